From an optimization exercise on the open Yosys and OpenROAD flow, aimed at small area and a short achievable clock period; shortcuts taken in it are not production practice.
Only simulation tests tie the RTL to the original design; equivalence was not proved.
The runs stand in the order in which they began. Some may have run side by side, so a run need not build on the results above it, and the first need not be the original design.
Some runs may be left out. An edit can pass the tests and still lose a function that they never use.

==> config.mk <==
export PLATFORM = sky130hd
export DESIGN_NAME = hulkFinder
export DESIGN_NICKNAME = hulkFinder
export VERILOG_FILES = /design/flow/design.v
export SDC_FILE = /design/flow/constraint.sdc
export NUM_CORES = 4
export LEC_CHECK = 0
export CAP_MARGIN = 20
export CORE_MARGIN = 2
export CORE_UTILIZATION = 40
export SLEW_MARGIN = 20
==> constraint.sdc <==
create_clock -name core_clock -period 11.0 [get_ports {clk}]
set_input_delay 2.2000 -clock core_clock [delete_from_list [all_inputs] [get_ports {clk}]]
set_output_delay 2.2000 -clock core_clock [all_outputs]
set_load 0.01 [all_outputs]
==> design.v <==
module fiveBitToAsciiDecoder(
	input [4:0]data,
	input mode,
	output [7:0]char
	);
	reg [7:0] next_char;
	always@(*)
	begin
		case({mode,data})
			6'b000000 : next_char = 8'b01100001;
			6'b000001 : next_char = 8'b01100010;
			6'b000010 : next_char = 8'b01100011;
			6'b000011 : next_char = 8'b01100100;
			6'b000100 : next_char = 8'b01100101;
			6'b000101 : next_char = 8'b01100110;
			6'b000110 : next_char = 8'b01100111;
			6'b000111 : next_char = 8'b01101000;
			6'b001000 : next_char = 8'b01101001;
			6'b001001 : next_char = 8'b01101010;
			6'b001010 : next_char = 8'b01101011;
			6'b001011 : next_char = 8'b01101100;
			6'b001100 : next_char = 8'b01101101;
			6'b001101 : next_char = 8'b01101110;
			6'b001110 : next_char = 8'b01101111;
			6'b001111 : next_char = 8'b01110000;
			6'b010000 : next_char = 8'b01110001;
			6'b010001 : next_char = 8'b01110010;
			6'b010010 : next_char = 8'b01110011;
			6'b010011 : next_char = 8'b01110100;
			6'b010100 : next_char = 8'b01110101;
			6'b010101 : next_char = 8'b01110110;
			6'b010110 : next_char = 8'b01110111;
			6'b010111 : next_char = 8'b01111000;
			6'b011000 : next_char = 8'b01111001;
			6'b011001 : next_char = 8'b01111010;
			6'b011010 : next_char = 8'b00100000;
			6'b011011 : next_char = 8'b00101100;
			6'b011100 : next_char = 8'b00101110;
			6'b011101 : next_char = 8'b00100001;
			6'b011110 : next_char = 8'b00101101;
			6'b011111 : next_char = 8'b00111111;
			6'b100000 : next_char = 8'b01000001;
			6'b100001 : next_char = 8'b01000010;
			6'b100010 : next_char = 8'b01000011;
			6'b100011 : next_char = 8'b01000100;
			6'b100100 : next_char = 8'b01000101;
			6'b100101 : next_char = 8'b01000110;
			6'b100110 : next_char = 8'b01000111;
			6'b100111 : next_char = 8'b01001000;
			6'b101000 : next_char = 8'b01001001;
			6'b101001 : next_char = 8'b01001010;
			6'b101010 : next_char = 8'b01001011;
			6'b101011 : next_char = 8'b01001100;
			6'b101100 : next_char = 8'b01001101;
			6'b101101 : next_char = 8'b01001110;
			6'b101110 : next_char = 8'b01001111;
			6'b101111 : next_char = 8'b01010000;
			6'b110000 : next_char = 8'b01010001;
			6'b110001 : next_char = 8'b01010010;
			6'b110010 : next_char = 8'b01010011;
			6'b110011 : next_char = 8'b01010100;
			6'b110100 : next_char = 8'b01010101;
			6'b110101 : next_char = 8'b01010110;
			6'b110110 : next_char = 8'b01010111;
			6'b110111 : next_char = 8'b01011000;
			6'b111000 : next_char = 8'b01011001;
			6'b111001 : next_char = 8'b01011010;
			6'b111010 : next_char = 8'b00100000;
			6'b111011 : next_char = 8'b00101100;
			6'b111100 : next_char = 8'b00101110;
			6'b111101 : next_char = 8'b00100001;
			6'b111110 : next_char = 8'b00101101;
			6'b111111 : next_char = 8'b00111111;
			default : next_char = 8'b00000000;
		endcase
	end
	assign char = next_char;
endmodule
module random_generator(
	input  rst,
	input  clk,
	input  ena,
	output [29:0]lfsr_next
);
	reg  [29:0] lfsr_reg;
	wire 		  feedback;
	always@(posedge clk or posedge rst) begin
		if (rst) begin
				lfsr_reg <= 30'b1000000000;
			end
		else if (ena) begin
				lfsr_reg <= lfsr_next;
			end
	end
	assign feedback = lfsr_reg[29] ^ lfsr_reg[28] ^ lfsr_reg[25] ^ lfsr_reg[24];
	assign lfsr_next = {lfsr_reg[28:0], feedback};
endmodule
module singleTeaBlock(
	input	clk,
	input [30:0]inLfsrState,
	input [127:0]key,
	input [63:0]inData,
	input [31:0]sum,
	output [63:0]outData,
	output [30:0]outLfsrState,
	output [127:0]keyOutput
);
	reg [31:0] block1;
	reg [31:0] block2;
	reg [31:0] b1, b2;
	reg [30:0] lfsrStateReg;
	reg [127:0] keyReg;
	always@(posedge clk)
	begin
		b2 = inData[31:0];
		b1 = inData[63:32];
		b2 = b2 - (((b1 << 4)+key[63:32]) ^ (b1 + sum) ^ ((b1 >> 5)+key[31:0]));
		b1 = b1 - (((b2 << 4)+key[127:96]) ^ (b2 + sum) ^ ((b2 >> 5)+key[95:64]));
		block2 <= b2;
		block1 <= b1;
		lfsrStateReg <= inLfsrState;
		keyReg <= key;
	end
	assign outData = {block1,block2};
	assign outLfsrState = lfsrStateReg;
	assign keyOutput = keyReg;
endmodule
module pdfCheckerFsm(
	input rst,
	input clk,
	input ena,
	input [63:0]data,
	output rdy
);
	reg state_reg, state_next;
	localparam finding = 1'b0, foundState = 1'b1;
	always@(posedge clk or posedge rst)
	begin
		if(rst)
			begin
			state_reg <= finding;
			end
		else if (ena)
			begin
			state_reg <= state_next;
			end
	end
	always@(*)
	begin
		case(state_reg)
			finding:	
					begin
						if(data[63:8]=="%PDF-1.")	
							state_next = foundState;
						else 
							state_next = finding;
					end
			foundState:
					begin
					state_next = finding;
					end
		endcase
	end
	assign rdy = state_next;
endmodule
module hulkFinder(
	input clk,
	input ena,
	input rst,
	input mode,
	input [31:0] dataA, dataB,
	output [31:0] result,
	output rdy
	);
	wire	[29:0] lfsr;
	wire	[7:0] char0;
	wire	[7:0] char1;
	wire	[7:0] char2;
	wire	[7:0] char3;
	wire	[7:0] char4;
	wire	[7:0] char5;
	wire	[127:0] key;
	wire	[63:0] decrypted;
	reg	[79:0] firstKeyPart;
	wire [63:0] teaWire01;
	wire [63:0] teaWire12;
	wire [63:0] teaWire23;
	wire [63:0] teaWire34;
	wire [63:0] teaWire45;
	wire [63:0] teaWire56;
	wire [63:0] teaWire67;
	wire [63:0] teaWire78;
	wire [63:0] teaWire89;
	wire [63:0] teaWire910;
	wire [63:0] teaWire1011;
	wire [63:0] teaWire1112;
	wire [63:0] teaWire1213;
	wire [63:0] teaWire1314;
	wire [63:0] teaWire1415;
	wire [63:0] teaWire1516;
	wire [63:0] teaWire1617;
	wire [63:0] teaWire1718;
	wire [63:0] teaWire1819;
	wire [63:0] teaWire1920;
	wire [63:0] teaWire2021;
	wire [63:0] teaWire2122;
	wire [63:0] teaWire2223;
	wire [63:0] teaWire2324;
	wire [63:0] teaWire2425;
	wire [63:0] teaWire2526;
	wire [63:0] teaWire2627;
	wire [63:0] teaWire2728;
	wire [63:0] teaWire2829;
	wire [63:0] teaWire2930;
	wire [63:0] teaWire3031;
	wire [63:0] teaWire3132;
	wire [30:0] LfsrStateWire0;
	wire [30:0] LfsrStateWire1;
	wire [30:0] LfsrStateWire2;
	wire [30:0] LfsrStateWire3;
	wire [30:0] LfsrStateWire4;
	wire [30:0] LfsrStateWire5;
	wire [30:0] LfsrStateWire6;
	wire [30:0] LfsrStateWire7;
	wire [30:0] LfsrStateWire8;
	wire [30:0] LfsrStateWire9;
	wire [30:0] LfsrStateWire10;
	wire [30:0] LfsrStateWire11;
	wire [30:0] LfsrStateWire12;
	wire [30:0] LfsrStateWire13;
	wire [30:0] LfsrStateWire14;
	wire [30:0] LfsrStateWire15;
	wire [30:0] LfsrStateWire16;
	wire [30:0] LfsrStateWire17;
	wire [30:0] LfsrStateWire18;
	wire [30:0] LfsrStateWire19;
	wire [30:0] LfsrStateWire20;
	wire [30:0] LfsrStateWire21;
	wire [30:0] LfsrStateWire22;
	wire [30:0] LfsrStateWire23;
	wire [30:0] LfsrStateWire24;
	wire [30:0] LfsrStateWire25;
	wire [30:0] LfsrStateWire26;
	wire [30:0] LfsrStateWire27;
	wire [30:0] LfsrStateWire28;
	wire [30:0] LfsrStateWire29;
	wire [30:0] LfsrStateWire30;
	wire [30:0] LfsrStateWire31;
	wire [127:0] keyWire0;
	wire [127:0] keyWire1;
	wire [127:0] keyWire2;
	wire [127:0] keyWire3;
	wire [127:0] keyWire4;
	wire [127:0] keyWire5;
	wire [127:0] keyWire6;
	wire [127:0] keyWire7;
	wire [127:0] keyWire8;
	wire [127:0] keyWire9;
	wire [127:0] keyWire10;
	wire [127:0] keyWire11;
	wire [127:0] keyWire12;
	wire [127:0] keyWire13;
	wire [127:0] keyWire14;
	wire [127:0] keyWire15;
	wire [127:0] keyWire16;
	wire [127:0] keyWire17;
	wire [127:0] keyWire18;
	wire [127:0] keyWire19;
	wire [127:0] keyWire20;
	wire [127:0] keyWire21;
	wire [127:0] keyWire22;
	wire [127:0] keyWire23;
	wire [127:0] keyWire24;
	wire [127:0] keyWire25;
	wire [127:0] keyWire26;
	wire [127:0] keyWire27;
	wire [127:0] keyWire28;
	wire [127:0] keyWire29;
	wire [127:0] keyWire30;
	wire [127:0] keyWire31;
	assign result = {1'b0,LfsrStateWire31};
	always@(mode)
	begin
		if(mode==1'b0)
			firstKeyPart = 80'h48756c6b206973207468;
		else
			firstKeyPart = 80'h48554c4b204953205448;
	end
	assign key = {firstKeyPart,char5,char4,char3,char2,char1,char0};
	random_generator gen0(
		.rst	(rst),
		.clk	(clk),
		.ena	(ena),
		.lfsr_next(lfsr)
	);
	pdfCheckerFsm fsm0(
		.rst(rst),
		.clk(clk),
		.ena(ena),
		.data(decrypted),
		.rdy(rdy)
	);
	fiveBitToAsciiDecoder dec0(
		.data(lfsr[4:0]),
		.mode(mode),
		.char(char0)
	);
	fiveBitToAsciiDecoder dec1(
		.data(lfsr[9:5]),
		.mode(mode),
		.char(char1)
	);
	fiveBitToAsciiDecoder dec2(
		.data(lfsr[14:10]),
		.mode(mode),
		.char(char2)
	);
	fiveBitToAsciiDecoder dec3(
		.data(lfsr[19:15]),
		.mode(mode),
		.char(char3)
	);
	fiveBitToAsciiDecoder dec4(
		.data(lfsr[24:20]),
		.mode(mode),
		.char(char4)
	);
	fiveBitToAsciiDecoder dec5(
		.data(lfsr[29:25]),
		.mode(mode),
		.char(char5)
	);
	singleTeaBlock tea0(
		.key(key),
		.clk(clk),
		.inData({dataA,dataB}),
		.sum(32'hc6ef3720),
		.outData(teaWire01),
		.inLfsrState({mode, lfsr[29:0]}),
		.outLfsrState(LfsrStateWire0),
		.keyOutput(keyWire0)
	);
	singleTeaBlock tea1(
		.key(keyWire0),
		.clk(clk),
		.inData(teaWire01),
		.sum(32'h28b7bd67),
		.outData(teaWire12),
		.inLfsrState(LfsrStateWire0),
		.outLfsrState(LfsrStateWire1),
		.keyOutput(keyWire1)
	);
	singleTeaBlock tea2(
		.key(keyWire1),
		.clk(clk),
		.inData(teaWire12),
		.sum(32'h8a8043ae),
		.outData(teaWire23),
		.inLfsrState(LfsrStateWire1),
		.outLfsrState(LfsrStateWire2),
		.keyOutput(keyWire2)
	);
	singleTeaBlock tea3(
		.key(keyWire2),
		.clk(clk),
		.inData(teaWire23),
		.sum(32'hec48c9f5),
		.outData(teaWire34),
		.inLfsrState(LfsrStateWire2),
		.outLfsrState(LfsrStateWire3),
		.keyOutput(keyWire3)
	);
	singleTeaBlock tea4(
		.key(keyWire3),
		.clk(clk),
		.inData(teaWire34),
		.sum(32'h4e11503c),
		.outData(teaWire45),
		.inLfsrState(LfsrStateWire3),
		.outLfsrState(LfsrStateWire4),
		.keyOutput(keyWire4)
	);
	singleTeaBlock tea5(
		.key(keyWire4),
		.clk(clk),
		.inData(teaWire45),
		.sum(32'hafd9d683),
		.outData(teaWire56),
		.inLfsrState(LfsrStateWire4),
		.outLfsrState(LfsrStateWire5),
		.keyOutput(keyWire5)
	);
	singleTeaBlock tea6(
		.key(keyWire5),
		.clk(clk),
		.inData(teaWire56),
		.sum(32'h11a25cca),
		.outData(teaWire67),
		.inLfsrState(LfsrStateWire5),
		.outLfsrState(LfsrStateWire6),
		.keyOutput(keyWire6)
	);
	singleTeaBlock tea7(
		.key(keyWire6),
		.clk(clk),
		.inData(teaWire67),
		.sum(32'h736ae311),
		.outData(teaWire78),
		.inLfsrState(LfsrStateWire6),
		.outLfsrState(LfsrStateWire7),
		.keyOutput(keyWire7)
	);
	singleTeaBlock tea8(
		.key(keyWire7),
		.clk(clk),
		.inData(teaWire78),
		.sum(32'hd5336958),
		.outData(teaWire89),
		.inLfsrState(LfsrStateWire7),
		.outLfsrState(LfsrStateWire8),
		.keyOutput(keyWire8)
	);
	singleTeaBlock tea9(
		.key(keyWire8),
		.clk(clk),
		.inData(teaWire89),
		.sum(32'h36fbef9f),
		.outData(teaWire910),
		.inLfsrState(LfsrStateWire8),
		.outLfsrState(LfsrStateWire9),
		.keyOutput(keyWire9)
	);
	singleTeaBlock tea10(
		.key(keyWire9),
		.clk(clk),
		.inData(teaWire910),
		.sum(32'h98c475e6),
		.outData(teaWire1011),
		.inLfsrState(LfsrStateWire9),
		.outLfsrState(LfsrStateWire10),
		.keyOutput(keyWire10)
	);
	singleTeaBlock tea11(
		.key(keyWire10),
		.clk(clk),
		.inData(teaWire1011),
		.sum(32'hfa8cfc2d),
		.outData(teaWire1112),
		.inLfsrState(LfsrStateWire10),
		.outLfsrState(LfsrStateWire11),
		.keyOutput(keyWire11)
	);
	singleTeaBlock tea12(
		.key(keyWire11),
		.clk(clk),
		.inData(teaWire1112),
		.sum(32'h5c558274),
		.outData(teaWire1213),
		.inLfsrState(LfsrStateWire11),
		.outLfsrState(LfsrStateWire12),
		.keyOutput(keyWire12)
	);
	singleTeaBlock tea13(
		.key(keyWire12),
		.clk(clk),
		.inData(teaWire1213),
		.sum(32'hbe1e08bb),
		.outData(teaWire1314),
		.inLfsrState(LfsrStateWire12),
		.outLfsrState(LfsrStateWire13),
		.keyOutput(keyWire13)
	);
	singleTeaBlock tea14(
		.key(keyWire13),
		.clk(clk),
		.inData(teaWire1314),
		.sum(32'h1fe68f02),
		.outData(teaWire1415),
		.inLfsrState(LfsrStateWire13),
		.outLfsrState(LfsrStateWire14),
		.keyOutput(keyWire14)
	);
	singleTeaBlock tea15(
		.key(keyWire14),
		.clk(clk),
		.inData(teaWire1415),
		.sum(32'h81af1549),
		.outData(teaWire1516),
		.inLfsrState(LfsrStateWire14),
		.outLfsrState(LfsrStateWire15),
		.keyOutput(keyWire15)
	);
	singleTeaBlock tea16(
		.key(keyWire15),
		.clk(clk),
		.inData(teaWire1516),
		.sum(32'he3779b90),
		.outData(teaWire1617),
		.inLfsrState(LfsrStateWire15),
		.outLfsrState(LfsrStateWire16),
		.keyOutput(keyWire16)
	);
	singleTeaBlock tea17(
		.key(keyWire16),
		.clk(clk),
		.inData(teaWire1617),
		.sum(32'h454021d7),
		.outData(teaWire1718),
		.inLfsrState(LfsrStateWire16),
		.outLfsrState(LfsrStateWire17),
		.keyOutput(keyWire17)
	);
	singleTeaBlock tea18(
		.key(keyWire17),
		.clk(clk),
		.inData(teaWire1718),
		.sum(32'ha708a81e),
		.outData(teaWire1819),
		.inLfsrState(LfsrStateWire17),
		.outLfsrState(LfsrStateWire18),
		.keyOutput(keyWire18)
	);
	singleTeaBlock tea19(
		.key(keyWire18),
		.clk(clk),
		.inData(teaWire1819),
		.sum(32'h8d12e65),
		.outData(teaWire1920),
		.inLfsrState(LfsrStateWire18),
		.outLfsrState(LfsrStateWire19),
		.keyOutput(keyWire19)
	);
	singleTeaBlock tea20(
		.key(keyWire19),
		.clk(clk),
		.inData(teaWire1920),
		.sum(32'h6a99b4ac),
		.outData(teaWire2021),
		.inLfsrState(LfsrStateWire19),
		.outLfsrState(LfsrStateWire20),
		.keyOutput(keyWire20)
	);
	singleTeaBlock tea21(
		.key(keyWire20),
		.clk(clk),
		.inData(teaWire2021),
		.sum(32'hcc623af3),
		.outData(teaWire2122),
		.inLfsrState(LfsrStateWire20),
		.outLfsrState(LfsrStateWire21),
		.keyOutput(keyWire21)
	);
	singleTeaBlock tea22(
		.key(keyWire21),
		.clk(clk),
		.inData(teaWire2122),
		.sum(32'h2e2ac13a),
		.outData(teaWire2223),
		.inLfsrState(LfsrStateWire21),
		.outLfsrState(LfsrStateWire22),
		.keyOutput(keyWire22)
	);
	singleTeaBlock tea23(
		.key(keyWire22),
		.clk(clk),
		.inData(teaWire2223),
		.sum(32'h8ff34781),
		.outData(teaWire2324),
		.inLfsrState(LfsrStateWire22),
		.outLfsrState(LfsrStateWire23),
		.keyOutput(keyWire23)
	);
	singleTeaBlock tea24(
		.key(keyWire23),
		.clk(clk),
		.inData(teaWire2324),
		.sum(32'hf1bbcdc8),
		.outData(teaWire2425),
		.inLfsrState(LfsrStateWire23),
		.outLfsrState(LfsrStateWire24),
		.keyOutput(keyWire24)
	);
	singleTeaBlock tea25(
		.key(keyWire24),
		.clk(clk),
		.inData(teaWire2425),
		.sum(32'h5384540f),
		.outData(teaWire2526),
		.inLfsrState(LfsrStateWire24),
		.outLfsrState(LfsrStateWire25),
		.keyOutput(keyWire25)
	);
	singleTeaBlock tea26(
		.key(keyWire25),
		.clk(clk),
		.inData(teaWire2526),
		.sum(32'hb54cda56),
		.outData(teaWire2627),
		.inLfsrState(LfsrStateWire25),
		.outLfsrState(LfsrStateWire26),
		.keyOutput(keyWire26)
	);
	singleTeaBlock tea27(
		.key(keyWire26),
		.clk(clk),
		.inData(teaWire2627),
		.sum(32'h1715609d),
		.outData(teaWire2728),
		.inLfsrState(LfsrStateWire26),
		.outLfsrState(LfsrStateWire27),
		.keyOutput(keyWire27)
	);
	singleTeaBlock tea28(
		.key(keyWire27),
		.clk(clk),
		.inData(teaWire2728),
		.sum(32'h78dde6e4),
		.outData(teaWire2829),
		.inLfsrState(LfsrStateWire27),
		.outLfsrState(LfsrStateWire28),
		.keyOutput(keyWire28)
	);
	singleTeaBlock tea29(
		.clk(clk),
		.key(keyWire28),
		.inData(teaWire2829),
		.sum(32'hdaa66d2b),
		.outData(teaWire2930),
		.inLfsrState(LfsrStateWire28),
		.outLfsrState(LfsrStateWire29),
		.keyOutput(keyWire29)
	);
	singleTeaBlock tea30(
		.clk(clk),
		.key(keyWire29),
		.inData(teaWire2930),
		.sum(32'h3c6ef372),
		.outData(teaWire3031),
		.inLfsrState(LfsrStateWire29),
		.outLfsrState(LfsrStateWire30),
		.keyOutput(keyWire30)
	);
	singleTeaBlock tea31(
		.clk(clk),
		.key(keyWire30),
		.inData(teaWire3031),
		.sum(32'h9e3779b9),
		.outData(decrypted),
		.inLfsrState(LfsrStateWire30),
		.outLfsrState(LfsrStateWire31),
		.keyOutput(keyWire31)
	);
endmodule
==> run.sh <==
#!/bin/bash
# synth_recipe.tcl (not shown) runs the flow's synth.tcl, then flattens the netlist and writes it again
# the make line also repeats each setting of config.mk as NAME=value (left out here)
make -C /OpenROAD-flow-scripts/flow DESIGN_CONFIG=/design/flow/config.mk WORK_HOME=/design/flow/orfs CLKGATE_MAP_FILE= SYNTH_SCRIPT=/design/flow/synth_recipe.tcl finish
==> impl_metrics.json, run 1 <==
{
  "outcome": "finished clean",
  "cts_buffers": 522,
  "yosys.area.top_type_share_pct": 25.3,
  "ys_seq_area_share_pct": 25.5,
  "ant_nets": 0,
  "vias": 288370,
  "critPathLaunchType": "register",
  "synth_top_family_by_area": "XOR/XNOR gates",
  "cpMostUsedCell": "a21o_1",
  "drt-initial-drc-count": 22405,
  "use_met1_pct": 34.5,
  "track_usage_pct": 23.9,
  "crit_required_ns": 11.95,
  "drv_slew": 0,
  "nNetsFinal": 43888,
  "slew_headroom_pct": 20.2,
  "synth_top_area_cell": "dfxtp_1",
  "area_growth_pct": 10.3,
  "setup_viol": 0,
  "htreeDepth": 6,
  "ys_ff_latch": 4396,
  "critPathKind": "reg2reg",
  "clk_path_buf_depth": 4,
  "clock-sinks": 4396,
  "ys_warn_count": 5,
  "top_level_ports": 101,
  "mostFrequentLayoutCell": "xnor2_1",
  "finClkSkew_ns": 0.0654,
  "hp-class": "reg2reg",
  "drcViolationCount": 0,
  "start_util_pct": 40.1,
  "root_buffer": "clkbuf_16",
  "tightest_slew_ns": 1.19,
  "grt_pass1_wl_um": 1670000,
  "period_minus_slack_ns": 10.07,
  "synthSimpleGateAreaFrac_pct": 13.1,
  "grt-busiest-layer": "met2",
  "r2r-end": "tea8.block1[31]",
  "synthesis.area_um2": 345000,
  "synth.distinct_cells": 139,
  "dp_hpwl_um": 876000,
  "crit_path_max_incr_delay_ns": 0.71,
  "min-delay-start": "tea28.lfsrStateReg[27]",
  "synthMuxAreaShare_pct": 0.256,
  "cts_tree": "yes",
  "die_h_um": 933,
  "avgViaCountPerCell": 5.53,
  "portBuffers": 99,
  "gp_congestion": 0.920,
  "worstHoldPathCells": 0,
  "grt_pass1_vias": 280316,
  "fp.dieW_um": 933,
  "layout_common_cells": "xnor2_1, dfxtp_1, ha_1, a21oi_1, nor2_1",
  "hold_violations": 0,
  "avgSynthCellArea_um2": 8.70,
  "drive_above_1_share_pct": 5.43,
  "syn_inst": 39719,
  "use_met2_pct": 37.5,
  "grt_start_max_net_pins": 44,
  "cp-end-kind": "register",
  "final_util_pct": 44.2,
  "path_clk_slew_ns": 0.06,
  "fmax_mhz": 99.3,
  "finalCritPeriodShare_pct": 91.6,
  "worstHoldEndpoint": "tea29.lfsrStateReg[27]",
  "cts_hold_buf": 0,
  "die_area_um2": 871000,
  "crit_slowest_cell": "a2111oi_1",
  "rsz0062_at_grt": "false",
  "met3_usage_pct": 2.38,
  "reg2reg_setup_slack_ns": 0.93,
  "syn_nets": 43438,
  "r2r_cells": 39,
  "drv_cap": 0,
  "finalWirelength_um": 1090000,
  "antenna_found_initial": 63,
  "wl_per_cell_um": 20.9,
  "grt_overflow": 0,
  "crit_fanout": 6,
  "synth_compound_area_share_pct": 18.8,
  "num_rows": 341,
  "synth_edf_count": 0,
  "worst_ep_arrival_time_ns": 11.02,
  "rr_startpoint": "tea7.block1[5]",
  "netlist_top_cells_area": "dfxtp_1, xnor2_1, ha_1",
  "clkLatencyLatePin_ns": 1.13,
  "async_flop_share_pct": 0.705,
  "synthAdderAreaFrac_pct": 13.5,
  "drt_first_pass_iters": 7,
  "synth_xor_xnor_area_share_pct": 26.1,
  "coreArea_um2": 861000,
  "synth-main-ff-cell": "dfxtp_1"
}
## synth_stat cells (703+ instances only)
cell	instances
clkbuf_1	703
a21oi_1	2588
a21o_1	1421
dfxtp_1	4365
o21ai_0	1640
ha_1	3523
xnor2_1	8581
nor3_1	823
nand2_1	2242
inv_1	1501
nand3_1	848
nor2_1	2436
xor2_1	1428
## routing by layer
| layer | wire length [um] | vias to the layer above |
|---|---|---|
| met1 | 525000 | 138178 |
| met5 | 41 | - |
| met3 | 58900 | 1543 |
| li1 | - | 140618 |
| met4 | 35700 | 6 |
| met2 | 471000 | 8025 |
## layout make-up
type,instances,area (um^2)
sequential,4396,88200
inverter,1626,6100
fill,83657,481000
tap,11490,14400
clock buffer,677,14700
multi-input combinational,32920,248000
clock inverter,268,3600
antenna,27,67.6
timing repair buffer,703,5550
## kinds of logic after synthesis
kind of cell | Yosys count
XOR/XNOR | 10131
AO/OA/AOI/OAI | 9766
AND/OR/NAND/NOR | 9286
flip-flops | 4396
adder cells (fa/ha/maj) | 3651
buffers and inverters | 2403
multiplexers | 85
other | 1
## worst max path at each step
stage / endpoint / slack (ns) / from
floorplan: tea0.block1[31] / 1.58 / mode
global placement: tea0.block1[31] / -0.18 / dataA[9]
detailed placement: tea0.block1[31] / 0.18 / dataA[9]
CTS: tea0.block1[31] / 0.89 / gen0.lfsr_reg[25]
global route: tea0.block1[31] / 0.12 / gen0.lfsr_reg[25]
finish: tea8.block1[31] / 0.93 / tea7.block1[5]
## worst max-delay path: cells and delay by family, from the launching register on
kind | cells | cell delay (ns)
compound gates | 21 | 5.21
xor+xnor | 5 | 1.32
fa+ha+maj | 4 | 1.36
buf+inv | 1 | 0.23
flops | 1 | 0.41
simple gates | 8 | 1.41
## metrics by stage
stage | setup slack, ns | area (um^2) | hold slack (ns) | TNS (ns) | cells
6_report | 0.926 | 381000 | 0.283 | 0 | 52107
2_1_floorplan | 1.58 | 345000 | 0.310 | 0 | 39719
3_3_place_gp | -0.183 | 362000 | 0.310 | -0.235 | 51134
5_1_grt | 0.123 | 381000 | 0.281 | 0 | 52082
4_1_cts | 0.888 | 381000 | 0.283 | 0 | 52080
3_5_place_dp | 0.175 | 362000 | 0.312 | 0 | 51135
## what timing repair did
| action | in CTS | in global routing |
|---|---|---|
| setup endpoints to repair | 0 | 1 |
| buffers inserted | 0 | 0 |
| resized for setup | 0 | 1 |
| hold endpoints to repair | 0 | 0 |
Power of run 1 is left out: the tool's default activity adds up to more than one toggle a clock period on the data nets, which glitch-free logic cannot reach.
==> inputs of run 2 (changes only) <==
==> design.v (replaced) <==
module fiveBitToAsciiDecoder(
	input [4:0] data,
	output [5:0] code
	);
	reg [4:0] lo;
	wire letter = (data < 5'd26);
	always @(*) begin
		case (data)
			5'd26: lo = 5'h00;
			5'd27: lo = 5'h0c;
			5'd28: lo = 5'h0e;
			5'd29: lo = 5'h01;
			5'd30: lo = 5'h0d;
			5'd31: lo = 5'h1f;
			default: lo = data + 5'd1;
		endcase
	end
	assign code = {letter, lo};
endmodule
module asciiToFiveBitDecoder(
	input [5:0] code,
	output reg [4:0] data
	);
	always @(*) begin
		if (code[5])
			data = code[4:0] - 5'd1;
		else
			case (code[4:0])
				5'h0c: data = 5'd27;
				5'h0e: data = 5'd28;
				5'h01: data = 5'd29;
				5'h0d: data = 5'd30;
				5'h1f: data = 5'd31;
				default: data = 5'd26;
			endcase
	end
endmodule
module charOfCode(
	input [5:0] code,
	input mode,
	output [7:0] char
	);
	assign char = {1'b0, code[5], ~code[5] | ~mode, code[4:0]};
endmodule
module random_generator(
	input  rst,
	input  clk,
	input  ena,
	output [29:0] lfsr_next
);
	reg  [29:0] lfsr_reg;
	wire        feedback;
	always @(posedge clk or posedge rst) begin
		if (rst)
			lfsr_reg <= 30'b1000000000;
		else if (ena)
			lfsr_reg <= lfsr_next;
	end
	assign feedback = lfsr_reg[29] ^ lfsr_reg[28] ^ lfsr_reg[25] ^ lfsr_reg[24];
	assign lfsr_next = {lfsr_reg[28:0], feedback};
endmodule
module teaHalfRound(
	input  [31:0] u,
	input  [31:0] v,
	input  [31:0] ka,
	input  [31:0] kb,
	input  [31:0] sum,
	output [31:0] f,
	output [31:0] vOut
);
	assign f = ((u << 4) + ka) ^ (u + sum) ^ ((u >> 5) + kb);
	assign vOut = v - f;
endmodule
module teaFixedKey(
	input mode,
	output [31:0] k0,
	output [31:0] k1
);
	assign k0 = mode ? 32'h48554c4b : 32'h48756c6b;
	assign k1 = mode ? 32'h20495320 : 32'h20697320;
endmodule
module teaLfsrKey(
	input mode,
	input [35:0] codes,
	output [31:0] k2,
	output [31:0] k3
);
	wire [7:0] c0, c1, c2, c3, c4, c5;
	charOfCode d0(.code(codes[5:0]),   .mode(mode), .char(c0));
	charOfCode d1(.code(codes[11:6]),  .mode(mode), .char(c1));
	charOfCode d2(.code(codes[17:12]), .mode(mode), .char(c2));
	charOfCode d3(.code(codes[23:18]), .mode(mode), .char(c3));
	charOfCode d4(.code(codes[29:24]), .mode(mode), .char(c4));
	charOfCode d5(.code(codes[35:30]), .mode(mode), .char(c5));
	assign k2 = {(mode ? 16'h5448 : 16'h7468), c5, c4};
	assign k3 = {c3, c2, c1, c0};
endmodule
module singleTeaBlock #(
	parameter [31:0] SUM_A = 32'hc6ef3720,
	parameter [31:0] SUM_B = 32'h28b7bd67,
	parameter LAST = 0
)(
	input clk,
	input [36:0] inLfsrState,
	input [63:0] inData,
	output reg [63:0] outData,
	output reg [36:0] outLfsrState
);
	wire [31:0] k0, k1, k2, k3, f0, f1, v0n, v1n;
	teaFixedKey fk(.mode(inLfsrState[36]), .k0(k0), .k1(k1));
	teaLfsrKey lk(.mode(inLfsrState[36]), .codes(inLfsrState[35:0]), .k2(k2), .k3(k3));
	teaHalfRound h0(.u(inData[31:0]), .v(inData[63:32]), .ka(k0), .kb(k1), .sum(SUM_A), .f(f0), .vOut(v0n));
	teaHalfRound h1(.u(v0n), .v(inData[31:0]), .ka(k2), .kb(k3), .sum(SUM_B), .f(f1), .vOut(v1n));
	always @(posedge clk) begin
		outData <= {(LAST ? v0n - 32'h25504446 : v0n), v1n};
		outLfsrState <= inLfsrState;
	end
endmodule
module pdfCheckerFsm(
	input rst,
	input clk,
	input ena,
	input match,
	output rdy
);
	reg state_reg;
	always @(posedge clk or posedge rst) begin
		if (rst)
			state_reg <= 1'b0;
		else if (ena)
			state_reg <= rdy;
	end
	assign rdy = ~state_reg & match;
endmodule
module hulkFinder(
	input clk,
	input ena,
	input rst,
	input mode,
	input [31:0] dataA, dataB,
	output [31:0] result,
	output rdy
	);
	localparam [31:0] DELTA = 32'h9e3779b9;
	localparam [31:0] SUM1  = 32'hc6ef3720;
	wire [29:0] lfsr;
	wire [63:0] data [0:32];
	wire [36:0] lfsrState [0:32];
	random_generator gen0(
		.rst(rst),
		.clk(clk),
		.ena(ena),
		.lfsr_next(lfsr)
	);
	wire [31:0] k2in, k3in, f1in, v1in;
	reg  [63:0] data1;
	reg  [36:0] lfsrState1;
	wire [35:0] codesIn;
	genvar i;
	generate
		for (i = 0; i < 6; i = i + 1) begin : enc
			fiveBitToAsciiDecoder dec(.data(lfsr[5 * i +: 5]), .code(codesIn[6 * i +: 6]));
		end
	endgenerate
	teaLfsrKey lk0(.mode(mode), .codes(codesIn), .k2(k2in), .k3(k3in));
	teaHalfRound h0(.u(dataA), .v(dataB), .ka(k2in), .kb(k3in), .sum(SUM1), .f(f1in), .vOut(v1in));
	always @(posedge clk) begin
		data1 <= {dataA, v1in};
		lfsrState1 <= {mode, codesIn};
	end
	assign data[1] = data1;
	assign lfsrState[1] = lfsrState1;
	generate
		for (i = 1; i <= 31; i = i + 1) begin : stage
			singleTeaBlock #(
				.SUM_A(SUM1 - (i - 1) * DELTA),
				.SUM_B(SUM1 - i * DELTA),
				.LAST(i == 31)
			) tea (
				.clk(clk),
				.inLfsrState(lfsrState[i]),
				.inData(data[i]),
				.outData(data[i + 1]),
				.outLfsrState(lfsrState[i + 1])
			);
		end
	endgenerate
	wire [31:0] k0out, k1out, f0out, v0unused;
	teaFixedKey fk0(.mode(lfsrState[32][36]), .k0(k0out), .k1(k1out));
	teaHalfRound h63(.u(data[32][31:0]), .v(data[32][63:32]), .ka(k0out), .kb(k1out),
		.sum(SUM1 - 31 * DELTA), .f(f0out), .vOut(v0unused));
	wire match = (f0out == data[32][63:32]) && (data[32][31:8] == 24'h2d312e);
	pdfCheckerFsm fsm0(
		.rst(rst),
		.clk(clk),
		.ena(ena),
		.match(match),
		.rdy(rdy)
	);
	wire [29:0] lfsrOut;
	generate
		for (i = 0; i < 6; i = i + 1) begin : dec
			asciiToFiveBitDecoder dec(.code(lfsrState[32][6 * i +: 6]), .data(lfsrOut[5 * i +: 5]));
		end
	endgenerate
	assign result = {1'b0, lfsrState[32][36], lfsrOut};
endmodule
==> run 2 against run 1 <==
Net effect: core utilization shrank 0.68 points; final cell count shrank 4.9%; flip-flop and latch count decreased by 1133; maximum frequency is 4.3% higher; cell area down 8.3%; global-route usage increased by 0.35 points; clock skew shrank 0.0023 ns; critical endpoint is now stage[8].tea.outData[31]; largest cell class unchanged.
==> impl_metrics.json, run 2 <==
{
  "num_rows": 329,
  "start_util_pct": 40.2,
  "worst_ep_arrival_time_ns": 10.59,
  "async_flop_share_pct": 0.950,
  "path_clk_slew_ns": 0.06,
  "synth_most_common_cell": "xnor2_1",
  "cts_buffers": 382,
  "hp-class": "reg2reg",
  "worstHoldEndpoint": "stage[18].tea.outLfsrState[28]",
  "ys_warn_count": 36,
  "clkLatencyLatePin_ns": 1.08,
  "drv_slew": 0,
  "drive_above_1_share_pct": 4.33,
  "reg2reg_setup_slack_ns": 1.34,
  "setup_viol": 0,
  "post_cts_buffers": 0,
  "synth_common_cells": "xnor2_1, ha_1, dfxtp_1",
  "fin_tns_setup_ns": 0,
  "yosys.area.top_type_share_pct": 23.4,
  "avgViaCountPerCell": 5.56,
  "root_buffer": "clkbuf_16",
  "area_growth_pct": 8.43,
  "coreArea_um2": 803000,
  "antenna_found_initial": 31,
  "finalCritPeriodShare_pct": 87.8,
  "htreeDepth": 5,
  "r2r_cells": 38,
  "drcViolationCount": 0,
  "gp_congestion": 0.923,
  "die_h_um": 902,
  "grt_pass1_wl_um": 1590000,
  "slew_headroom_pct": 21.9,
  "drv_cap": 0,
  "crit_path_max_incr_delay_ns": 0.48,
  "rr_startpoint": "stage[7].tea.outLfsrState[36]",
  "syn_nets": 42430,
  "fmax_mhz": 104,
  "hold_violations": 0,
  "top_register": "stage.tea.outData",
  "synth_edf_count": 0,
  "r2r-end": "stage[8].tea.outData[31]",
  "nNetsFinal": 42369,
  "min-delay-start": "stage[17].tea.outLfsrState[28]",
  "critPathKind": "reg2reg",
  "cts_tree": "yes",
  "portBuffers": 99,
  "ctsResizeCount": 0,
  "avgSynthCellArea_um2": 8.33,
  "top_level_ports": 101,
  "drt_first_pass_iters": 9,
  "dp_hpwl_um": 839000,
  "synth_top_area_cell": "xnor2_1",
  "period_minus_slack_ns": 9.66,
  "drt-initial-drc-count": 19812,
  "fp.dieW_um": 902,
  "worstHoldPathCells": 0,
  "grt_start_max_net_pins": 43,
  "clock-sinks": 3263,
  "top_regs": "stage.tea.outData x1984, stage.tea.outLfsrState x1147, data1 x64",
  "finalWirelength_um": 1030000,
  "largest_reg_flops": 1984,
  "ys_seq_area_share_pct": 20.3,
  "ys_ff_latch": 3263,
  "clk_path_buf_depth": 4,
  "synth-main-ff-cell": "dfxtp_1",
  "grt_pass1_vias": 269140,
  "synthesis.area_um2": 322000,
  "crit_required_ns": 11.93,
  "synth.distinct_cells": 126,
  "crit_slowest_cell": "dfxtp_1",
  "critPathLaunchType": "register",
  "track_usage_pct": 24.2,
  "layout_common_cells": "xnor2_1, ha_1, dfxtp_1, a21oi_1, nor2_1",
  "syn_inst": 38671,
  "crit_fanout": 8,
  "vias": 275400,
  "die_area_um2": 813000,
  "ant_nets": 0,
  "cp-end-kind": "register",
  "tightest_slew_ns": 1.16,
  "cts_hold_buf": 0,
  "mostFrequentLayoutCell": "xnor2_1",
  "rsz0062_at_grt": "false",
  "netlist_top_cells_area": "xnor2_1, dfxtp_1, ha_1",
  "grt_overflow": 0,
  "wl_per_cell_um": 20.8,
  "finClkSkew_ns": 0.0631,
  "outcome": "finished clean"
}
run 2: layer usage:
layer / GRT usage, % / part of all wire, % / vias up
li1: - / - / 135076
met1: 32.7 / 46 / 131747
met2: 40.9 / 46 / 7016
met3: 2.01 / 4.7 / 1547
met4: 7.59 / 3.6 / 14
met5: 0 / 0.0086 / -
run 2: cell families (layout without fill, tap and decap cells):
family / count (synthesis) / count (layout) / share of synthesized area, %
other: 1 / 39 / 0.00116
buffers and inverters: 2598 / 2853 / 3.04
XOR/XNOR: 10360 / 10360 / 28.5
multiplexers: 70 / 70 / 0.229
AO/OA/AOI/OAI: 9519 / 9519 / 19.6
flip-flops: 3263 / 3263 / 20.3
adder cells (fa/ha/maj): 3691 / 3691 / 14.6
AND/OR/NAND/NOR: 9169 / 9169 / 13.7
run 2: worst max-delay path: cells and delay by family (launching register included):
family | cells | cell delay [ns]
AOI/OAI and AO/OA | 14 | 3.81
xor gates and xnor gates | 9 | 2.10
adders and majority gates | 5 | 1.58
buffers and inverters | 3 | 0.64
DFF | 1 | 0.48
and+or+nand+nor | 7 | 0.96
run 2: area by class of cell:
type / instances / area, um^2
Inverter: 1648 / 6190
Timing Repair Buffer: 505 / 4040
Antenna cell: 38 / 95.1
Sequential cell: 3263 / 65500
Tap cell: 10592 / 13300
Fill cell: 79293 / 453000
Clock buffer: 472 / 10400
Multi-Input combinational cell: 32810 / 247000
Clock inverter: 228 / 2890
run 2: metrics by stage:
| step | utilization (%) | cells | worst slack (ns) | area, um^2 | hold WS, ns |
|---|---|---|---|---|---|
| after global placement | 41.9 | 48815 | 1.47 | 336000 | 0.352 |
| after floorplan | - | 38671 | 2.70 | 322000 | 0.329 |
| after CTS | 43.5 | 49515 | 1.33 | 349000 | 0.363 |
| after global routing | 43.5 | 49537 | 0.732 | 349000 | 0.372 |
| final | 43.5 | 49556 | 1.34 | 349000 | 0.355 |
| after detailed placement | 41.9 | 48815 | 1.36 | 336000 | 0.355 |
run 2: how the worst max path moves through the flow:
stage | end | cells after the start | start
floorplan | stage[19].tea.outData[31] | 38 | stage[18].tea.outLfsrState[36]
global placement | stage[8].tea.outData[31] | 38 | stage[7].tea.outLfsrState[36]
detailed placement | stage[1].tea.outData[31] | 35 | lfsrState1[36]
CTS | stage[1].tea.outData[31] | 35 | lfsrState1[36]
global route | stage[17].tea.outData[31] | 40 | stage[16].tea.outLfsrState[36]
finish | stage[8].tea.outData[31] | 38 | stage[7].tea.outLfsrState[36]
Power of run 2 is left out for the same reason.
==> inputs of run 3 (changes only) <==
--- a/design.v
+++ b/design.v
@@ -60,4 +60,80 @@
 	assign lfsr_next = {lfsr_reg[28:0], feedback};
 endmodule
+module pfxAdd #(parameter W = 32, parameter ARCH = 1)(
+	input [W-1:0] a,
+	input [W-1:0] b,
+	input ci,
+	output [W-1:0] s
+);
+	generate
+	if (ARCH == 0) begin : beh
+		assign s = a + b + ci;
+	end else begin : pfx
+	reg [W-1:0] g, p, g2, p2, c;
+	integer l, i, j;
+	always @(*) begin
+		g = a & b;
+		p = a ^ b;
+		g[0] = g[0] | (p[0] & ci);
+		if (ARCH == 1) begin
+			for (l = 0; (1 << l) < W; l = l + 1)
+				for (i = (2 << l) - 1; i < W; i = i + (2 << l)) begin
+					g[i] = g[i] | (p[i] & g[i - (1 << l)]);
+					p[i] = p[i] & p[i - (1 << l)];
+				end
+			for (l = 5; l >= 0; l = l - 1)
+				if ((2 << l) < W)
+					for (i = 3 * (1 << l) - 1; i < W; i = i + (2 << l)) begin
+						g[i] = g[i] | (p[i] & g[i - (1 << l)]);
+						p[i] = p[i] & p[i - (1 << l)];
+					end
+		end else if (ARCH == 2) begin
+			for (i = 1; i < W; i = i + 1) begin
+				g[i] = g[i] | (p[i] & g[i - 1]);
+				p[i] = p[i] & p[i - 1];
+			end
+		end else if (ARCH == 3) begin
+			for (l = 0; (1 << l) < W; l = l + 1)
+				for (i = 0; i < W; i = i + 1)
+					if ((i >> l) & 1) begin
+						j = ((i >> l) << l) - 1;
+						g[i] = g[i] | (p[i] & g[j]);
+						p[i] = p[i] & p[j];
+					end
+		end else if (ARCH == 4) begin
+			for (i = 1; i < W; i = i + 2) begin
+				g[i] = g[i] | (p[i] & g[i - 1]);
+				p[i] = p[i] & p[i - 1];
+			end
+			for (l = 1; (1 << l) < W; l = l + 1) begin
+				g2 = g; p2 = p;
+				for (i = 1; i < W; i = i + 2)
+					if (i >= (1 << l) + 1) begin
+						g2[i] = g[i] | (p[i] & g[i - (1 << l)]);
+						p2[i] = p[i] & p[i - (1 << l)];
+					end
+				g = g2; p = p2;
+			end
+			for (i = 2; i < W; i = i + 2) begin
+				g[i] = g[i] | (p[i] & g[i - 1]);
+				p[i] = p[i] & p[i - 1];
+			end
+		end else begin
+			for (l = 0; (1 << l) < W; l = l + 1) begin
+				g2 = g; p2 = p;
+				for (i = 0; i < W; i = i + 1)
+					if (i >= (1 << l)) begin
+						g2[i] = g[i] | (p[i] & g[i - (1 << l)]);
+						p2[i] = p[i] & p[i - (1 << l)];
+					end
+				g = g2; p = p2;
+			end
+		end
+		c = {g[W-2:0], ci};
+	end
+	assign s = a ^ b ^ c;
+	end
+	endgenerate
+endmodule
 module teaHalfRound(
 	input  [31:0] u,
@@ -69,6 +145,12 @@
 	output [31:0] vOut
 );
-	assign f = ((u << 4) + ka) ^ (u + sum) ^ ((u >> 5) + kb);
-	assign vOut = v - f;
+	localparam ARCH_K = 1, ARCH_S = 3;
+	wire [31:0] a, b, c;
+	pfxAdd #(.W(28), .ARCH(ARCH_K)) ra(.a(u[27:0]), .b(ka[31:4]), .ci(1'b0), .s(a[31:4]));
+	assign a[3:0] = ka[3:0];
+	pfxAdd #(.W(32), .ARCH(ARCH_K)) rb(.a(u), .b(sum), .ci(1'b0), .s(b));
+	pfxAdd #(.W(32), .ARCH(ARCH_K)) rc(.a({5'b00000, u[31:5]}), .b(kb), .ci(1'b0), .s(c));
+	assign f = a ^ b ^ c;
+	pfxAdd #(.W(32), .ARCH(ARCH_S)) rs(.a(v), .b(~f), .ci(1'b1), .s(vOut));
 endmodule
 module teaFixedKey(
--- a/config.mk
+++ b/config.mk
@@ -8,4 +8,5 @@
 export CAP_MARGIN = 20
 export CORE_MARGIN = 2
-export CORE_UTILIZATION = 40
+export CORE_UTILIZATION = 55
+export PLACE_DENSITY = 0.65
 export SLEW_MARGIN = 20
==> run 3 against run 2 <==
Net effect: final cell count is 22% lower; flip-flop and latch count unchanged; largest cell class unchanged; synthesized cell count shrank 20%; still clean.
==> impl_metrics.json, run 3 <==
{
  "grt-busiest-layer": "met2",
  "drive_above_1_share_pct": 4.41,
  "seqCellArea_um2": 65500,
  "finalCritPeriodShare_pct": 91.7,
  "synth_common_cells": "xnor2_1, ha_1, dfxtp_1",
  "portBuffers": 99,
  "cpMostUsedCell": "xnor2_1",
  "use_met2_pct": 50.9,
  "top_register": "stage.tea.outData",
  "top_regs": "stage.tea.outData x1984, stage.tea.outLfsrState x1147, data1 x64",
  "synth-main-ff-cell": "dfxtp_1",
  "outcome": "finished clean",
  "cts_buffers": 376,
  "r2r_cells": 44,
  "async_flop_share_pct": 0.950,
  "post_cts_buffers": 0,
  "synthesis.area_um2": 294000,
  "fp.dieW_um": 736,
  "track_usage_pct": 28.9,
  "crit_fanout": 6,
  "hold_violations": 0,
  "die_area_um2": 541000,
  "start_util_pct": 55.2,
  "top_level_ports": 101,
  "htreeDepth": 5,
  "met3_usage_pct": 2.83,
  "avgSynthCellArea_um2": 9.54,
  "fin_area_um2": 319000,
  "synth_edf_count": 0,
  "rr_startpoint": "stage[9].tea.outData[0]",
  "crit_required_ns": 11.90,
  "period_minus_slack_ns": 10.09,
  "ys_seq_area_share_pct": 22.2,
  "finalWirelength_um": 796000,
  "crit_path_max_incr_delay_ns": 0.51,
  "drcViolationCount": 0,
  "crit_slowest_cell": "o21ai_0",
  "syn_nets": 37184,
  "min-delay-start": "stage[27].tea.outLfsrState[1]",
  "die_h_um": 736,
  "vias": 218125,
  "path_clk_slew_ns": 0.06,
  "hp-class": "reg2reg",
  "drt-initial-drc-count": 12863,
  "grt_pass1_wl_um": 1250000,
  "cts_hold_buf": 0,
  "mostFrequentLayoutCell": "xnor2_1",
  "worstHoldEndpoint": "stage[28].tea.outLfsrState[1]",
  "critPathLaunchType": "register",
  "clkLatencyLatePin_ns": 1.05,
  "netlist_top_cells_area": "ha_1, dfxtp_1, xnor2_1",
  "ant_nets": 0,
  "slew_headroom_pct": 28.9,
  "num_rows": 268,
  "synth_most_common_cell": "xnor2_1",
  "fin_tns_setup_ns": 0,
  "worstHoldPathCells": 0,
  "finClkSkew_ns": 0.0586,
  "dp_hpwl_um": 668000,
  "ys_ff_latch": 3263,
  "layout_common_cells": "xnor2_1, ha_1, dfxtp_1, inv_1, xor2_1",
  "rsz0062_at_grt": "false",
  "syn_inst": 30871,
  "root_buffer": "clkbuf_16",
  "r2r-end": "stage[10].tea.outData[31]",
  "cp-end-kind": "register",
  "worst_ep_arrival_time_ns": 10.99,
  "grt_pass1_vias": 221249,
  "antenna_found_initial": 25,
  "drt_first_pass_iters": 8,
  "coreArea_um2": 533000,
  "tightest_slew_ns": 1.06,
  "grt_start_max_net_pins": 43,
  "use_met1_pct": 37.3,
  "setup_viol": 0,
  "drv_slew": 0,
  "ctsResizeCount": 0,
  "placed_cell_area_um2": 306000,
  "ys_warn_count": 39,
  "avgViaCountPerCell": 5.61,
  "multi_input_area_um2": 218000,
  "wl_per_cell_um": 20.5,
  "fillers": 46224,
  "synth.distinct_cells": 140,
  "critPathKind": "reg2reg",
  "clk_path_buf_depth": 4,
  "clock-sinks": 3263,
  "largest_reg_flops": 1984,
  "yosys.area.top_type_share_pct": 22.5,
  "reg2reg_setup_slack_ns": 0.91,
  "gp_congestion": 0.918,
  "area_growth_pct": 8.40,
  "drv_cap": 0,
  "fmax_mhz": 99.1,
  "cts_tree": "yes",
  "grt_overflow": 0,
  "synth_top_area_cell": "ha_1",
  "nNetsFinal": 37820
}
==> run 3: metrics by stage <==
stage | cells | utilization (%) | hold slack [ns] | worst slack (ns)
floorplan | 30871 | - | 0.329 | 2.21
global placement | 38149 | 57.4 | 0.335 | 1.07
detailed placement | 38149 | 57.4 | 0.342 | 1.01
CTS | 38841 | 59.9 | 0.352 | 0.951
global route | 38842 | 59.9 | 0.361 | 0.0928
finish | 38850 | 59.9 | 0.352 | 0.910
==> run 3: critical path: cells and delay by family (launching register included) <==
| kind | cells | cell delay, ns |
|---|---|---|
| buf+inv | 2 | 0.25 |
| flops | 1 | 0.34 |
| simple gates | 10 | 1.81 |
| xor+xnor | 8 | 1.52 |
| fa+ha+maj | 6 | 1.87 |
| compound gates | 18 | 4.17 |
==> run 3: final cells by class <==
type	instances	share of cell area (%)
tap	7020	2.75
clock inverter	221	0.909
clock buffer	471	3.23
timing repair buffer	407	1.03
multi-input combinational	24794	68.4
sequential	3263	20.5
inverter	2665	3.13
antenna	9	0.00705
==> run 3: worst max path at each step <==
stage / cells past startpoint / end / startpoint / slack (ns)
4_1_cts: 44 / stage[10].tea.outData[31] / stage[9].tea.outData[0] / 0.95
3_5_place_dp: 44 / stage[10].tea.outData[31] / stage[9].tea.outData[0] / 1.01
2_1_floorplan: 40 / stage[4].tea.outData[31] / stage[3].tea.outData[0] / 2.21
3_3_place_gp: 44 / stage[10].tea.outData[31] / stage[9].tea.outData[0] / 1.07
5_1_grt: 44 / stage[10].tea.outData[31] / stage[9].tea.outData[0] / 0.09
6_report: 44 / stage[10].tea.outData[31] / stage[9].tea.outData[0] / 0.91
==> run 3: logic make-up after synthesis <==
logic type | share of synthesized area [%]
other | 0.00127
adders and majority gates | 29.0
xor gates and xnor gates | 23.7
and+or+nand+nor | 8.85
AOI/OAI and AO/OA | 12.4
muxes | 0.201
buffers and inverters | 3.59
DFF | 22.2
==> run 3: per-layer routing <==
metal	wire length, um	vias to the layer above	part of all wire (%)
met5	37	-	0.0046
met4	25600	6	3.2
met3	35800	1297	4.5
met2	383000	4706	48
met1	352000	104758	44
li1	-	107358	-
Power of run 3 is left out for the same reason.
==> inputs of run 4 (changes only) <==
--- a/config.mk
+++ b/config.mk
@@ -10,3 +10,4 @@
 export CORE_UTILIZATION = 55
 export PLACE_DENSITY = 0.65
+export SETUP_SLACK_MARGIN = 2.0
 export SLEW_MARGIN = 20
==> run 4 against run 3 <==
Net effect: worst hold slack got worse by 0.0017 ns; final cell count increased by 1.3%; die area unchanged; synthesized area unchanged; register-to-register slack improved by 1.3 ns; critical path type unchanged; worst setup slack improved by 1.3 ns; maximum frequency increased by 14%; via count increased by 1.3%; wire length increased by 1.8%; still clean on timing, DRC and antenna; highest routed layer unchanged.
==> impl_metrics.json, run 4 <==
{
  "finalCritPeriodShare_pct": 80.2,
  "num_rows": 268,
  "outcome": "finished clean",
  "track_usage_pct": 29.0,
  "clk_path_buf_depth": 4,
  "grt_overflow": 0,
  "antenna_found_initial": 23,
  "synth-main-ff-cell": "dfxtp_1",
  "synth_xor_xnor_area_share_pct": 23.7,
  "critPathKind": "reg2reg",
  "crit_slowest_cell": "or4_4",
  "top_register": "stage.tea.outData",
  "fin_tns_setup_ns": 0,
  "mostFrequentLayoutCell": "xnor2_1",
  "coreArea_um2": 533000,
  "post-place-ws_ns": 1.01,
  "worst_ep_arrival_time_ns": 9.77,
  "synth_most_common_cell": "xnor2_1",
  "synth_top_area_cell": "ha_1",
  "drv_slew": 0,
  "crit_fanout": 5,
  "syn_nets": 37184,
  "netlist_top_cells_area": "ha_1, dfxtp_1, xnor2_1",
  "tightest_slew_ns": 1.15,
  "slew_headroom_pct": 22.5,
  "drive_above_1_share_pct": 9.97,
  "clkLatencyLatePin_ns": 1.05,
  "ys_warn_count": 39,
  "clock-sinks": 3263,
  "syn_inst": 30871,
  "critPathLaunchType": "register",
  "die_h_um": 736,
  "synthMuxAreaShare_pct": 0.201,
  "grt_start_max_net_pins": 43,
  "vias": 221013,
  "fmax_mhz": 113,
  "ys_ff_latch": 3263,
  "finClkSkew_ns": 0.0582,
  "synth_edf_count": 0,
  "crit_path_max_incr_delay_ns": 0.59,
  "grt_pass1_wl_um": 1250000,
  "setup_viol": 0,
  "top_level_ports": 101,
  "cts_tree": "yes",
  "path_clk_slew_ns": 0.06,
  "synth_common_cells": "xnor2_1, ha_1, dfxtp_1",
  "top_regs": "stage.tea.outData x1984, stage.tea.outLfsrState x1147, data1 x64",
  "synthesis.area_um2": 294000,
  "fp.dieW_um": 736,
  "wl_per_cell_um": 20.6,
  "drt_first_pass_iters": 7,
  "synth.distinct_cells": 140,
  "synth_top_family_by_area": "adder cells",
  "dp_hpwl_um": 668000,
  "area_growth_pct": 12.4,
  "portBuffers": 99,
  "grt_pass1_vias": 222325,
  "crit_required_ns": 11.95,
  "async_flop_share_pct": 0.950,
  "drt-initial-drc-count": 12824,
  "synthAdderAreaFrac_pct": 29.0,
  "layout_common_cells": "xnor2_1, ha_1, dfxtp_1, inv_1, xor2_1",
  "hp-class": "reg2reg",
  "root_buffer": "clkbuf_16",
  "synthSimpleGateAreaFrac_pct": 8.85,
  "rsz0062_at_grt": "true",
  "avgSynthCellArea_um2": 9.54,
  "htreeDepth": 5,
  "gp_congestion": 0.918,
  "period_minus_slack_ns": 8.82,
  "synth_compound_area_share_pct": 12.4,
  "largest_reg_flops": 1984,
  "drcViolationCount": 0,
  "avgViaCountPerCell": 5.61,
  "cts_buffers": 376,
  "fillers": 45071,
  "cp-end-kind": "register",
  "setup_ws_ns": 2.18,
  "drv_cap": 0,
  "die_area_um2": 541000,
  "ys_seq_area_share_pct": 22.2,
  "yosys.area.top_type_share_pct": 22.5,
  "hold_violations": 0,
  "nNetsFinal": 38340,
  "ant_nets": 0,
  "start_util_pct": 55.2,
  "finalWirelength_um": 810000
}
[run 4: cell counts after synthesis]
No cell type changed its count.
[run 4: path summary, 6_finish.rpt]
check	start	end	slack, ns	cells past startpoint
worst max-delay path	stage[23].tea.outData[0]	stage[24].tea.outData[31]	2.18	45
worst min-delay path	stage[27].tea.outLfsrState[1]	stage[28].tea.outLfsrState[1]	0.35	0
worst max register to register	stage[23].tea.outData[0]	stage[24].tea.outData[31]	2.18	45
worst min register to register	stage[27].tea.outLfsrState[1]	stage[28].tea.outLfsrState[1]	0.35	0
max in group asynchronous	rst	gen0.lfsr_reg[9]	9.02	3
min in group asynchronous	rst	gen0.lfsr_reg[2]	1.62	3
[run 4: cell type report]
| type | count | area (um^2) | area share [%] |
|---|---|---|---|
| Antenna cell | 10 | 25.0 | 0.00756 |
| Clock buffer | 471 | 10300 | 3.12 |
| Timing Repair Buffer | 927 | 7250 | 2.19 |
| Multi-Input combinational cell | 24794 | 226000 | 68.3 |
| Inverter | 2665 | 10100 | 3.06 |
| Clock inverter | 221 | 2900 | 0.877 |
| Tap cell | 7020 | 8780 | 2.65 |
| Sequential cell | 3263 | 65700 | 19.8 |
[run 4: per-layer routing]
metal | track usage (%) | wire [um]
met2 | 51.2 | 393000
met1 | 37.4 | 355000
met4 | 8.66 | 26700
met3 | 2.78 | 36000
met5 | 0 | 23
[run 4: cells by family (layout without fill, tap and decap cells)]
family,Yosys count,count (layout)
xor+xnor,7936,7936
fa+ha+maj,6255,6255
compound gates,5319,5319
simple gates,5227,5227
flops,3263,3263
buf+inv,2814,4284
mux,56,56
other cells,1,11
[run 4: per-stage QoR]
stage | instances | cell area (um^2) | hold slack [ns] | utilization, %
after floorplan | 30871 | 294000 | 0.329 | -
after global placement | 38149 | 306000 | 0.335 | 57.4
after detailed placement | 38149 | 306000 | 0.342 | 57.4
after CTS | 38925 | 322000 | 0.352 | 60.3
after global routing | 39363 | 331000 | 0.361 | 62.1
final | 39371 | 331000 | 0.351 | 62.1
[run 4: what timing repair did]
item	4_1_cts	5_1_grt
endpoints found under the hold margin	0	0
hold buffers	0	0
gates resized for setup	400	1330
pin swaps	82	634
setup buffers	84	436
endpoints found under the setup margin	160	197
[run 4: critical path, delay by kind of cell (launching register included)]
family	cells	cell delay (ns)
flops	1	0.37
buf+inv	3	0.33
xor+xnor	9	1.43
simple gates	10	1.92
fa+ha+maj	6	1.52
compound gates	17	3.14
Power of run 4 is left out for the same reason.
==> inputs of run 5 (changes only) <==
--- a/config.mk
+++ b/config.mk
@@ -10,4 +10,4 @@
 export CORE_UTILIZATION = 55
 export PLACE_DENSITY = 0.65
-export SETUP_SLACK_MARGIN = 2.0
+export SETUP_SLACK_MARGIN = 4.0
 export SLEW_MARGIN = 20
==> run 5 against run 4 <==
Net effect: global-route usage up 2.1 points; maximum frequency up 1.3%; worst setup slack better by 0.11 ns; final cell count up 5.1%; largest cell class unchanged.
==> impl_metrics.json, run 5 <==
{
  "drt-initial-drc-count": 13577,
  "crit_slowest_cell": "fa_2",
  "avgSynthCellArea_um2": 9.54,
  "yosys.area.top_type_share_pct": 22.5,
  "area_growth_pct": 24.9,
  "die_h_um": 736,
  "synth_top_area_cell": "ha_1",
  "num_rows": 268,
  "gp_congestion": 0.920,
  "portBuffers": 99,
  "period_minus_slack_ns": 8.71,
  "grt_pass1_wl_um": 1340000,
  "finClkSkew_ns": 0.0684,
  "grt_start_max_net_pins": 43,
  "final_util_pct": 69.0,
  "rsz0062_at_grt": "true",
  "async_flop_share_pct": 0.950,
  "crit_fanout": 8,
  "hp-class": "reg2reg",
  "finalWirelength_um": 883000,
  "start_util_pct": 55.2,
  "min-delay-start": "stage[3].tea.outLfsrState[1]",
  "synth_most_common_cell": "xnor2_1",
  "mostFrequentLayoutCell": "xnor2_1",
  "track_usage_pct": 31.1,
  "synth_edf_count": 0,
  "ys_warn_count": 39,
  "setup_viol": 0,
  "syn_nets": 37184,
  "synthesis.area_um2": 294000,
  "cts_tree": "yes",
  "critPathLaunchType": "register",
  "largest_reg_flops": 1984,
  "synth_common_cells": "xnor2_1, ha_1, dfxtp_1",
  "crit_required_ns": 11.95,
  "top_register": "stage.tea.outData",
  "rr_startpoint": "stage[23].tea.outLfsrState[36]",
  "grt_overflow": 0,
  "path_clk_slew_ns": 0.06,
  "netlist_top_cells_area": "ha_1, dfxtp_1, xnor2_1",
  "tightest_slew_ns": 1.05,
  "worstHoldEndpoint": "stage[4].tea.outLfsrState[1]",
  "r2r-end": "stage[24].tea.outData[30]",
  "ys_seq_area_share_pct": 22.2,
  "avgViaCountPerCell": 5.64,
  "critPathTopFamily": "adder cells",
  "drt_first_pass_iters": 6,
  "top_level_ports": 101,
  "nNetsFinal": 40332,
  "fp.dieW_um": 736,
  "slew_headroom_pct": 29.3,
  "drv_slew": 0,
  "hold_violations": 0,
  "antenna_found_initial": 22,
  "finalCritPeriodShare_pct": 79.2,
  "layout_common_cells": "xnor2_1, ha_1, dfxtp_1, buf_4, inv_1",
  "reg2reg_setup_slack_ns": 2.29,
  "cp_num_buf_inv": 5,
  "fin_tns_setup_ns": 0,
  "cts_hold_buf": 0,
  "cp-end-kind": "register",
  "worst_ep_arrival_time_ns": 9.66,
  "outcome": "finished clean",
  "fmax_mhz": 115,
  "synth-main-ff-cell": "dfxtp_1",
  "coreArea_um2": 533000,
  "worstSetupStartpoint": "stage[23].tea.outLfsrState[36]",
  "drive_above_1_share_pct": 24.3,
  "drv_cap": 0,
  "top_regs": "stage.tea.outData x1984, stage.tea.outLfsrState x1147, data1 x64",
  "worstHoldPathCells": 0,
  "dp_hpwl_um": 677000,
  "root_buffer": "clkbuf_16",
  "clk_path_buf_depth": 4,
  "clkLatencyLatePin_ns": 1.06,
  "r2r_cells": 41,
  "wl_per_cell_um": 21.3,
  "crit_path_max_incr_delay_ns": 0.62,
  "grt_pass1_vias": 236404,
  "cpMostUsedCell": "xnor2_1",
  "syn_inst": 30871,
  "ant_nets": 0,
  "critPathKind": "reg2reg",
  "htreeDepth": 5,
  "ys_ff_latch": 3263,
  "die_area_um2": 541000,
  "vias": 233204,
  "synth.distinct_cells": 140,
  "clock-sinks": 3263,
  "drcViolationCount": 0,
  "cts_buffers": 371
}
## run 5: changes by cell type in the layout (fill, tap and decap cells not counted), moves of 198 or more
cell     change
dfxtp_1    -198
xnor2_2    +375
xnor2_1    -449
o21ai_0    -201
buf_4     +1684
ha_4       +302
ha_1       -503
ha_2       +201
buf_6      +308
a21oi_1    -364
a21oi_2    +275
## run 5: per-layer routing
| metal | track usage (%) | wire [um] | vias up |
|---|---|---|---|
| met2 | 54.5 | 428000 | 5560 |
| met4 | 11.5 | 37800 | 6 |
| met3 | 3.37 | 41900 | 1797 |
| met1 | 39.4 | 375000 | 113602 |
| met5 | 0 | 42 | - |
| li1 | - | - | 112239 |
## run 5: worst max path at each step
stage	cells after the start	slack [ns]	endpoint
2_1_floorplan	44	2.88	stage[24].tea.outData[31]
3_3_place_gp	39	1.72	stage[8].tea.outData[31]
3_5_place_dp	39	1.55	stage[8].tea.outData[31]
4_1_cts	44	2.48	stage[24].tea.outData[31]
5_1_grt	43	1.92	stage[24].tea.outData[30]
6_report	41	2.29	stage[24].tea.outData[30]
## run 5: final cells by class
type / count / area, um^2
antenna: 28 / 70.1
clock buffer: 467 / 10300
clock inverter: 219 / 2800
fill: 40497 / 165000
inverter: 2665 / 10300
multi-input combinational: 24794 / 246000
sequential: 3263 / 66200
tap: 7020 / 8780
timing repair buffer: 2924 / 23500
## run 5: logic make-up after synthesis
logic type               after synthesis  synth area share, %
multiplexers                          56                0.201
flip-flops                          3263                 22.2
AO/OA/AOI/OAI                       5319                 12.4
adder cells (fa/ha/maj)             6255                 29.0
buffers and inverters               2814                 3.59
XOR/XNOR                            7936                 23.7
AND/OR/NAND/NOR                     5227                 8.85
other                                  1              0.00127
## run 5: timing repair
| item | CTS | global route |
|---|---|---|
| pin swaps | 2350 | 2053 |
| cloned | 0 | 0 |
| setup endpoints to repair | 642 | 587 |
| setup buffers | 1707 | 932 |
| gates resized for setup | 3127 | 2033 |
## run 5: through the flow
stage / std cells / hold WS [ns] / setup slack, ns / area, um^2
2_1_floorplan: 30871 / 0.327 / 2.88 / 300000
3_3_place_gp: 38027 / 0.341 / 1.72 / 310000
3_5_place_dp: 38027 / 0.337 / 1.55 / 310000
4_1_cts: 40420 / 0.337 / 2.48 / 351000
5_1_grt: 41364 / 0.339 / 1.92 / 368000
6_report: 41380 / 0.342 / 2.29 / 368000
Power of run 5 is left out for the same reason.
==> inputs of run 6 (changes only) <==
--- a/config.mk
+++ b/config.mk
@@ -8,6 +8,6 @@
 export CAP_MARGIN = 20
 export CORE_MARGIN = 2
-export CORE_UTILIZATION = 55
-export PLACE_DENSITY = 0.65
-export SETUP_SLACK_MARGIN = 4.0
+export CORE_UTILIZATION = 65
+export PLACE_DENSITY = 0.72
+export SETUP_SLACK_MARGIN = 2.5
 export SLEW_MARGIN = 20
==> run 6 against run 5 <==
Net effect: clock skew is 0.017 ns lower; sequential share of layout area is 1.3 points higher; maximum frequency is 0.64% higher; core utilization rose by 6.7 points; global-route usage rose by 3.5 points; cell area is 7.0% lower; worst setup slack improved by 0.056 ns; critical path type unchanged.
==> impl_metrics.json, run 6 <==
{
  "grt_pass1_vias": 228812,
  "finClkSkew_ns": 0.0517,
  "wl_per_cell_um": 21.5,
  "mostFrequentLayoutCell": "xnor2_1",
  "worst_ep_arrival_time_ns": 9.58,
  "die_h_um": 677,
  "critPathKind": "reg2reg",
  "crit_path_max_incr_delay_ns": 0.59,
  "rr_startpoint": "stage[23].tea.outData[0]",
  "crit_fanout": 4,
  "portBuffers": 99,
  "cpMostUsedCell": "xnor2_1",
  "nNetsFinal": 39027,
  "r2r_cells": 41,
  "ys_warn_count": 39,
  "crit_required_ns": 11.93,
  "drt-initial-drc-count": 15272,
  "ys_ff_latch": 3263,
  "avgSynthCellArea_um2": 9.54,
  "r2r-end": "stage[24].tea.outData[31]",
  "setup_viol": 0,
  "fin_tns_setup_ns": 0,
  "synth_edf_count": 0,
  "period_minus_slack_ns": 8.65,
  "layout_common_cells": "xnor2_1, ha_1, dfxtp_1, inv_1, buf_4",
  "hold_violations": 0,
  "min-delay-start": "stage[22].tea.outLfsrState[31]",
  "tightest_slew_ns": 1.14,
  "met3_usage_pct": 4.35,
  "cts_buffers": 358,
  "top_register": "stage.tea.outData",
  "grt_pass1_wl_um": 1280000,
  "async_flop_share_pct": 0.950,
  "synth.distinct_cells": 140,
  "netlist_top_cells_area": "ha_1, dfxtp_1, xnor2_1",
  "fp.dieW_um": 677,
  "critPathLaunchType": "register",
  "synth-main-ff-cell": "dfxtp_1",
  "worstHoldEndpoint": "stage[23].tea.outLfsrState[31]",
  "area_growth_pct": 16.1,
  "slew_headroom_pct": 23.6,
  "dp_hpwl_um": 659000,
  "vias": 229661,
  "finalCritPeriodShare_pct": 78.7,
  "coreArea_um2": 452000,
  "ant_nets": 0,
  "ys_seq_area_share_pct": 22.2,
  "clkLatencyLatePin_ns": 1.05,
  "grt_overflow": 0,
  "antenna_found_initial": 13,
  "grt_start_max_net_pins": 43,
  "clock-sinks": 3263,
  "drive_above_1_share_pct": 15.5,
  "synth_top_area_cell": "ha_1",
  "drt_first_pass_iters": 7,
  "rsz0062_at_grt": "true",
  "syn_inst": 30871,
  "drv_slew": 0,
  "top_regs": "stage.tea.outData x1984, stage.tea.outLfsrState x1147, data1 x64",
  "use_met1_pct": 44.2,
  "hp-class": "reg2reg",
  "root_buffer": "clkbuf_16",
  "fmax_mhz": 116,
  "top_level_ports": 101,
  "cts_hold_buf": 0,
  "crit_slowest_cell": "fa_2",
  "cp-end-kind": "register",
  "largest_reg_flops": 1984,
  "clk_path_buf_depth": 4,
  "start_util_pct": 65.2,
  "outcome": "finished clean",
  "num_rows": 247,
  "use_met2_pct": 59.4,
  "grt-busiest-layer": "met2",
  "die_area_um2": 458000,
  "worstHoldPathCells": 0,
  "path_clk_slew_ns": 0.07,
  "drcViolationCount": 0,
  "avgViaCountPerCell": 5.89,
  "synth_most_common_cell": "xnor2_1",
  "finalWirelength_um": 837000,
  "reg2reg_setup_slack_ns": 2.35,
  "synthesis.area_um2": 294000,
  "gp_congestion": 0.954,
  "syn_nets": 37184,
  "htreeDepth": 5,
  "track_usage_pct": 34.6,
  "cts_tree": "yes",
  "drv_cap": 0,
  "yosys.area.top_type_share_pct": 22.5,
  "synth_common_cells": "xnor2_1, ha_1, dfxtp_1"
}
==> run 6: logic make-up after synthesis <==
group           share of synthesized area, %
compound gates                          12.4
xor+xnor                                23.7
fa+ha+maj                               29.0
buf+inv                                 3.59
flops                                   22.2
mux                                    0.201
other cells                          0.00127
simple gates                            8.85
==> run 6: layer usage <==
metal / share of wire, % / wire length, um
met5: 0.0065 / 54
met4: 4.6 / 38800
met3: 6.0 / 50200
met2: 48 / 400000
met1: 42 / 348000
==> run 6: timing repair <==
item,CTS,global route
setup buffers,409,842
setup endpoints to repair,296,241
pin swaps,551,1600
resized for setup,1288,2083
==> run 6: layout make-up <==
class / instances / area (um^2)
diodes: 5 / 12.5
clock inverters: 211 / 2770
well taps: 5976 / 7480
fillers: 32095 / 110000
inverters: 2665 / 10200
multi-input cells: 24794 / 233000
flip-flops and latches: 3263 / 65900
repair buffers: 1632 / 12700
clock buffers: 454 / 9970
==> run 6: worst max-delay path by stage <==
stage	from	endpoint	slack [ns]
after floorplan	stage[3].tea.outData[0]	stage[4].tea.outData[31]	2.48
after global placement	stage[5].tea.outLfsrState[36]	stage[6].tea.outData[31]	1.21
after detailed placement	stage[5].tea.outLfsrState[36]	stage[6].tea.outData[31]	1.08
after CTS	stage[23].tea.outData[0]	stage[24].tea.outData[30]	2.46
after global routing	stage[23].tea.outData[1]	stage[24].tea.outData[31]	1.90
final	stage[23].tea.outData[0]	stage[24].tea.outData[31]	2.35
==> run 6: through the flow <==
| stage | hold WS (ns) | worst slack, ns | area (um^2) | instances | util (%) |
|---|---|---|---|---|---|
| final | 0.348 | 2.35 | 342000 | 39000 | 75.7 |
| after CTS | 0.352 | 2.46 | 326000 | 38153 | 72.2 |
| after detailed placement | 0.342 | 1.08 | 305000 | 37079 | 67.4 |
| after global placement | 0.339 | 1.21 | 305000 | 37079 | 67.4 |
| after global routing | 0.351 | 1.90 | 342000 | 38996 | 75.7 |
| after floorplan | 0.329 | 2.48 | 295000 | 30871 | - |
==> run 6: worst max-delay path, delay by kind of cell (launching register included) <==
| family | cells | cell delay, ns |
|---|---|---|
| compound gates | 12 | 2.44 |
| flops | 1 | 0.35 |
| simple gates | 12 | 2.32 |
| buf+inv | 2 | 0.26 |
| xor+xnor | 8 | 1.06 |
| fa+ha+maj | 7 | 2.07 |
Power of run 6 is left out for the same reason.
==> inputs of run 7 (changes only) <==
--- a/design.v
+++ b/design.v
@@ -145,5 +145,5 @@
 	output [31:0] vOut
 );
-	localparam ARCH_K = 1, ARCH_S = 3;
+	localparam ARCH_K = 5, ARCH_S = 3;
 	wire [31:0] a, b, c;
 	pfxAdd #(.W(28), .ARCH(ARCH_K)) ra(.a(u[27:0]), .b(ka[31:4]), .ci(1'b0), .s(a[31:4]));
--- a/config.mk
+++ b/config.mk
@@ -8,6 +8,6 @@
 export CAP_MARGIN = 20
 export CORE_MARGIN = 2
-export CORE_UTILIZATION = 65
-export PLACE_DENSITY = 0.72
-export SETUP_SLACK_MARGIN = 2.5
+export CORE_UTILIZATION = 55
+export PLACE_DENSITY = 0.65
+export SETUP_SLACK_MARGIN = 2.0
 export SLEW_MARGIN = 20
==> run 7 against run 6 <==
Net effect: sequential share of layout area is 0.31 points higher; worst setup slack lost 0.16 ns; largest cell class unchanged; flip-flop and latch count unchanged; core utilization shrank 15 points; worst hold slack better by 0.0032 ns; global-route usage fell by 3.9 points; synthesized area increased by 4.0%; synthesized cell count grew 15%; critical endpoint is now stage[17].tea.outData[31]; first-iteration DRC count up 19%; via count rose by 9.3%; maximum frequency decreased by 1.8%; wire length grew 7.8%.
==> impl_metrics.json, run 7 <==
{
  "seqCellArea_um2": 65600,
  "synth_compound_area_share_pct": 16.4,
  "track_usage_pct": 30.8,
  "synth_xor_xnor_area_share_pct": 29.5,
  "largest_reg_flops": 1984,
  "finClkSkew_ns": 0.0507,
  "worstHoldPathCells": 0,
  "nNetsFinal": 39583,
  "finalHoldWorstSlack_ns": 0.351,
  "cp-end-kind": "register",
  "grt_pass1_vias": 245953,
  "htreeDepth": 5,
  "async_flop_share_pct": 0.950,
  "crit_required_ns": 11.89,
  "hp-class": "reg2reg",
  "fp.dieW_um": 750,
  "fin_tns_setup_ns": 0,
  "synth-main-ff-cell": "dfxtp_1",
  "avgViaCountPerCell": 5.78,
  "path_clk_slew_ns": 0.06,
  "ys_seq_area_share_pct": 21.4,
  "cts_buffers": 374,
  "crit_path_max_incr_delay_ns": 0.57,
  "multi_input_area_um2": 235000,
  "tightest_slew_ns": 1.13,
  "syn_nets": 39517,
  "die_area_um2": 563000,
  "cp_num_buf_inv": 3,
  "slew_headroom_pct": 22.6,
  "synth_edf_count": 0,
  "drt-initial-drc-count": 18144,
  "final_util_pct": 60.3,
  "die_h_um": 750,
  "setup_viol": 0,
  "wl_per_cell_um": 20.8,
  "synth_common_cells": "xnor2_1, ha_1, dfxtp_1",
  "ys_ff_latch": 3263,
  "cpMostUsedCell": "ha_1",
  "num_rows": 274,
  "synthesis.area_um2": 306000,
  "ant_nets": 0,
  "start_util_pct": 55.1,
  "mostFrequentLayoutCell": "xnor2_1",
  "coreArea_um2": 556000,
  "vias": 251115,
  "critPathLaunchType": "register",
  "top_regs": "stage.tea.outData x1984, stage.tea.outLfsrState x1147, data1 x64",
  "finalWirelength_um": 902000,
  "crit_fanout": 9,
  "synth.distinct_cells": 127,
  "post-place-ws_ns": 1.10,
  "root_buffer": "clkbuf_16",
  "synthMuxAreaShare_pct": 0.281,
  "period_minus_slack_ns": 8.82,
  "gp_congestion": 0.944,
  "finalCritPeriodShare_pct": 80.1,
  "hold_violations": 0,
  "synth_most_common_cell": "xnor2_1",
  "cts_tree": "yes",
  "synth_top_family_by_area": "XOR/XNOR gates",
  "critPathTopFamily": "compound AO/OA/AOI/OAI gates",
  "netlist_top_cells_area": "xnor2_1, dfxtp_1, ha_1",
  "clk_path_buf_depth": 4,
  "top_register": "stage.tea.outData",
  "clkLatencyLatePin_ns": 1.04,
  "top_level_ports": 101,
  "antenna_found_initial": 23,
  "critPathKind": "reg2reg",
  "grt_overflow": 0,
  "rsz0062_at_grt": "true",
  "cp.depth": 36,
  "reg2reg_setup_slack_ns": 2.18,
  "portBuffers": 99,
  "layout_common_cells": "xnor2_1, ha_1, dfxtp_1, nor2_1, nand2_1",
  "clock-sinks": 3263,
  "outcome": "finished clean",
  "fmax_mhz": 113,
  "fillers": 49338,
  "dp_hpwl_um": 728000,
  "yosys.area.top_type_share_pct": 24.1,
  "drt_first_pass_iters": 9,
  "area_growth_pct": 9.41,
  "synthSimpleGateAreaFrac_pct": 12.3,
  "drv_slew": 0,
  "synth_top_area_cell": "xnor2_1",
  "r2r_cells": 36,
  "synthAdderAreaFrac_pct": 16.7,
  "setup_ws_ns": 2.18,
  "avgSynthCellArea_um2": 8.60,
  "crit_slowest_cell": "fa_1",
  "drcViolationCount": 0,
  "syn_inst": 35603,
  "worst_ep_arrival_time_ns": 9.71,
  "drive_above_1_share_pct": 6.90,
  "drv_cap": 0,
  "grt_start_max_net_pins": 43,
  "ys_warn_count": 39,
  "grt_pass1_wl_um": 1400000
}
## run 7: worst paths after layout
check                                                     from                        endpoint
worst max-delay path            stage[16].tea.outLfsrState[36]       stage[17].tea.outData[31]
worst min-delay path            stage[29].tea.outLfsrState[14]  stage[30].tea.outLfsrState[14]
worst max register to register  stage[16].tea.outLfsrState[36]       stage[17].tea.outData[31]
worst min register to register  stage[29].tea.outLfsrState[14]  stage[30].tea.outLfsrState[14]
max in group asynchronous                                  rst                gen0.lfsr_reg[9]
min in group asynchronous                                  rst                  fsm0.state_reg
## run 7: area by class of cell
cell class | count | share of cell area (%)
multi-input combinational | 29561 | 70.1
sequential | 3263 | 19.6
clock buffer | 455 | 3.06
tap | 7452 | 2.78
inverter | 1861 | 2.12
timing repair buffer | 608 | 1.46
clock inverter | 238 | 0.877
antenna | 21 | 0.0157
## run 7: metrics by stage
stage               area (um^2)  cells
finish                   335000  43459
global route             335000  43451
CTS                      330000  43252
detailed placement       315000  42519
global placement         315000  42519
floorplan                306000  35603
## run 7: layer usage
layer	track usage (%)	wire length [um]	vias up
met2	52.0	419000	7014
met3	3.02	47700	1561
li1	-	-	122450
met4	10.1	31600	0
met5	0	0	-
met1	41.1	404000	120090
## run 7: cell families after synthesis
kind of cell / Yosys count
compound gates: 7537
xor+xnor: 10206
fa+ha+maj: 3850
buf+inv: 2779
flops: 3263
mux: 82
other cells: 1
simple gates: 7885
## run 7: worst reg2reg max path: cells and delay by family, from the launching register on
kind | cells | cell delay [ns]
AOI/OAI and AO/OA | 12 | 2.88
adders and majority gates | 6 | 2.07
and+or+nand+nor | 8 | 1.49
xor gates and xnor gates | 7 | 1.47
DFF | 1 | 0.41
buffers and inverters | 3 | 0.36
## run 7: timing repair
item                       4_1_cts  5_1_grt
pin swaps                       18      198
hold buffers                     0        0
resized for setup              178      867
buffers inserted                40      185
setup endpoints to repair       79      134
Power of run 7 is left out for the same reason.
==> inputs of run 8 (changes only) <==
--- a/design.v
+++ b/design.v
@@ -145,5 +145,5 @@
 	output [31:0] vOut
 );
-	localparam ARCH_K = 5, ARCH_S = 3;
+	localparam ARCH_K = 1, ARCH_S = 3;
 	wire [31:0] a, b, c;
 	pfxAdd #(.W(28), .ARCH(ARCH_K)) ra(.a(u[27:0]), .b(ka[31:4]), .ci(1'b0), .s(a[31:4]));
--- a/config.mk
+++ b/config.mk
@@ -6,8 +6,9 @@
 export NUM_CORES = 4
 export LEC_CHECK = 0
-export CAP_MARGIN = 20
+export CAP_MARGIN = 10
 export CORE_MARGIN = 2
 export CORE_UTILIZATION = 55
+export CTS_BUF_LIST = sky130_fd_sc_hd__clkbuf_8
 export PLACE_DENSITY = 0.65
 export SETUP_SLACK_MARGIN = 2.0
-export SLEW_MARGIN = 20
+export SLEW_MARGIN = 10
==> run 8 against run 7 <==
Net effect: still clean; clock skew increased by 0.013 ns; non-clock buffer count is 304 higher; via count is 12% lower; synthesized area decreased by 3.8%; first-iteration DRC count decreased by 30%; count of clock-buffer cells in the layout up 264; cell area is 1.3% lower; global-route usage decreased by 1.7 points; worst setup slack gained 0.047 ns; final cell count shrank 8.6%; register-to-register slack improved by 0.05 ns; synthesized cell count is 13% lower.
==> impl_metrics.json, run 8 <==
{
  "outcome": "finished clean",
  "path_clk_slew_ns": 0.07,
  "nNetsFinal": 38536,
  "worst_ep_arrival_time_ns": 9.95,
  "grt_overflow": 0,
  "post-place-ws_ns": 1.01,
  "period_minus_slack_ns": 8.77,
  "slew_headroom_pct": 22.6,
  "area_growth_pct": 12.3,
  "netlist_top_cells_area": "ha_1, dfxtp_1, xnor2_1",
  "hp-class": "reg2reg",
  "finalHoldWorstSlack_ns": 0.345,
  "ys_ff_latch": 3263,
  "top_regs": "stage.tea.outData x1984, stage.tea.outLfsrState x1147, data1 x64",
  "start_util_pct": 55.2,
  "wl_per_cell_um": 20.4,
  "root_buffer": "clkbuf_8",
  "syn_nets": 37184,
  "setup_ws_ns": 2.23,
  "setup_viol": 0,
  "largest_reg_flops": 1984,
  "top_register": "stage.tea.outData",
  "cts_tree": "yes",
  "critPathLaunchType": "register",
  "grt_pass1_wl_um": 1260000,
  "clk_path_buf_depth": 4,
  "die_area_um2": 541000,
  "antenna_found_initial": 24,
  "synth_common_cells": "xnor2_1, ha_1, dfxtp_1",
  "drive_above_1_share_pct": 10.7,
  "synth.distinct_cells": 140,
  "synth_most_common_cell": "xnor2_1",
  "num_rows": 268,
  "synthesis.area_um2": 294000,
  "placed_cells": 38149,
  "clock-sinks": 3263,
  "finalWirelength_um": 811000,
  "instances_no_fill": 39717,
  "crit_required_ns": 12.18,
  "drv_cap": 0,
  "cts_hold_buf": 0,
  "critPathKind": "reg2reg",
  "cts_buffers": 587,
  "avgViaCountPerCell": 5.58,
  "clkLatencyLatePin_ns": 1.33,
  "finalCritPeriodShare_pct": 79.7,
  "dp_hpwl_um": 668000,
  "die_h_um": 736,
  "hold_violations": 0,
  "cp-end-kind": "register",
  "crit_path_max_incr_delay_ns": 0.44,
  "avgSynthCellArea_um2": 9.54,
  "drt-initial-drc-count": 12695,
  "fp.dieW_um": 736,
  "coreArea_um2": 533000,
  "synth_edf_count": 0,
  "synth-main-ff-cell": "dfxtp_1",
  "layout_common_cells": "xnor2_1, ha_1, dfxtp_1, inv_1, xor2_1",
  "drt_first_pass_iters": 6,
  "fmax_mhz": 114,
  "mostFrequentLayoutCell": "xnor2_1",
  "syn_inst": 30871,
  "gp_congestion": 0.918,
  "cpMostUsedCell": "xnor2_1",
  "ys_warn_count": 39,
  "finClkSkew_ns": 0.0637,
  "htreeDepth": 6,
  "track_usage_pct": 29.0,
  "synth_top_area_cell": "ha_1",
  "vias": 221736,
  "drcViolationCount": 0,
  "rsz0062_at_grt": "true",
  "top_level_ports": 101,
  "crit_fanout": 4,
  "grt_pass1_vias": 223469,
  "ys_seq_area_share_pct": 22.2,
  "fin_tns_setup_ns": 0,
  "portBuffers": 99,
  "yosys.area.top_type_share_pct": 22.5,
  "crit_slowest_cell": "o41a_1",
  "async_flop_share_pct": 0.950,
  "ant_nets": 0,
  "tightest_slew_ns": 1.15,
  "grt_start_max_net_pins": 43,
  "drv_slew": 0
}
run 8: cell types whose count changed after synthesis, moves of 218 or more:
cell	delta
a21oi_1	-735
clkbuf_1	-729
fa_1	+573
ha_1	+1826
inv_1	+842
nand2_1	-908
nor2_1	-937
nor3_1	-218
o21ai_0	-390
xnor2_1	-2019
run 8: area by class of cell:
class,count,area [um^2]
Multi-Input combinational cell,24794,226000
Fill cell,45367,202000
Timing Repair Buffer,912,7140
Antenna cell,15,37.5
Tap cell,7020,8780
Clock buffer,719,9900
Inverter,2665,10100
Sequential cell,3263,65700
Clock inverter,329,3270
run 8: worst max-delay path: cells and delay by family, from the launching register on:
family          cells  cell delay, ns
buf+inv             3            0.29
simple gates        9            1.19
fa+ha+maj           8            2.42
xor+xnor            9            1.43
flops               1            0.36
compound gates     13            2.98
run 8: logic make-up (layout without fill, tap and decap cells):
family | count (synthesis) | count (layout) | synth area share, %
AOI/OAI and AO/OA | 5319 | 5319 | 12.4
other | 1 | 16 | 0.00127
DFF | 3263 | 3263 | 22.2
buffers and inverters | 2814 | 4625 | 3.59
adders and majority gates | 6255 | 6255 | 29.0
muxes | 56 | 56 | 0.201
and+or+nand+nor | 5227 | 5227 | 8.85
xor gates and xnor gates | 7936 | 7936 | 23.7
run 8: per-stage QoR:
step	utilization, %	cell area, um^2
final	62.0	331000
after global routing	62.0	331000
after CTS	60.3	321000
after detailed placement	57.4	306000
after global placement	57.4	306000
after floorplan	-	294000
run 8: path summary, 6_finish.rpt:
check	start	endpoint	slack (ns)	cells after the start
min reg2reg	stage[10].tea.outLfsrState[33]	stage[11].tea.outLfsrState[33]	0.35	0
min in group asynchronous	rst	gen0.lfsr_reg[11]	1.33	3
max reg2reg	stage[17].tea.outData[0]	stage[18].tea.outData[31]	2.23	42
max	stage[17].tea.outData[0]	stage[18].tea.outData[31]	2.23	42
max in group asynchronous	rst	gen0.lfsr_reg[27]	9.32	3
min	stage[10].tea.outLfsrState[33]	stage[11].tea.outLfsrState[33]	0.35	0
run 8: routing by layer:
metal	vias to the layer above	track usage, %	share of wire (%)
met1	106691	37.4	44
met2	4756	51.0	48
met4	2	9.24	3.5
met3	1471	2.84	4.4
li1	108816	-	-
met5	-	0	0.00099
run 8: repair_timing:
item,4_1_cts,5_1_grt
setup buffers,87,417
pin swaps,78,619
setup endpoints to repair,160,202
gates resized for setup,386,1329
Power of run 8 is left out for the same reason.
==> inputs of run 9 (changes only) <==
==> config.mk (replaced) <==
export PLATFORM = sky130hd
export DESIGN_NAME = hulkFinder
export DESIGN_NICKNAME = hulkFinder
export VERILOG_FILES = /design/flow/design.v
export SDC_FILE = /design/flow/constraint.sdc
export NUM_CORES = 4
export LEC_CHECK = 0
export CAP_MARGIN = 20
export CORE_MARGIN = 2
export CORE_UTILIZATION = 55
export PLACE_DENSITY = 0.65
export SETUP_SLACK_MARGIN = 1.5
export SLEW_MARGIN = 20
==> run 9 against run 8 <==
Net effect: sequential share of layout area is 0.42 points higher; via count is 1.3% lower; core utilization is 1.4 points lower; die area stayed put; critical path type is now reg2out; highest routed layer unchanged.
==> impl_metrics.json, run 9 <==
{
  "hold_violations": 0,
  "top_level_ports": 101,
  "largest_reg_flops": 1984,
  "htreeDepth": 5,
  "nNetsFinal": 37971,
  "r2r-end": "stage[19].tea.outData[31]",
  "slew_headroom_pct": 22.2,
  "cts_hold_buf": 0,
  "synthesis.area_um2": 294000,
  "drv_cap": 0,
  "async_flop_share_pct": 0.950,
  "grt_overflow": 0,
  "mostFrequentLayoutCell": "xnor2_1",
  "top_regs": "stage.tea.outData x1984, stage.tea.outLfsrState x1147, data1 x64",
  "rr_startpoint": "stage[18].tea.outData[4]",
  "cp-end-kind": "output pin",
  "synth_most_common_cell": "xnor2_1",
  "wl_per_cell_um": 20.5,
  "critPathKind": "reg2out",
  "dp_hpwl_um": 668000,
  "hp-class": "reg2reg",
  "synth_common_cells": "xnor2_1, ha_1, dfxtp_1",
  "tightest_slew_ns": 1.16,
  "syn_nets": 37184,
  "root_buffer": "clkbuf_16",
  "portBuffers": 99,
  "drive_above_1_share_pct": 6.37,
  "vias": 218880,
  "crit_fanout": 5,
  "clock-sinks": 3263,
  "clkLatencyLatePin_ns": 1.05,
  "num_rows": 268,
  "track_usage_pct": 28.9,
  "drt_first_pass_iters": 6,
  "drcViolationCount": 0,
  "drv_slew": 0,
  "antenna_found_initial": 25,
  "die_h_um": 736,
  "finClkSkew_ns": 0.0549,
  "start_util_pct": 55.2,
  "synth_edf_count": 0,
  "min-delay-start": "stage[28].tea.outLfsrState[1]",
  "finalCritPeriodShare_pct": 83.8,
  "avgViaCountPerCell": 5.61,
  "synth_top_area_cell": "ha_1",
  "period_minus_slack_ns": 9.22,
  "top_register": "stage.tea.outData",
  "clk_path_buf_depth": 4,
  "drt-initial-drc-count": 12817,
  "worst_ep_arrival_time_ns": 7.02,
  "grt_pass1_vias": 221384,
  "grt_pass1_wl_um": 1250000,
  "outcome": "finished clean",
  "finalWirelength_um": 801000,
  "r2r_cells": 40,
  "setup_viol": 0,
  "layout_common_cells": "xnor2_1, ha_1, dfxtp_1, inv_1, xor2_1",
  "syn_inst": 30871,
  "synth.distinct_cells": 140,
  "ant_nets": 0,
  "ys_ff_latch": 3263,
  "ys_seq_area_share_pct": 22.2,
  "gp_congestion": 0.918,
  "path_clk_slew_ns": 0.06,
  "avgSynthCellArea_um2": 9.54,
  "fmax_mhz": 108,
  "worstHoldPathCells": 0,
  "fin_tns_setup_ns": 0,
  "cts_buffers": 376,
  "ys_warn_count": 39,
  "crit_required_ns": 8.80,
  "synth-main-ff-cell": "dfxtp_1",
  "cts_tree": "yes",
  "yosys.area.top_type_share_pct": 22.5,
  "fp.dieW_um": 736,
  "critPathLaunchType": "register",
  "reg2reg_setup_slack_ns": 1.88,
  "grt_start_max_net_pins": 43,
  "netlist_top_cells_area": "ha_1, dfxtp_1, xnor2_1",
  "coreArea_um2": 533000,
  "worstHoldEndpoint": "stage[29].tea.outLfsrState[1]",
  "die_area_um2": 541000,
  "area_growth_pct": 9.73,
  "rsz0062_at_grt": "true"
}
-- run 9: cells by family (layout without fill, tap and decap cells) --
family / Yosys count / in the layout / synth area share (%)
AOI/OAI and AO/OA: 5319 / 5319 / 12.4
xor gates and xnor gates: 7936 / 7936 / 23.7
muxes: 56 / 56 / 0.201
other: 1 / 9 / 0.00127
DFF: 3263 / 3263 / 22.2
buffers and inverters: 2814 / 3915 / 3.59
adders and majority gates: 6255 / 6255 / 29.0
and+or+nand+nor: 5227 / 5227 / 8.85
-- run 9: critical path, cell delays in order (launching register included) --
cell and delay (ns):
dfxtp_1 0.36, inv_1 0.20, ha_1 0.27, o21a_1 0.19, nand3_1 0.11, nand2_1 0.11
a31oi_1 0.24, o21bai_1 0.14, o21ai_0 0.44, a21bo_2 0.24, nand2_1 0.05, a21o_1 0.20
o21a_1 0.21, a41o_1 0.29, nand3_1 0.09, ha_1 0.24, xnor2_1 0.35, nand4_1 0.16
nor4_1 0.41, o2111ai_1 0.27, nor4_4 0.46, buf_6 0.34, clkdlybuf4s50_1 0.61
-- run 9: final cells by class --
class | instances | area (um^2)
Clock inverter | 221 | 2900
Inverter | 2665 | 10100
Multi-Input combinational cell | 24794 | 221000
Fill cell | 45834 | 210000
Sequential cell | 3263 | 65500
Clock buffer | 471 | 10300
Tap cell | 7020 | 8780
Timing Repair Buffer | 558 | 4440
Antenna cell | 8 | 20.0
-- run 9: how the worst max path moves through the flow --
| stage | slack, ns | to | start |
|---|---|---|---|
| after detailed placement | 1.01 | stage[10].tea.outData[31] | stage[9].tea.outData[0] |
| after global routing | 1.40 | stage[14].tea.outData[31] | stage[13].tea.outData[0] |
| after floorplan | 2.21 | stage[4].tea.outData[31] | stage[3].tea.outData[0] |
| final | 1.78 | rdy | stage[31].tea.outLfsrState[36] |
| after global placement | 1.07 | stage[10].tea.outData[31] | stage[9].tea.outData[0] |
| after CTS | 1.42 | stage[10].tea.outData[31] | stage[9].tea.outData[0] |
-- run 9: timing repair --
action,CTS,global route
setup buffers,7,144
resized for setup,57,578
hold endpoints to repair,0,0
pin swaps,1,130
setup endpoints to repair,48,170
-- run 9: layer usage --
| metal | GRT usage, % | vias to the layer above | share of wire (%) |
|---|---|---|---|
| met5 | 0 | - | 0.0046 |
| met4 | 8.58 | 6 | 3.3 |
| met2 | 51.0 | 4750 | 48 |
| li1 | - | 107653 | - |
| met3 | 2.83 | 1331 | 4.7 |
| met1 | 37.3 | 105140 | 44 |
-- run 9: stage by stage --
stage | instance area, um^2 | hold WS (ns) | utilization, % | std cells | setup slack [ns]
after floorplan | 294000 | 0.329 | - | 30871 | 2.21
after global placement | 306000 | 0.335 | 57.4 | 38149 | 1.07
after detailed placement | 306000 | 0.342 | 57.4 | 38149 | 1.01
after CTS | 320000 | 0.352 | 59.9 | 38848 | 1.42
after global routing | 323000 | 0.361 | 60.6 | 38994 | 1.40
final | 323000 | 0.354 | 60.6 | 39000 | 1.78
Power of run 9 is left out for the same reason.
==> inputs of run 10 (changes only) <==
==> config.mk (replaced) <==
export PLATFORM = sky130hd
export DESIGN_NAME = hulkFinder
export DESIGN_NICKNAME = hulkFinder
export VERILOG_FILES = /design/flow/design.v
export SDC_FILE = /design/flow/constraint.sdc
export NUM_CORES = 4
export LEC_CHECK = 0
export CAP_MARGIN = 10
export CORE_MARGIN = 2
export CORE_UTILIZATION = 62
export CTS_BUF_LIST = sky130_fd_sc_hd__clkbuf_8
export PLACE_DENSITY = 0.7
export SETUP_SLACK_MARGIN = 2.0
export SLEW_MARGIN = 10
==> run 10 against run 9 <==
Net effect: synthesized area stayed put; wire length is 0.92% higher; clock skew is 0.016 ns higher; count of clock-buffer cells in the layout is 210 higher; die area is 11% lower; maximum frequency is 4.3% higher; flip-flop and latch count stayed put; sequential share of layout area is 0.38 points lower; first-iteration DRC count is 7.5% higher; critical path depth is 19 higher; register-to-register slack better by 0.28 ns; critical endpoint is now stage[24].tea.outData[30]; highest routed layer unchanged.
==> impl_metrics.json, run 10 <==
{
  "outcome": "finished clean",
  "cts_buffers": 581,
  "die_h_um": 693,
  "area_growth_pct": 12.0,
  "largest_reg_flops": 1984,
  "async_flop_share_pct": 0.950,
  "root_buffer": "clkbuf_8",
  "setup_ws_ns": 2.16,
  "path_clk_slew_ns": 0.06,
  "fmax_mhz": 113,
  "vias": 223849,
  "hp-class": "reg2reg",
  "track_usage_pct": 32.6,
  "yosys.area.top_type_share_pct": 22.5,
  "layout_common_cells": "xnor2_1, ha_1, dfxtp_1, inv_1, xor2_1",
  "cpMostUsedCell": "xnor2_1",
  "portBuffers": 99,
  "start_util_pct": 62.1,
  "synth_edf_count": 0,
  "drv_slew": 0,
  "syn_inst": 30871,
  "fp.dieW_um": 693,
  "synth.distinct_cells": 140,
  "finalCritPeriodShare_pct": 80.3,
  "antenna_found_initial": 24,
  "syn_nets": 37184,
  "drcViolationCount": 0,
  "top_register": "stage.tea.outData",
  "htreeDepth": 6,
  "rsz0062_at_grt": "true",
  "grt_pass1_wl_um": 1250000,
  "slew_headroom_pct": 14.3,
  "cts_tree": "yes",
  "grt_start_max_net_pins": 43,
  "synth-main-ff-cell": "dfxtp_1",
  "final_util_pct": 69.6,
  "synth_top_area_cell": "ha_1",
  "critPathKind": "reg2reg",
  "drv_cap": 0,
  "critPathLaunchType": "register",
  "setup_viol": 0,
  "avgSynthCellArea_um2": 9.54,
  "num_rows": 253,
  "gp_congestion": 0.939,
  "wl_per_cell_um": 20.7,
  "netlist_top_cells_area": "ha_1, dfxtp_1, xnor2_1",
  "fin_tns_setup_ns": 0,
  "dp_hpwl_um": 659000,
  "clkLatencyLatePin_ns": 1.31,
  "period_minus_slack_ns": 8.84,
  "clk_path_buf_depth": 4,
  "drt-initial-drc-count": 13780,
  "crit_path_max_incr_delay_ns": 0.53,
  "synthesis.area_um2": 294000,
  "crit_slowest_cell": "or4_4",
  "grt_pass1_vias": 224804,
  "coreArea_um2": 474000,
  "top_level_ports": 101,
  "finalWirelength_um": 808000,
  "top_regs": "stage.tea.outData x1984, stage.tea.outLfsrState x1147, data1 x64",
  "finalHoldWorstSlack_ns": 0.336,
  "finClkSkew_ns": 0.0706,
  "post-place-ws_ns": 0.904,
  "drive_above_1_share_pct": 10.9,
  "mostFrequentLayoutCell": "xnor2_1",
  "nNetsFinal": 38521,
  "tightest_slew_ns": 1.25,
  "synth_most_common_cell": "xnor2_1",
  "hold_violations": 0,
  "drt_first_pass_iters": 8,
  "crit_fanout": 6,
  "cts_hold_buf": 0,
  "ant_nets": 0,
  "grt_overflow": 0,
  "synth_common_cells": "xnor2_1, ha_1, dfxtp_1",
  "clock-sinks": 3263,
  "ys_warn_count": 39,
  "cp-end-kind": "register",
  "avgViaCountPerCell": 5.75,
  "crit_required_ns": 12.18,
  "worst_ep_arrival_time_ns": 10.01,
  "ys_ff_latch": 3263,
  "ys_seq_area_share_pct": 22.2,
  "die_area_um2": 481000,
  "fillers": 37420
}
run 10: cell type report:
type                       count  area, um^2  area share [%]
clock buffer                 681        9370            2.84
tap                         6247        7820            2.37
multi-input combinational  24794      226000            68.5
clock inverter               364        3780            1.15
timing repair buffer         903        7090            2.15
antenna                       23        57.6          0.0174
sequential                  3263       65700            19.9
inverter                    2665       10100            3.07
run 10: worst paths after layout:
kind | start | end | slack, ns | cells past startpoint
min in group asynchronous | rst | gen0.lfsr_reg[0] | 1.33 | 3
hold / removal | stage[26].tea.outLfsrState[1] | stage[27].tea.outLfsrState[1] | 0.34 | 0
setup reg to reg | stage[23].tea.outData[2] | stage[24].tea.outData[30] | 2.16 | 41
max in group asynchronous | rst | gen0.lfsr_reg[18] | 9.25 | 3
setup / recovery | stage[23].tea.outData[2] | stage[24].tea.outData[30] | 2.16 | 41
hold reg to reg | stage[26].tea.outLfsrState[1] | stage[27].tea.outLfsrState[1] | 0.34 | 0
run 10: layer usage:
| metal | global-route usage [%] | vias up | part of all wire, % |
|---|---|---|---|
| met5 | 0 | - | 0.010 |
| met2 | 56.3 | 5581 | 48 |
| met1 | 41.6 | 107744 | 43 |
| met3 | 4.08 | 1701 | 5.3 |
| li1 | - | 108815 | - |
| met4 | 11.7 | 8 | 4.0 |
run 10: metrics by stage:
step                      instances  area [um^2]
after floorplan               30871       294000
after global placement        37348       305000
after detailed placement      37348       305000
after CTS                     38492       321000
after global routing          38928       330000
final                         38940       330000
run 10: repair_timing:
action	4_1_cts	5_1_grt
endpoints found under the setup margin	159	208
endpoints found under the hold margin	0	0
buffers inserted	99	425
resized for setup	433	1348
pin swaps	93	643
run 10: logic make-up (layout without fill, tap and decap cells):
family	after synthesis	count (layout)	share of synthesized area, %
AOI/OAI and AO/OA	5319	5319	12.4
xor gates and xnor gates	7936	7936	23.7
adders and majority gates	6255	6255	29.0
buffers and inverters	2814	4613	3.59
DFF	3263	3263	22.2
muxes	56	56	0.201
other	1	24	0.00127
and+or+nand+nor	5227	5227	8.85
run 10: worst max-delay path: cells and delay by family (launching register included):
kind	cells	cell delay, ns
AO/OA/AOI/OAI	15	2.68
AND/OR/NAND/NOR	10	2.42
XOR/XNOR	9	1.48
adder cells (fa/ha/maj)	5	1.41
flip-flops	1	0.50
buffers and inverters	2	0.26
Power of run 10 is left out for the same reason.
==> inputs of run 11 (changes only) <==
--- a/config.mk
+++ b/config.mk
@@ -8,7 +8,7 @@
 export CAP_MARGIN = 10
 export CORE_MARGIN = 2
-export CORE_UTILIZATION = 62
+export CORE_UTILIZATION = 55
 export CTS_BUF_LIST = sky130_fd_sc_hd__clkbuf_8
-export PLACE_DENSITY = 0.7
+export PLACE_DENSITY = 0.78
 export SETUP_SLACK_MARGIN = 2.0
 export SLEW_MARGIN = 10
==> run 11 against run 10 <==
Net effect: still clean; count of clock-buffer cells in the layout up 18; sequential share of layout area down 0.10 points; synthesized area unchanged; die area up 13%; critical path depth up 4.
==> impl_metrics.json, run 11 <==
{
  "outcome": "finished clean",
  "post-place-ws_ns": 0.978,
  "gp_congestion": 0.947,
  "cp-end-kind": "register",
  "min-delay-start": "stage[29].tea.outLfsrState[24]",
  "worst_ep_arrival_time_ns": 10.12,
  "yosys.area.top_type_share_pct": 22.5,
  "ys_warn_count": 39,
  "avgViaCountPerCell": 5.74,
  "rsz0062_at_grt": "true",
  "hold_violations": 0,
  "placed_cells": 38115,
  "area_growth_pct": 12.7,
  "start_util_pct": 55.2,
  "finClkSkew_ns": 0.0914,
  "synth_top_area_cell": "ha_1",
  "ant_nets": 0,
  "top_register": "stage.tea.outData",
  "async_flop_share_pct": 0.950,
  "synth.distinct_cells": 140,
  "grt_pass1_vias": 229939,
  "worstHoldEndpoint": "stage[30].tea.outLfsrState[24]",
  "period_minus_slack_ns": 8.91,
  "synthesis.area_um2": 294000,
  "reg2reg_setup_slack_ns": 2.09,
  "crit_fanout": 4,
  "largest_reg_flops": 1984,
  "drv_cap": 0,
  "coreArea_um2": 533000,
  "instances_no_fill": 39752,
  "htreeDepth": 6,
  "portBuffers": 99,
  "fp.dieW_um": 736,
  "clk_path_buf_depth": 4,
  "drcViolationCount": 0,
  "ys_ff_latch": 3263,
  "grt_pass1_wl_um": 1260000,
  "wl_per_cell_um": 20.6,
  "cts_tree": "yes",
  "r2r-end": "stage[24].tea.outData[30]",
  "clkLatencyLatePin_ns": 1.30,
  "top_regs": "stage.tea.outData x1984, stage.tea.outLfsrState x1147, data1 x64",
  "vias": 228294,
  "slew_headroom_pct": 9.26,
  "root_buffer": "clkbuf_8",
  "fin_tns_setup_ns": 0,
  "num_rows": 268,
  "syn_nets": 37184,
  "tightest_slew_ns": 1.35,
  "avgSynthCellArea_um2": 9.54,
  "rr_startpoint": "stage[23].tea.outData[0]",
  "drv_slew": 0,
  "top_level_ports": 101,
  "finalCritPeriodShare_pct": 81.0,
  "cts_hold_buf": 0,
  "die_area_um2": 541000,
  "setup_ws_ns": 2.09,
  "finalWirelength_um": 818000,
  "dp_hpwl_um": 658000,
  "crit_path_max_incr_delay_ns": 0.60,
  "antenna_found_initial": 26,
  "cts_buffers": 578,
  "synth-main-ff-cell": "dfxtp_1",
  "drive_above_1_share_pct": 11.1,
  "grt_overflow": 0,
  "layout_common_cells": "xnor2_1, ha_1, dfxtp_1, inv_1, xor2_1",
  "hp-class": "reg2reg",
  "cpMostUsedCell": "xnor2_1",
  "nNetsFinal": 38565,
  "syn_inst": 30871,
  "track_usage_pct": 28.9,
  "setup_viol": 0,
  "netlist_top_cells_area": "ha_1, dfxtp_1, xnor2_1",
  "crit_slowest_cell": "or4_4",
  "worstHoldPathCells": 0,
  "final_util_pct": 62.2,
  "mostFrequentLayoutCell": "xnor2_1",
  "path_clk_slew_ns": 0.07,
  "synth_most_common_cell": "xnor2_1",
  "die_h_um": 736,
  "ys_seq_area_share_pct": 22.2,
  "synth_common_cells": "xnor2_1, ha_1, dfxtp_1",
  "critPathLaunchType": "register",
  "drt-initial-drc-count": 15827,
  "critPathKind": "reg2reg",
  "grt_start_max_net_pins": 43,
  "crit_required_ns": 12.20,
  "synth_edf_count": 0,
  "fmax_mhz": 112,
  "drt_first_pass_iters": 8,
  "r2r_cells": 45,
  "clock-sinks": 3263
}
run 11: cell counts after synthesis:
Identical to the previous run, type by type.
run 11: stage by stage:
step           hold WS, ns  cell area, um^2
5_1_grt              0.349           332000
2_1_floorplan        0.329           294000
4_1_cts              0.346           322000
6_report             0.346           332000
3_3_place_gp         0.339           306000
3_5_place_dp         0.336           306000
run 11: routing by layer:
| metal | track usage (%) | share of wire [%] | up-vias |
|---|---|---|---|
| li1 | - | - | 108898 |
| met2 | 48.5 | 46 | 7129 |
| met5 | 0 | 0.0040 | - |
| met4 | 10.4 | 3.9 | 6 |
| met1 | 38.2 | 43 | 110380 |
| met3 | 3.71 | 6.4 | 1881 |
run 11: worst max path at each step:
| stage | from | endpoint | cells past startpoint | slack [ns] |
|---|---|---|---|---|
| final | stage[23].tea.outData[0] | stage[24].tea.outData[30] | 45 | 2.09 |
| after global routing | stage[23].tea.outData[0] | stage[24].tea.outData[30] | 46 | 1.73 |
| after CTS | stage[3].tea.outLfsrState[36] | stage[4].tea.outData[31] | 41 | 1.98 |
| after detailed placement | stage[3].tea.outData[0] | stage[4].tea.outData[31] | 41 | 0.98 |
| after global placement | stage[9].tea.outData[0] | stage[10].tea.outData[31] | 46 | 0.84 |
| after floorplan | stage[3].tea.outData[0] | stage[4].tea.outData[31] | 40 | 2.21 |
run 11: worst max-delay path, delay by kind of cell (launching register included):
kind	cells	cell delay, ns
AOI/OAI and AO/OA	14	2.62
and+or+nand+nor	11	2.05
adders and majority gates	7	1.95
xor gates and xnor gates	9	1.40
buffers and inverters	4	0.43
DFF	1	0.37
run 11: repair_timing:
action	in CTS	in global routing
resized for setup	436	1411
setup endpoints to repair	161	206
pin swaps	86	674
buffers inserted	95	482
run 11: cell type report:
cell class	instances	area (um^2)
Multi-Input combinational cell	24794	226000
Timing Repair Buffer	950	7430
Fill cell	42694	201000
Sequential cell	3263	65700
Clock buffer	699	9620
Antenna cell	19	47.5
Clock inverter	342	3680
Inverter	2665	10100
Tap cell	7020	8780
run 11: kinds of logic after synthesis:
| family | Yosys count | synth area share, % |
|---|---|---|
| DFF | 3263 | 22.2 |
| AOI/OAI and AO/OA | 5319 | 12.4 |
| other | 1 | 0.00127 |
| muxes | 56 | 0.201 |
| and+or+nand+nor | 5227 | 8.85 |
| adders and majority gates | 6255 | 29.0 |
| xor gates and xnor gates | 7936 | 23.7 |
| buffers and inverters | 2814 | 3.59 |
Power of run 11 is left out for the same reason.
==> inputs of run 12 (changes only) <==
--- a/config.mk
+++ b/config.mk
@@ -9,6 +9,8 @@
 export CORE_MARGIN = 2
 export CORE_UTILIZATION = 55
-export CTS_BUF_LIST = sky130_fd_sc_hd__clkbuf_8
-export PLACE_DENSITY = 0.78
+export CTS_BUF_LIST = sky130_fd_sc_hd__clkbuf_16
+export CTS_CLUSTER_DIAMETER = 110
+export CTS_CLUSTER_SIZE = 22
+export PLACE_DENSITY = 0.65
 export SETUP_SLACK_MARGIN = 2.0
 export SLEW_MARGIN = 10
==> run 12 against run 11 <==
Net effect: still clean on timing, DRC and antenna; clock skew shrank 0.041 ns; critical path depth fell by 1; synthesized area did not move; die area unchanged; first-iteration DRC count decreased by 20%; worst setup slack improved by 0.14 ns; register-to-register slack improved by 0.14 ns; flip-flop and latch count did not move; global-route usage down 0.15 points; maximum frequency grew 1.6%; synthesized cell count did not move; critical path type unchanged; highest routed layer unchanged.
==> impl_metrics.json, run 12 <==
{
  "setup_ws_ns": 2.23,
  "synth_common_cells": "xnor2_1, ha_1, dfxtp_1",
  "start_util_pct": 55.2,
  "htreeDepth": 4,
  "hold_violations": 0,
  "crit_path_max_incr_delay_ns": 0.59,
  "antenna_found_initial": 27,
  "grt_start_max_net_pins": 43,
  "finalWirelength_um": 804000,
  "coreArea_um2": 533000,
  "ys_seq_area_share_pct": 22.2,
  "path_clk_slew_ns": 0.10,
  "crit_slowest_cell": "or4_4",
  "hp-class": "reg2reg",
  "cp-end-kind": "register",
  "seqCellArea_um2": 65700,
  "root_buffer": "clkbuf_16",
  "ant_nets": 0,
  "netlist_top_cells_area": "ha_1, dfxtp_1, xnor2_1",
  "nNetsFinal": 38173,
  "avgSynthCellArea_um2": 9.54,
  "cts_tree": "yes",
  "drt_first_pass_iters": 6,
  "die_h_um": 736,
  "grt_pass1_wl_um": 1240000,
  "track_usage_pct": 28.8,
  "top_regs": "stage.tea.outData x1984, stage.tea.outLfsrState x1147, data1 x64",
  "worst_ep_arrival_time_ns": 9.69,
  "crit_required_ns": 11.91,
  "async_flop_share_pct": 0.950,
  "wl_per_cell_um": 20.6,
  "top_level_ports": 101,
  "die_area_um2": 541000,
  "crit_fanout": 4,
  "post-place-ws_ns": 1.01,
  "fin_area_um2": 324000,
  "syn_nets": 37184,
  "finClkSkew_ns": 0.0504,
  "period_minus_slack_ns": 8.77,
  "largest_reg_flops": 1984,
  "avgViaCountPerCell": 5.62,
  "rsz0062_at_grt": "true",
  "ys_ff_latch": 3263,
  "drv_cap": 0,
  "multi_input_area_um2": 226000,
  "placed_cell_area_um2": 306000,
  "fin_tns_setup_ns": 0,
  "critPathTopFamily": "compound AO/OA/AOI/OAI gates",
  "fillers": 45845,
  "outcome": "finished clean",
  "finalCritPeriodShare_pct": 79.7,
  "num_rows": 268,
  "clk_path_buf_depth": 4,
  "grt_overflow": 0,
  "drcViolationCount": 0,
  "setup_viol": 0,
  "synth-main-ff-cell": "dfxtp_1",
  "synth_top_area_cell": "ha_1",
  "syn_inst": 30871,
  "slew_headroom_pct": 19.9,
  "critPathLaunchType": "register",
  "fmax_mhz": 114,
  "mostFrequentLayoutCell": "xnor2_1",
  "yosys.area.top_type_share_pct": 22.5,
  "area_growth_pct": 9.97,
  "drt-initial-drc-count": 12736,
  "synthesis.area_um2": 294000,
  "fp.dieW_um": 736,
  "top_register": "stage.tea.outData",
  "drv_slew": 0,
  "clkLatencyLatePin_ns": 0.99,
  "cp_num_buf_inv": 2,
  "grt_pass1_vias": 219363,
  "clock-sinks": 3263,
  "tightest_slew_ns": 1.19,
  "synth_most_common_cell": "xnor2_1",
  "critPathKind": "reg2reg",
  "dp_hpwl_um": 668000,
  "final_util_pct": 60.7,
  "synth.distinct_cells": 140,
  "synth_edf_count": 0,
  "ys_warn_count": 39,
  "vias": 219138,
  "drive_above_1_share_pct": 9.06,
  "layout_common_cells": "xnor2_1, ha_1, dfxtp_1, inv_1, xor2_1",
  "portBuffers": 99,
  "cts_buffers": 191,
  "gp_congestion": 0.918
}
==> run 12: cell counts after synthesis <==
No cell type changed its count.
==> run 12: kinds of logic after synthesis <==
group,after synthesis,synth area share [%]
buffers and inverters,2814,3.59
AOI/OAI and AO/OA,5319,12.4
adders and majority gates,6255,29.0
other,1,0.00127
and+or+nand+nor,5227,8.85
muxes,56,0.201
DFF,3263,22.2
xor gates and xnor gates,7936,23.7
==> run 12: area by class of cell <==
cell class                      count  area share (%)
Clock inverter                     71           0.280
Inverter                         2665            3.13
Tap cell                         7020            2.71
Sequential cell                  3263            20.3
Timing Repair Buffer              945            2.28
Antenna cell                       18          0.0139
Clock buffer                      194            1.50
Multi-Input combinational cell  24794            69.8
==> run 12: worst register-to-register path, delay by kind of cell (launching register included) <==
| kind | cells | cell delay [ns] |
|---|---|---|
| DFF | 1 | 0.38 |
| buffers and inverters | 2 | 0.15 |
| xor gates and xnor gates | 9 | 1.44 |
| AOI/OAI and AO/OA | 16 | 2.96 |
| and+or+nand+nor | 11 | 2.24 |
| adders and majority gates | 6 | 1.53 |
==> run 12: timing repair <==
action / CTS / global route
endpoints found under the setup margin: 164 / 200
pin swaps: 78 / 649
hold buffers: 0 / 0
resized for setup: 400 / 1382
buffers inserted: 84 / 453
==> run 12: final timing paths <==
check / cells after the start / slack [ns] / startpoint / to
min: 0 / 0.34 / stage[7].tea.outLfsrState[1] / stage[8].tea.outLfsrState[1]
max in group asynchronous: 3 / 8.98 / rst / gen0.lfsr_reg[9]
min reg2reg: 0 / 0.34 / stage[7].tea.outLfsrState[1] / stage[8].tea.outLfsrState[1]
max reg2reg: 44 / 2.23 / stage[23].tea.outData[0] / stage[24].tea.outData[31]
min in group asynchronous: 3 / 1.64 / rst / gen0.lfsr_reg[2]
max: 44 / 2.23 / stage[23].tea.outData[0] / stage[24].tea.outData[31]
==> run 12: layer usage <==
metal	wire length (um)	vias to the layer above	global-route usage [%]
met2	390000	4283	50.8
met4	26600	8	8.23
li1	-	107763	-
met1	354000	105850	37.4
met5	46	-	0
met3	33700	1234	2.42
==> run 12: per-stage QoR <==
step	cells	hold WS, ns
after global routing	38960	0.359
after floorplan	30871	0.329
after detailed placement	38149	0.342
after CTS	38498	0.350
after global placement	38149	0.335
final	38970	0.345
Power of run 12 is left out for the same reason.

## static timing again, ports no longer ideal
Ports are ideal in the flow. The routed layouts listed here were re-timed in OpenROAD. Step 1 sets driving cells, clkbuf_16 on the clock port and buf_2 on the other inputs (assumed; they add their load-dependent delay and slew). Step 2, shift: input delay + t, output delay - t, t = (earliest + latest rising clock arrival at the registers) / 2. This alone moves slack from input paths to output paths. a / b / c = no drivers / after step 1 / after step 2; a / b = the first two.
run	t (ns)	setup slack, ns	slew at the worst register clock pin (ns)
run 1	1.243	0.926 / 0.926 / 0.302	0.07 / 0.07
run 2	1.162	1.343 / 1.343 / 1.343	0.07 / 0.07
run 3	1.140	0.910 / 0.910 / 0.910	0.07 / 0.07
run 4	1.144	2.178 / 2.178 / 2.172	0.07 / 0.07
run 5	1.150	2.290 / 2.290 / 2.290	0.07 / 0.07
run 6	1.127	2.345 / 2.345 / 2.345	0.08 / 0.08
run 7	1.141	2.185 / 2.185 / 2.048	0.08 / 0.08
run 8	1.414	2.232 / 2.177 / 2.232	0.08 / 0.08
run 9	1.146	1.782 / 1.662 / 1.883	0.07 / 0.07
run 10	1.394	2.164 / 2.164 / 2.164	0.08 / 0.08
run 11	1.388	2.085 / 2.085 / 2.068	0.08 / 0.08
run 12	1.086	2.229 / 2.179 / 2.229	0.11 / 0.11
After both steps every run listed still meets setup and hold. The setup slack of run 1, which loses most, moves by 0.000 ns with the drivers and by -0.624 ns with both steps.
